This is an optimization exercise on Yosys and OpenROAD, whose aim is small area, not a production implementation.
In this exercise RTL edits were held to simulation tests only and were not proved equivalent to the original.
Runs are listed by start time; runs that overlapped did not see each other's results, and the first one shown may already differ from the original design.
The series may have gaps, and a smaller design here may also do less where the tests do not look.
No activity file was given, so power comes from the tool's default toggle rates.

==> flow/design.v <==
module Debounce_Switch
    (input i_Clk,
    input i_Rst,
    input i_Switch,
    output o_Switch);
    parameter c_DEBOUNCE_LIMIT = 250000;         
    reg r_State;
    reg [17:0] r_Count;
    always @(posedge i_Clk) begin
        if (i_Rst)
            begin
               r_Count <= 0;
               r_State <= 1'b0;
            end
        else if ((i_Switch != r_State) && (r_Count < c_DEBOUNCE_LIMIT))
            r_Count <= r_Count + 1;         
        else if (r_Count == c_DEBOUNCE_LIMIT)
            begin
               r_Count <= 0;
               r_State <= i_Switch; 
            end
        else
            r_Count <= 0;
    end
    assign o_Switch = r_State;
endmodule
module Binary_To_7Segment(
    input i_Clk,
    input [3:0] i_Binary_Num,
    output      o_Segment_A,
    output      o_Segment_B,
    output      o_Segment_C,
    output      o_Segment_D,
    output      o_Segment_E,
    output      o_Segment_F,
    output      o_Segment_G);
reg [6:0] r_Hex_Encoding;
always @(posedge i_Clk)
    begin
       case (i_Binary_Num)
        4'b0000 : r_Hex_Encoding <= 7'h7E;
        4'b0001 : r_Hex_Encoding <= 7'h30;
        4'b0010 : r_Hex_Encoding <= 7'h6D;
        4'b0011 : r_Hex_Encoding <= 7'h79;
        4'b0100 : r_Hex_Encoding <= 7'h33;
        4'b0101 : r_Hex_Encoding <= 7'h5B;
        4'b0110 : r_Hex_Encoding <= 7'h5F;
        4'b0111 : r_Hex_Encoding <= 7'h70;
        4'b1000 : r_Hex_Encoding <= 7'h7F;
        4'b1001 : r_Hex_Encoding <= 7'h7B;
        4'b1010 : r_Hex_Encoding <= 7'h77;
        4'b1011 : r_Hex_Encoding <= 7'h1F;
        4'b1100 : r_Hex_Encoding <= 7'h4E;
        4'b1101 : r_Hex_Encoding <= 7'h3D;
        4'b1110 : r_Hex_Encoding <= 7'h4F;
        4'b1111 : r_Hex_Encoding <= 7'h47;
       endcase        
    end
assign o_Segment_A = r_Hex_Encoding[6];
assign o_Segment_B = r_Hex_Encoding[5];
assign o_Segment_C = r_Hex_Encoding[4];
assign o_Segment_D = r_Hex_Encoding[3];
assign o_Segment_E = r_Hex_Encoding[2];
assign o_Segment_F = r_Hex_Encoding[1];
assign o_Segment_G = r_Hex_Encoding[0];
endmodule
module uart_recv
#(
    parameter CLKS_PER_BIT = 217                
)
(
    input i_clk,						 
    input i_rst,						 
    input i_rx_serial,					 
    output o_rx_dv,						 
  output [7:0] o_rx_byte				 
);
  localparam STATE_IDLE = 0;			 
  localparam STATE_STARTBIT = 1;		 
  localparam STATE_DATABITS = 2;		 
  localparam STATE_STOPBIT = 3;			 
  localparam STATE_CLEANUP = 4;			 
  reg [2:0] r_state;
  reg r_rx_dv;							 
  reg [7:0] r_rx_byte;					 
  reg [10:0] r_counter;					 
  reg [2:0] r_bit_index;				 
  always @(posedge i_clk)
    begin
      if (i_rst) begin
        r_state <= STATE_IDLE;
        r_rx_dv <= 0;
      end
      else
      case (r_state)
        STATE_IDLE : begin
          r_rx_dv <= 0;
          if (i_rx_serial == 0) begin
            r_state <= STATE_STARTBIT;
            r_counter <= 0;
          end
        end
        STATE_STARTBIT : begin
          if (r_counter == CLKS_PER_BIT/2)
            begin
              r_counter <= 0;
              r_state <= STATE_DATABITS;
              r_bit_index <= 0;
            end
          else
            begin
                r_counter <= r_counter + 1;
            end
        end
        STATE_DATABITS : begin
          if (r_counter == CLKS_PER_BIT)
            begin
              r_counter <= 0;
              r_rx_byte[r_bit_index] <= i_rx_serial;		 
              if (r_bit_index == 7)
                begin
                  r_state <= STATE_STOPBIT;
                end
              else
                begin
                  r_bit_index <= r_bit_index + 1;
                end
            end
          else
            begin
              r_counter <= r_counter + 1;
            end
        end
        STATE_STOPBIT : begin
          if (r_counter == CLKS_PER_BIT)
            begin
              r_rx_dv <= 1;
              r_state <= STATE_CLEANUP;          
            end
          else
            r_counter <= r_counter + 1;
        end
        STATE_CLEANUP : begin
          r_rx_dv <= 0;
          r_state <= STATE_IDLE;
        end
        default : begin
          r_state <= STATE_IDLE;
        end
      endcase
    end
  assign o_rx_dv = r_rx_dv;
  assign o_rx_byte[7:0] = r_rx_byte[7:0];
endmodule
module uart_send
  #(
    parameter CLKS_PER_BIT = 217
  )
  (
    input i_clk,				 
    input i_rst,				 
    input [7:0] i_tx_byte,		 
    input i_tx_dv,				 
    output o_tx_active,			 
    output o_tx_serial,			 
    output o_tx_done  			 
  );
  reg [7:0] r_tx_byte;			 
  reg r_tx_active;				 
  reg r_tx_done;
  reg r_tx_serial;
  reg [2:0] r_bit_index;
  reg [7:0] r_counter;
  localparam STATE_IDLE = 0;
  localparam STATE_STARTBIT = 1;
  localparam STATE_DATABITS = 2;
  localparam STATE_STOPBIT = 3;
  localparam STATE_CLEANUP = 4;
  reg [2:0] state;
  always @(posedge i_clk)
  	begin
      if (i_rst)
        begin
          state <= STATE_IDLE;
          r_tx_done <= 0;
          r_tx_active <= 0;
          r_tx_serial <= 1;
        end
      else
      case (state)
        STATE_IDLE :
          begin
            r_tx_done <= 0;
            r_tx_active <= 0;
            r_tx_serial <= 1;
            if (i_tx_dv) 
              begin
                r_tx_byte[7:0] <= i_tx_byte[7:0];
                r_tx_active <= 1;
                r_counter <= 0;
                state <= STATE_STARTBIT;
              end
          end
        STATE_STARTBIT :
          begin
            r_tx_serial <= 0;
            if (r_counter == (CLKS_PER_BIT-1)) 
              begin
                r_bit_index <= 0;
                r_counter <= 0;
                state <= STATE_DATABITS;                
              end
            else
              begin
                r_counter <= r_counter + 1;
              end
          end
        STATE_DATABITS :
          begin
            r_tx_serial <= r_tx_byte[r_bit_index];
            if (r_counter == (CLKS_PER_BIT-1)) 
              begin
                r_counter <= 0;
                if (r_bit_index == 7)
                  begin
                    state <= STATE_STOPBIT;
                  end
                else
                  begin
                   	r_bit_index <= r_bit_index + 1;
                  end
              end
            else
              begin
                r_counter <= r_counter + 1;
              end
          end
        STATE_STOPBIT :
          begin
            r_tx_serial <= 1;
            if (r_counter == (CLKS_PER_BIT-1))
              begin
                r_tx_done <= 1;
                state <= STATE_CLEANUP;
              end
            else
              begin
                r_counter <= r_counter + 1;
              end
          end
        STATE_CLEANUP :
          begin
            r_tx_done <= 0;
            r_tx_active <= 0;
            state <= STATE_IDLE;
          end
        default :
          begin
            state <= STATE_IDLE;
          end
      endcase
    end  
  assign o_tx_active = r_tx_active;
  assign o_tx_done = r_tx_done;
  assign o_tx_serial = r_tx_serial;
endmodule
module VGASyncPulseGenerator
  #(
    parameter WIDTH = 800,   
    parameter HEIGHT = 525,
    parameter WIDTH_ACTIVE = 640,
    parameter HEIGHT_ACTIVE = 480
  )
  (
    input i_clk,
    input i_rst,
    output o_hsync,
    output o_vsync,
    output [10:0] o_x,
    output [10:0] o_y,
    output o_active
  );
  reg [10:0] r_counter_x;
  reg [10:0] r_counter_y;
  always @(posedge i_clk)
    begin
      if (i_rst)
        begin
          r_counter_x <= 0;
          r_counter_y <= 0;
        end
      else if (r_counter_x < (WIDTH-1))
        begin
          r_counter_x <= r_counter_x + 1;
        end
      else
        begin
          r_counter_x <= 0;
          if (r_counter_y < (HEIGHT-1))
            begin
              r_counter_y <= r_counter_y + 1;
            end
          else
            begin
              r_counter_y <= 0;
            end           
        end
    end
  assign o_hsync = (r_counter_x < WIDTH_ACTIVE);
  assign o_vsync = (r_counter_y < HEIGHT_ACTIVE);
  assign o_x = r_counter_x;
  assign o_y = r_counter_y;
  assign o_active = (r_counter_x < WIDTH_ACTIVE) && (r_counter_y < HEIGHT_ACTIVE);
endmodule
module VGASyncPorch
  #(
    parameter WIDTH = 800,   
    parameter HEIGHT = 525,
    parameter WIDTH_ACTIVE = 640,
    parameter HEIGHT_ACTIVE = 480,
    parameter FRONT_PORCH_X = 18,
    parameter BACK_PORCH_X = 50,
    parameter FRONT_PORCH_Y = 10,
    parameter BACK_PORCH_Y = 33
  )  
  (
    input [2:0] i_red,
    input [2:0] i_green,
    input [2:0] i_blue,
    input i_active,
    input i_hsync,
    input i_vsync,
    input [10:0] i_x,
    input [10:0] i_y,
    output [2:0] o_red,
    output [2:0] o_green,
    output [2:0] o_blue,
    output reg o_hsync,
    output reg o_vsync
  );
  always @*
    begin
 		  o_hsync = (i_x < (WIDTH_ACTIVE + FRONT_PORCH_X)) || (i_x >= (WIDTH - BACK_PORCH_X));
  		o_vsync = (i_y < (HEIGHT_ACTIVE + FRONT_PORCH_Y)) | (i_y >= (HEIGHT - BACK_PORCH_Y));
    end
  assign o_red[2:0] = i_active ? i_red[2:0] : 0;
  assign o_green[2:0] = i_active ? i_green[2:0] : 0;
  assign o_blue[2:0] = i_active ? i_blue[2:0] : 0;
endmodule
module Rectangle(
    input [10:0] i_left,
    input [10:0] i_top,
    input [10:0] i_right,
    input [10:0] i_bottom,
    input [10:0] i_test_x,
    input [10:0] i_test_y,
    output o_is_xy_inside
);
    reg r_is_xy_inside;
    always @*
    begin
        r_is_xy_inside = (i_test_x >= i_left) & (i_test_x < i_right) & (i_test_y >= i_top) & (i_test_y < i_bottom);
    end
    assign o_is_xy_inside = r_is_xy_inside;
endmodule
module Sprite
    #(
        parameter WIDTH = 3,
        parameter HEIGHT = 5,
        parameter PIXEL_SIZE = 8
    )
    (
        input [(WIDTH*HEIGHT)-1:0] i_data,
        input [10:0] i_pos_x,
        input [10:0] i_pos_y,
        input [10:0] i_test_x,
        input [10:0] i_test_y,
        output o_test_result
    );
    reg r_test_result;
    always @*
    begin
        if ((i_test_x < i_pos_x) || (i_test_x >= (i_pos_x + (WIDTH * PIXEL_SIZE)) || (i_test_y < i_pos_y) || (i_test_y >= (i_pos_y + (HEIGHT * PIXEL_SIZE)))))
        begin
            r_test_result = 0;
        end
        else
        begin
            r_test_result = i_data[((HEIGHT - 1 - ((i_test_y - i_pos_y) / PIXEL_SIZE)) * WIDTH) + (WIDTH - 1 - ((i_test_x - i_pos_x) / PIXEL_SIZE))];
        end
    end
    assign o_test_result = r_test_result;
endmodule
module ScoreSprite
    #(
        parameter WIDTH = 3,
        parameter HEIGHT = 5,
        parameter PIXEL_SIZE = 8
    )
    (
        input [3:0] i_score,
        input [10:0] i_pos_x,
        input [10:0] i_pos_y,
        input [10:0] i_test_x,
        input [10:0] i_test_y,
        output o_test_result
    );
    wire w_output_active_sprite;
    wire w_output_active_sprite_0;
    wire w_output_active_sprite_1;
    wire w_output_active_sprite_2;
    wire w_output_active_sprite_3;
    wire w_output_active_sprite_4;
    wire w_output_active_sprite_5;
    wire w_output_active_sprite_6;
    wire w_output_active_sprite_7;
    wire w_output_active_sprite_8;
    wire w_output_active_sprite_9;
    Sprite #(.WIDTH(WIDTH), .HEIGHT(HEIGHT), .PIXEL_SIZE(PIXEL_SIZE)) sprite_0(
        .i_data( { 3'b111, 3'b101, 3'b101, 3'b101, 3'b111 } ),
        .i_pos_x( i_pos_x ),
        .i_pos_y( i_pos_y ),
        .i_test_x( i_test_x ),
        .i_test_y( i_test_y ),
        .o_test_result( w_output_active_sprite_0 )
    );
    Sprite #(.WIDTH(WIDTH), .HEIGHT(HEIGHT), .PIXEL_SIZE(PIXEL_SIZE)) sprite_1(
        .i_data( { 3'b010, 3'b010, 3'b010, 3'b010, 3'b010 } ),
        .i_pos_x( i_pos_x ),
        .i_pos_y( i_pos_y ),
        .i_test_x( i_test_x ),
        .i_test_y( i_test_y ),
        .o_test_result( w_output_active_sprite_1 )
    );
    Sprite #(.WIDTH(WIDTH), .HEIGHT(HEIGHT), .PIXEL_SIZE(PIXEL_SIZE)) sprite_2(
        .i_data( { 3'b111, 3'b001, 3'b111, 3'b100, 3'b111 } ),
        .i_pos_x( i_pos_x ),
        .i_pos_y( i_pos_y ),
        .i_test_x( i_test_x ),
        .i_test_y( i_test_y ),
        .o_test_result( w_output_active_sprite_2 )
    );
    Sprite #(.WIDTH(WIDTH), .HEIGHT(HEIGHT), .PIXEL_SIZE(PIXEL_SIZE)) sprite_3(
        .i_data( { 3'b111, 3'b001, 3'b111, 3'b001, 3'b111 } ),
        .i_pos_x( i_pos_x ),
        .i_pos_y( i_pos_y ),
        .i_test_x( i_test_x ),
        .i_test_y( i_test_y ),
        .o_test_result( w_output_active_sprite_3 )
    );
    Sprite #(.WIDTH(WIDTH), .HEIGHT(HEIGHT), .PIXEL_SIZE(PIXEL_SIZE)) sprite_4(
        .i_data( { 3'b101, 3'b101, 3'b111, 3'b001, 3'b001 } ),
        .i_pos_x( i_pos_x ),
        .i_pos_y( i_pos_y ),
        .i_test_x( i_test_x ),
        .i_test_y( i_test_y ),
        .o_test_result( w_output_active_sprite_4 )
    );
    Sprite #(.WIDTH(WIDTH), .HEIGHT(HEIGHT), .PIXEL_SIZE(PIXEL_SIZE)) sprite_5(
        .i_data( { 3'b111, 3'b100, 3'b111, 3'b001, 3'b111 } ),
        .i_pos_x( i_pos_x ),
        .i_pos_y( i_pos_y ),
        .i_test_x( i_test_x ),
        .i_test_y( i_test_y ),
        .o_test_result( w_output_active_sprite_5 )
    );
    Sprite #(.WIDTH(WIDTH), .HEIGHT(HEIGHT), .PIXEL_SIZE(PIXEL_SIZE)) sprite_6(
        .i_data( { 3'b111, 3'b100, 3'b111, 3'b101, 3'b111 } ),
        .i_pos_x( i_pos_x ),
        .i_pos_y( i_pos_y ),
        .i_test_x( i_test_x ),
        .i_test_y( i_test_y ),
        .o_test_result( w_output_active_sprite_6 )
    );
    Sprite #(.WIDTH(WIDTH), .HEIGHT(HEIGHT), .PIXEL_SIZE(PIXEL_SIZE)) sprite_7(
        .i_data( { 3'b111, 3'b001, 3'b001, 3'b001, 3'b001 } ),
        .i_pos_x( i_pos_x ),
        .i_pos_y( i_pos_y ),
        .i_test_x( i_test_x ),
        .i_test_y( i_test_y ),
        .o_test_result( w_output_active_sprite_7 )
    );
    Sprite #(.WIDTH(WIDTH), .HEIGHT(HEIGHT), .PIXEL_SIZE(PIXEL_SIZE)) sprite_8(
        .i_data( { 3'b111, 3'b101, 3'b111, 3'b101, 3'b111 } ),
        .i_pos_x( i_pos_x ),
        .i_pos_y( i_pos_y ),
        .i_test_x( i_test_x ),
        .i_test_y( i_test_y ),
        .o_test_result( w_output_active_sprite_8 )
    );
    Sprite #(.WIDTH(WIDTH), .HEIGHT(HEIGHT), .PIXEL_SIZE(PIXEL_SIZE)) sprite_9(
        .i_data( { 3'b111, 3'b101, 3'b111, 3'b001, 3'b001 } ),
        .i_pos_x( i_pos_x ),
        .i_pos_y( i_pos_y ),
        .i_test_x( i_test_x ),
        .i_test_y( i_test_y ),
        .o_test_result( w_output_active_sprite_9 )
    );
    reg r_output_active;
    always @*
    begin
        case (i_score)
            0: r_output_active = w_output_active_sprite_0;
            1: r_output_active = w_output_active_sprite_1;
            2: r_output_active = w_output_active_sprite_2;
            3: r_output_active = w_output_active_sprite_3;
            4: r_output_active = w_output_active_sprite_4;
            5: r_output_active = w_output_active_sprite_5;
            6: r_output_active = w_output_active_sprite_6;
            7: r_output_active = w_output_active_sprite_7;
            8: r_output_active = w_output_active_sprite_8;
            9: r_output_active = w_output_active_sprite_9;
            default: r_output_active = 1'b0;
        endcase
    end
    assign o_test_result = r_output_active;
endmodule
module pong_top
#(
    parameter CLOCK_DIVIDER_BITS = 9,
    parameter DEBOUNCE_LIMIT = 250,
    parameter FLASH_COUNTER_BITS = 14
)
(
    input i_Clk,                 
    input i_Rst,                 
    input i_UART_RX,
    output o_UART_TX,
    input i_Switch_1,
    input i_Switch_2,
    input i_Switch_3,
    input i_Switch_4,
    output o_LED_1,
    output o_LED_2,
    output o_LED_3,
    output o_LED_4,
    output o_Segment1_A,
    output o_Segment1_B,
    output o_Segment1_C,
    output o_Segment1_D,
    output o_Segment1_E,
    output o_Segment1_F,
    output o_Segment1_G,
    output o_Segment2_A,
    output o_Segment2_B,
    output o_Segment2_C,
    output o_Segment2_D,
    output o_Segment2_E,
    output o_Segment2_F,
    output o_Segment2_G,
    output o_VGA_HSync,
    output o_VGA_VSync,
    output o_VGA_Red_0,
    output o_VGA_Red_1,
    output o_VGA_Red_2,
    output o_VGA_Grn_0,
    output o_VGA_Grn_1,
    output o_VGA_Grn_2,
    output o_VGA_Blu_0,
    output o_VGA_Blu_1,
    output o_VGA_Blu_2
);
    localparam PADDLE_WIDTH = 20;
    localparam PADDLE_HEIGHT = 100;
    localparam SCREEN_WIDTH_ACTIVE = 640;
    localparam SCREEN_HEIGHT_ACTIVE = 480;
    localparam BALL_WIDTH = 20;
    localparam BALL_HEIGHT = 20;
    localparam SCORE_WIN = 9;
    assign o_LED_1 = 1'b0;
    assign o_LED_2 = 1'b0;
    assign o_LED_3 = 1'b0;
    assign o_LED_4 = 1'b0;
    wire w_reset;
    reg r_game_active;
    reg r_game_over;
    reg r_game_over_flash;
    reg [FLASH_COUNTER_BITS-1:0] r_game_over_flash_counter;
    reg [10:0] r_paddle_y_1;
    reg [3:0] r_score_1;
    reg [10:0] r_paddle_y_2;
    reg [3:0] r_score_2;
    reg [10:0] r_ball_x;
    reg [10:0] r_ball_y;
    reg [10:0] r_ball_last_x;
    reg [10:0] r_ball_last_y;
    wire w_Switch_1;
    wire w_Switch_2;
    wire w_Switch_3;
    wire w_Switch_4;
    Debounce_Switch #(.c_DEBOUNCE_LIMIT(DEBOUNCE_LIMIT)) debounce_switch_1(
        .i_Clk(i_Clk),
        .i_Rst(i_Rst),
        .i_Switch(i_Switch_1),
        .o_Switch(w_Switch_1)
    );
    Debounce_Switch #(.c_DEBOUNCE_LIMIT(DEBOUNCE_LIMIT)) debounce_switch_2(
        .i_Clk(i_Clk),
        .i_Rst(i_Rst),
        .i_Switch(i_Switch_2),
        .o_Switch(w_Switch_2)
    );
    Debounce_Switch #(.c_DEBOUNCE_LIMIT(DEBOUNCE_LIMIT)) debounce_switch_3(
        .i_Clk(i_Clk),
        .i_Rst(i_Rst),
        .i_Switch(i_Switch_3),
        .o_Switch(w_Switch_3)
    );
    Debounce_Switch #(.c_DEBOUNCE_LIMIT(DEBOUNCE_LIMIT)) debounce_switch_4(
        .i_Clk(i_Clk),
        .i_Rst(i_Rst),
        .i_Switch(i_Switch_4),
        .o_Switch(w_Switch_4)
    );
    wire w_Segment1_A;
    wire w_Segment1_B;
    wire w_Segment1_C;
    wire w_Segment1_D;
    wire w_Segment1_E;
    wire w_Segment1_F;
    wire w_Segment1_G;
    Binary_To_7Segment score_7segment_1(
        .i_Clk(i_Clk),
        .i_Binary_Num(r_score_1),
        .o_Segment_A(w_Segment1_A),
        .o_Segment_B(w_Segment1_B),
        .o_Segment_C(w_Segment1_C),
        .o_Segment_D(w_Segment1_D),
        .o_Segment_E(w_Segment1_E),
        .o_Segment_F(w_Segment1_F),
        .o_Segment_G(w_Segment1_G)
    );
    wire w_game_over_flash;
    assign w_game_over_flash = r_game_over & r_game_over_flash;
    assign o_Segment1_A = ~w_Segment1_A | w_game_over_flash;
    assign o_Segment1_B = ~w_Segment1_B | w_game_over_flash;
    assign o_Segment1_C = ~w_Segment1_C | w_game_over_flash;
    assign o_Segment1_D = ~w_Segment1_D | w_game_over_flash;
    assign o_Segment1_E = ~w_Segment1_E | w_game_over_flash;
    assign o_Segment1_F = ~w_Segment1_F | w_game_over_flash;
    assign o_Segment1_G = ~w_Segment1_G | w_game_over_flash;
    wire w_Segment2_A;
    wire w_Segment2_B;
    wire w_Segment2_C;
    wire w_Segment2_D;
    wire w_Segment2_E;
    wire w_Segment2_F;
    wire w_Segment2_G;
    Binary_To_7Segment score_7segment_2(
        .i_Clk(i_Clk),
        .i_Binary_Num(r_score_2),
        .o_Segment_A(w_Segment2_A),
        .o_Segment_B(w_Segment2_B),
        .o_Segment_C(w_Segment2_C),
        .o_Segment_D(w_Segment2_D),
        .o_Segment_E(w_Segment2_E),
        .o_Segment_F(w_Segment2_F),
        .o_Segment_G(w_Segment2_G)
    );
    assign o_Segment2_A = ~w_Segment2_A | w_game_over_flash;
    assign o_Segment2_B = ~w_Segment2_B | w_game_over_flash;
    assign o_Segment2_C = ~w_Segment2_C | w_game_over_flash;
    assign o_Segment2_D = ~w_Segment2_D | w_game_over_flash;
    assign o_Segment2_E = ~w_Segment2_E | w_game_over_flash;
    assign o_Segment2_F = ~w_Segment2_F | w_game_over_flash;
    assign o_Segment2_G = ~w_Segment2_G | w_game_over_flash;
    wire w_RX_DV;
    wire [7:0] w_RX_Byte;
    wire w_TX_Active;
    wire w_TX_Serial;
    wire w_TX_Done;
    uart_recv uart_recv_inst(
        .i_clk(i_Clk),
        .i_rst(i_Rst),
        .i_rx_serial(i_UART_RX),
        .o_rx_dv(w_RX_DV),
        .o_rx_byte(w_RX_Byte)
    );
    uart_send uart_send_inst(
        .i_clk(i_Clk),
        .i_rst(i_Rst),
        .i_tx_dv(w_RX_DV),               
        .i_tx_byte(w_RX_Byte),           
        .o_tx_active(w_TX_Active),
        .o_tx_serial(w_TX_Serial),
        .o_tx_done(w_TX_Done)
    );
    assign o_UART_TX = w_TX_Active ? w_TX_Serial : 1'b1;
    assign w_reset = w_RX_DV;
    wire w_hsync;
    wire w_vsync;
    wire [10:0] w_x;
    wire [10:0] w_y;
    wire w_active;
    wire [2:0] w_red;
    wire [2:0] w_green;
    wire [2:0] w_blue;
    wire [2:0] w_output_red;
    wire [2:0] w_output_green;
    wire [2:0] w_output_blue;
    wire w_output_hsync;
    wire w_output_vsync;
    VGASyncPulseGenerator uut_syncpulse(
        .i_clk(i_Clk),
        .i_rst(i_Rst),
        .o_hsync(w_hsync),
        .o_vsync(w_vsync),
        .o_x(w_x),
        .o_y(w_y),
        .o_active(w_active)
    );
    VGASyncPorch uut_syncporch(
        .i_red(w_red),
        .i_green(w_green),
        .i_blue(w_blue),
        .i_active(w_active),
        .i_hsync(w_hsync),
        .i_vsync(w_vsync),
        .i_x(w_x),
        .i_y(w_y),
        .o_red(w_output_red),
        .o_green(w_output_green),
        .o_blue(w_output_blue),
        .o_hsync(w_output_hsync),
        .o_vsync(w_output_vsync)
    );
    assign o_VGA_HSync = w_output_hsync;
    assign o_VGA_VSync = w_output_vsync;
    assign o_VGA_Red_0 = w_output_red[0];
    assign o_VGA_Red_1 = w_output_red[1];
    assign o_VGA_Red_2 = w_output_red[2];
    assign o_VGA_Grn_0 = w_output_green[0];
    assign o_VGA_Grn_1 = w_output_green[1];
    assign o_VGA_Grn_2 = w_output_green[2];
    assign o_VGA_Blu_0 = w_output_blue[0];
    assign o_VGA_Blu_1 = w_output_blue[1];
    assign o_VGA_Blu_2 = w_output_blue[2];
    reg [CLOCK_DIVIDER_BITS-1:0] clock_divider;
    always @(posedge i_Clk)
    begin
        clock_divider <= clock_divider + 1;
        if (i_Rst)
        begin
            clock_divider <= 0;
            r_paddle_y_1 <= (SCREEN_HEIGHT_ACTIVE - PADDLE_HEIGHT) / 2;
            r_paddle_y_2 <= (SCREEN_HEIGHT_ACTIVE - PADDLE_HEIGHT) / 2;
            r_ball_x <= (SCREEN_WIDTH_ACTIVE - BALL_WIDTH) / 2;
            r_ball_y <= (SCREEN_HEIGHT_ACTIVE - BALL_HEIGHT) / 2;
            r_ball_last_x <= ((SCREEN_WIDTH_ACTIVE - BALL_WIDTH) / 2) - 1;
            r_ball_last_y <= ((SCREEN_HEIGHT_ACTIVE - BALL_HEIGHT) / 2) - 1;
            r_score_1 <= 0;
            r_score_2 <= 0;
            r_game_active <= 1;
            r_game_over <= 0;
            r_game_over_flash <= 0;
            r_game_over_flash_counter <= 0;
        end
        else if (w_reset) 
        begin
            r_paddle_y_1 <= (SCREEN_HEIGHT_ACTIVE - PADDLE_HEIGHT) / 2;
            r_paddle_y_2 <= (SCREEN_HEIGHT_ACTIVE - PADDLE_HEIGHT) / 2;
            r_ball_x <= (SCREEN_WIDTH_ACTIVE - BALL_WIDTH) / 2;
            r_ball_y <= (SCREEN_HEIGHT_ACTIVE - BALL_HEIGHT) / 2;
            r_score_1 <= 0;
            r_score_2 <= 0;
            r_game_active <= 1;
            r_game_over <= 0;
        end
        else if (r_game_over) begin
            r_game_over_flash_counter <= r_game_over_flash_counter + 1;
            if (&r_game_over_flash_counter == 1) 
            begin
                r_game_over_flash <= ~r_game_over_flash;
            end
        end
        else if ((r_score_1 == SCORE_WIN) || (r_score_2 == SCORE_WIN))
        begin
            r_game_active <= 0;
            r_game_over <= 1;
        end
        else
        begin
            if (&clock_divider == 1)
            begin
                r_ball_last_x <= r_ball_x;
                r_ball_last_y <= r_ball_y;
                if (r_ball_x > r_ball_last_x)
                begin
                    if (r_ball_x == SCREEN_WIDTH_ACTIVE)
                    begin
                        r_score_1 <= r_score_1 + 1;
                        r_ball_x <= SCREEN_WIDTH_ACTIVE / 2;
                        r_ball_y <= SCREEN_HEIGHT_ACTIVE / 2;
                    end
                    else if ((r_ball_x >= (SCREEN_WIDTH_ACTIVE - BALL_WIDTH)) && ((r_ball_y + BALL_HEIGHT) > r_paddle_y_2) && (((r_ball_y + BALL_HEIGHT) - r_paddle_y_2) < (PADDLE_HEIGHT + BALL_HEIGHT)))
                    begin
                        r_ball_x <= r_ball_x - 1;
                    end
                    else
                    begin
                        r_ball_x <= r_ball_x + 1;
                    end
                end
                else if (r_ball_x < r_ball_last_x)
                begin
                    if (r_ball_x == 0)
                    begin
                        r_score_2 <= r_score_2 + 1;
                        r_ball_x <= SCREEN_WIDTH_ACTIVE / 2;
                        r_ball_y <= SCREEN_HEIGHT_ACTIVE / 2;
                    end
                    else if ((r_ball_x <= BALL_WIDTH) && ((r_ball_y + BALL_HEIGHT) > r_paddle_y_1) && (((r_ball_y + BALL_HEIGHT) - r_paddle_y_1) < (PADDLE_HEIGHT + BALL_HEIGHT)))
                    begin
                        r_ball_x <= r_ball_x + 1;
                    end
                    else
                    begin
                        r_ball_x <= r_ball_x - 1;
                    end
                end
                if (r_ball_y > r_ball_last_y)
                begin
                    if (r_ball_y >= (SCREEN_HEIGHT_ACTIVE - BALL_HEIGHT))
                    begin
                        r_ball_y <= r_ball_y - 1;
                    end
                    else
                    begin
                        r_ball_y <= r_ball_y + 1;
                    end
                end
                else if (r_ball_y < r_ball_last_y)
                begin
                    if (r_ball_y == 0)
                    begin
                        r_ball_y <= r_ball_y + 1;
                    end
                    else
                    begin
                        r_ball_y <= r_ball_y - 1;
                    end
                end
                if (w_Switch_1)
                begin
                    if (r_paddle_y_1 > 0)
                        r_paddle_y_1 <= r_paddle_y_1 - 1;
                end
                else if (w_Switch_2)
                begin
                    if (r_paddle_y_1 < (SCREEN_HEIGHT_ACTIVE - PADDLE_HEIGHT))
                        r_paddle_y_1 <= r_paddle_y_1 + 1;
                end
                if (w_Switch_3)
                begin
                    if (r_paddle_y_2 > 0)
                        r_paddle_y_2 <= r_paddle_y_2 - 1;
                end
                else if (w_Switch_4)
                begin
                    if (r_paddle_y_2 < (SCREEN_HEIGHT_ACTIVE - PADDLE_HEIGHT))
                        r_paddle_y_2 <= r_paddle_y_2 + 1;
                end
            end
        end
    end
    wire output_active;
    wire output_active_paddle1;
    wire output_active_paddle2;
    wire output_active_ball;
    Rectangle rectangle_paddle1(
        .i_left(0),
        .i_right(PADDLE_WIDTH),
        .i_top(r_paddle_y_1),
        .i_bottom(r_paddle_y_1 + PADDLE_HEIGHT),
        .i_test_x(w_x),
        .i_test_y(w_y),
        .o_is_xy_inside(output_active_paddle1)
    );
    Rectangle rectangle_paddle2(
        .i_left(SCREEN_WIDTH_ACTIVE-PADDLE_WIDTH),
        .i_right(SCREEN_WIDTH_ACTIVE),
        .i_top(r_paddle_y_2),
        .i_bottom(r_paddle_y_2 + PADDLE_HEIGHT),
        .i_test_x(w_x),
        .i_test_y(w_y),
        .o_is_xy_inside(output_active_paddle2)
    );
    Rectangle rectangle_ball(
        .i_left(r_ball_x),
        .i_right(r_ball_x + BALL_WIDTH),
        .i_top(r_ball_y),
        .i_bottom(r_ball_y + BALL_HEIGHT),
        .i_test_x(w_x),
        .i_test_y(w_y),
        .o_is_xy_inside(output_active_ball)
    );
    wire w_output_active_sprite_1;
    wire w_output_active_sprite_2;
    ScoreSprite score_sprite_1(
        .i_score( r_score_1 ),
        .i_pos_x( (SCREEN_WIDTH_ACTIVE / 2) - (4*8) ),
        .i_pos_y( 20 ),
        .i_test_x( w_x ),
        .i_test_y( w_y ),
        .o_test_result( w_output_active_sprite_1 )
    );
    ScoreSprite score_sprite_2(
        .i_score( r_score_2 ),
        .i_pos_x( SCREEN_WIDTH_ACTIVE / 2 ),
        .i_pos_y( 20 ),
        .i_test_x( w_x ),
        .i_test_y( w_y ),
        .o_test_result( w_output_active_sprite_2 )
    );
    assign output_active = output_active_paddle1 | output_active_paddle2 | (r_game_active & output_active_ball) | w_output_active_sprite_1 | w_output_active_sprite_2;
    assign w_red = output_active ? 3'b111 : 3'b000;
    assign w_green = output_active ? 3'b111 : 3'b000;
    assign w_blue = output_active ? 3'b111 : 3'b000;
endmodule
==> flow/run.sh <==
#!/bin/bash
# synth_recipe.tcl (not shown) runs the flow's synth.tcl, then flattens the netlist and writes it again
# the make line also repeats each setting of config.mk as NAME=value (left out here)
make -C /OpenROAD-flow-scripts/flow DESIGN_CONFIG=/design/flow/config.mk WORK_HOME=/design/flow/orfs CLKGATE_MAP_FILE= SYNTH_SCRIPT=/design/flow/synth_recipe.tcl finish
==> flow/config.mk <==
export PLATFORM = sky130hd
export DESIGN_NAME = pong_top
export DESIGN_NICKNAME = pong_top
export VERILOG_FILES = /design/flow/design.v
export SDC_FILE = /design/flow/constraint.sdc
export NUM_CORES = 4
export LEC_CHECK = 0
export CAP_MARGIN = 20
export CORE_MARGIN = 2
export CORE_UTILIZATION = 40
export SLEW_MARGIN = 20
==> flow/constraint.sdc <==
create_clock -name core_clock -period 40.0 [get_ports {i_Clk}]
set_input_delay 8.0000 -clock core_clock [delete_from_list [all_inputs] [get_ports {i_Clk}]]
set_output_delay 8.0000 -clock core_clock [all_outputs]
set_load 0.01 [all_outputs]
==> run summary, run 1 <==
The buffers inserted during post-CTS setup optimization came out at 0. The mapped cell area came out at 18100 um^2. The leakage power of the design is between 8 and 9 nW. The data required time of the worst path is ~32 ns. The minimum clock period is approximately 15 ns. At the later pin of the worst-skew pair, clock insertion delay measures 0.58 ns.

The cell count of the worst reg-to-reg path is 19. The headroom to the max-slew limit is 0.294. The async set-or-reset flop fraction in the synthesized netlist is 0. The actual transition at the worst max-transition pin came out at approximately 1.1 ns. The number of antenna violations at the first check in global routing is 0. The number of different library cells used by synthesis comes to 85. The filler cell count is between 4000 and 5000. The count of antenna diodes in the layout came out at 0.

The area of the die is 47000 um^2. The starting density of the core came out at 0.402. Ranked by instance count, the synthesized netlist is headed by nor2_1, ha_1, dfxtp_1. Yosys printed 22 warnings. For this run, the leading register cell type out of synthesis is dfxtp_1.

The flow ran to the end and the layout has no timing, DRC or antenna violations. In this run the remaining antenna-violating nets after routing total 0. The number of global-route vias before repair came to between 10000 and 15000. The final instance area is roughly 20000 um^2.

The ratio of total power to cell area is between 30 and 40 nW/um^2. The count of pins on the block boundary is 37. The number of cells produced by synthesis is 2163. The area overhead of the layout relative to synthesis came out at 10.6%. At the end of the flow, the number of nets in the layout was around 2400. By area the synthesized netlist is led by dfxtp_1, ha_1, edfxtp_1. The number of failing setup endpoints in the final timing report is 0. The setup TNS is 0 ns. The maximum fanout along the worst path is 15. Of the available clock period, the critical path in the final layout requires 0.378. The share of post-route cells with drive strength above 1 is 0.0412. Setup repair after global routing left no endpoint under its margin. The die outline height is around 220 um. The minimum setup slack after placement came out at approximately 26 ns.

The worst hold path terminates at uart_send_inst.r_tx_byte[0]. The maximum resistive drop on vdd is 0.0340 mV. Of the synthesized area, sequential elements account for 0.312. The max-slew violation count came to 0. The placeable core area is 45100 um^2. The number of hold buffers added after CTS was 0.

The largest total area in the synthesized netlist belongs to dfxtp_1. The total iterations of the first detailed-routing run is 5. The wire length of the first global-routing pass came out at between 70000 and 80000 um. The worst clock skew came out at about 0.022 ns. The critical path in this run is classified as reg2out. The clock transition time at the flip-flop clock pins of the worst setup and hold paths came out at roughly 0.060 ns. On the worst path, the slowest cell contributes a delay of 0.85 ns. After detailed routing, the average wire length per cell comes to approximately 15 um. The achievable clock frequency is ~66 MHz. The worst register-to-register path ends at r_ball_x[4]. The number of buffers inserted during clock tree synthesis came out at 31. The final-report hold violation count is 0. The clock passes through at most 3 buffers. Max-cap violations in this run came to 0.

The number of cells upsized or downsized after cts came out at 0. The area share of the largest cell type after synthesis came out at 0.244. The maximum number of pins on one net before global-route repair came out at 45.

Dividing the detail-routed via count by the number of cells gives 5.38. The leftover overflow at the end of global routing came out at 0. The global placement routability congestion is ~0.84.

The reg2reg setup slack came out at 34.41 ns. Yosys instantiated no cell more often than nor2_1. The number of H-tree levels is 1. STA classifies the critical path endpoint as an output pin.

The worst setup path is launched from a flip-flop. The clock sink count came out at around 260. In the routed design, unresolved DRC markers number 0. The final route contains 15100 vias. For this block, the routed nets add up to roughly 43000 um of wire. The post-placement cell area came out at between 15000 and 20000 um^2. STA puts the critical path data arrival time at 7.12 ns. TritonCTS built the clock tree. The path class of the tightest hold or removal check is reg2reg. The cell sitting at the root of the clock tree is a clkbuf_16. The post-synthesis sequential element count is 262.

The worst hold path begins at uart_recv_inst.r_rx_byte[0]. Buffers placed on the I/O ports in this run total 32. In this run, the number of DRC markers left after iteration 0 of detailed routing was about 860. The cell with the biggest individual delay on the critical path is xnor2_1.

The signal on the critical path passes through inv_1 -> ha_1 -> xnor2_1 -> inv_1 -> ha_1 -> xnor2_1 -> fa_1 -> ha_1 -> xnor2_1 -> nor2b_1 -> nand2_1 -> nand3_1 -> nand3b_1 -> a31oi_1 -> a21oi_1 -> or4_1 -> a211oi_2 -> clkdlybuf4s50_1. The average footprint of a synthesized cell came out at about 8.4 um^2. The instance count along the most critical hold path came out at 0. The site row count is between 70 and 80. Counting flops with a built-in enable in the synthesized netlist gives about 40.

The die is between 200 and 250 um wide. The setup slack after layout came out at 24.88 ns. The startpoint identified for the worst register-to-register timing path is r_ball_y[2]. The overall routing resource usage is 0.181.

The HPWL reported at the end of detailed placement came out at 32000 um.
sequential cells by signal, indices dropped and copies added (netlist names), 14 cells and up:
| register | cells |
|---|---|
| debounce_switch_4.r_Count | 18 |
| debounce_switch_3.r_Count | 18 |
| debounce_switch_2.r_Count | 18 |
| debounce_switch_1.r_Count | 18 |
| r_game_over_flash_counter | 14 |
through the flow:
step	cells	utilization	hold WS (ns)	power [W]
after floorplan	2206	-	0.418	0.000326
after global placement	2753	0.422	0.428	0.000336
after detailed placement	2753	0.422	0.438	0.000337
after CTS	2809	0.445	0.453	0.000628
after global routing	2809	0.445	0.471	0.000645
final	2809	0.445	0.447	0.000620
layout by cell type (no fill, tap or decap), drive strengths merged, types with 12 or more instances in the layout:
| cell | Yosys | routed |
|---|---|---|
| clkbuf | 62 | 39 |
| nand2b | 24 | 24 |
| inv | 146 | 149 |
| a211oi | 12 | 12 |
| nor3 | 58 | 58 |
| o211ai | 25 | 25 |
| xnor2 | 117 | 117 |
| a21o | 29 | 29 |
| or3 | 17 | 17 |
| nand3 | 90 | 90 |
| nor4 | 31 | 31 |
| ha | 225 | 225 |
| mux2i | 32 | 32 |
| nor2 | 253 | 253 |
| dfxtp | 221 | 221 |
| xor2 | 60 | 60 |
| conb | 1 | 44 |
| o21ai | 102 | 102 |
| edfxtp | 41 | 41 |
| clkdlybuf4s50 | 0 | 31 |
| and3 | 22 | 22 |
| nor2b | 30 | 30 |
| a211o | 14 | 14 |
| o21a | 17 | 17 |
| a31oi | 17 | 17 |
| nand4 | 37 | 37 |
| a21oi | 111 | 111 |
| nand2 | 158 | 158 |
| and2 | 13 | 13 |
area by class of cell:
class                      instances  area (um^2)  area share
clock buffer                      39          826      0.0412
clock inverter                    17          206      0.0103
inverter                         147          552      0.0275
multi-input combinational       1704        11700       0.583
sequential                       262         5660       0.282
tap                              600          751      0.0374
timing repair buffer              40          375      0.0187
worst max-delay path, delay by kind of cell, from the launching register on:
family,cells,cell delay [ns]
flip-flops,1,0.64
adder cells (fa/ha/maj),4,1.42
AND/OR/NAND/NOR,5,1.24
buffers and inverters,3,0.95
XOR/XNOR,3,1.57
AO/OA/AOI/OAI,3,0.72
layer usage:
| layer | global-route usage | part of all wire | wire length, um | vias to the layer above |
|---|---|---|---|---|
| met5 | 0 | 0 | 0 | - |
| met4 | 0.0603 | 0.029 | 1250 | 0 |
| met3 | 0.0264 | 0.040 | 1720 | 78 |
| met2 | 0.314 | 0.47 | 20400 | 287 |
| met1 | 0.231 | 0.46 | 19800 | 7079 |
| li1 | - | - | - | 7661 |
worst max-delay path by stage:
| stage | from | slack, ns | endpoint |
|---|---|---|---|
| global placement | uut_syncpulse.r_counter_y[2] | 25.83 | o_VGA_Red_0 |
| finish | uut_syncpulse.r_counter_y[2] | 24.88 | o_VGA_Red_2 |
| CTS | uut_syncpulse.r_counter_y[2] | 24.93 | o_VGA_Red_2 |
| detailed placement | uut_syncpulse.r_counter_y[2] | 25.58 | o_VGA_Red_2 |
| global route | uut_syncpulse.r_counter_y[3] | 24.50 | o_VGA_Red_1 |
| floorplan | uut_syncpulse.r_counter_y[2] | 26.92 | o_VGA_Blu_1 |
power breakdown:
| group | leakage [nW] | switching (W) | internal [W] |
|---|---|---|---|
| registers | 2.18 | 0.0000104 | 0.000279 |
| clock network | 0.501 | 0.000116 | 0.000172 |
| logic | 5.38 | 0.0000257 | 0.0000164 |
| total | 8.06 | 0.000152 | 0.000467 |
logic make-up (layout without fill, tap and decap cells):
| logic type | Yosys count | count (layout) | synth area share |
|---|---|---|---|
| buffers and inverters | 240 | 243 | 0.0535 |
| AO/OA/AOI/OAI | 435 | 435 | 0.158 |
| AND/OR/NAND/NOR | 776 | 776 | 0.205 |
| XOR/XNOR | 177 | 177 | 0.0859 |
| other | 1 | 44 | 0.000207 |
| flip-flops | 262 | 262 | 0.312 |
| adder cells (fa/ha/maj) | 230 | 230 | 0.160 |
| multiplexers | 42 | 42 | 0.0251 |
==> inputs of run 2 (changes only) <==
==> flow/design.v (replaced) <==
module Debounce_Switch
    (input i_Clk,
    input i_Rst,
    input i_Switch,
    output o_Switch);
    reg r_State;
    reg [7:0] r_Count;
    wire [7:0] w_Next = {r_Count[6:0], ~(r_Count[7] ^ r_Count[5] ^ r_Count[4] ^ r_Count[3])};
    always @(posedge i_Clk) begin
        if (i_Rst) begin
            r_Count <= 0;
            r_State <= 1'b0;
        end else if (r_Count == 8'b11011000) begin
            r_Count <= 0;
            r_State <= i_Switch;
        end else if (i_Switch != r_State)
            r_Count <= w_Next;
        else
            r_Count <= 0;
    end
    assign o_Switch = r_State;
endmodule
module pong_top
(
    input i_Clk,                 
    input i_Rst,                 
    input i_UART_RX,
    output o_UART_TX,
    input i_Switch_1,
    input i_Switch_2,
    input i_Switch_3,
    input i_Switch_4,
    output o_LED_1,
    output o_LED_2,
    output o_LED_3,
    output o_LED_4,
    output o_Segment1_A,
    output o_Segment1_B,
    output o_Segment1_C,
    output o_Segment1_D,
    output o_Segment1_E,
    output o_Segment1_F,
    output o_Segment1_G,
    output o_Segment2_A,
    output o_Segment2_B,
    output o_Segment2_C,
    output o_Segment2_D,
    output o_Segment2_E,
    output o_Segment2_F,
    output o_Segment2_G,
    output o_VGA_HSync,
    output o_VGA_VSync,
    output o_VGA_Red_0,
    output o_VGA_Red_1,
    output o_VGA_Red_2,
    output o_VGA_Grn_0,
    output o_VGA_Grn_1,
    output o_VGA_Grn_2,
    output o_VGA_Blu_0,
    output o_VGA_Blu_1,
    output o_VGA_Blu_2
);
    assign o_LED_1 = 1'b0;
    assign o_LED_2 = 1'b0;
    assign o_LED_3 = 1'b0;
    assign o_LED_4 = 1'b0;
    function [9:0] inc10;
        input [9:0] a;
        integer i;
        reg c;
        begin
            c = 1'b1;
            for (i = 0; i < 10; i = i + 1) begin
                inc10[i] = a[i] ^ c;
                c = c & a[i];
            end
        end
    endfunction
    function [9:0] updn10;
        input [9:0] a;
        input dn;
        integer i;
        reg c;
        begin
            c = 1'b1;
            for (i = 0; i < 10; i = i + 1) begin
                updn10[i] = a[i] ^ c;
                c = c & (a[i] ^ dn);
            end
        end
    endfunction
    function [9:0] sub10;
        input [9:0] a;
        input [9:0] b;
        integer i;
        reg c;
        begin
            c = 1'b1;
            for (i = 0; i < 10; i = i + 1) begin
                sub10[i] = a[i] ^ ~b[i] ^ c;
                c = (a[i] & ~b[i]) | (c & (a[i] | ~b[i]));
            end
        end
    endfunction
    wire w_Switch_1, w_Switch_2, w_Switch_3, w_Switch_4;
    Debounce_Switch debounce_switch_1(.i_Clk(i_Clk), .i_Rst(i_Rst), .i_Switch(i_Switch_1), .o_Switch(w_Switch_1));
    Debounce_Switch debounce_switch_2(.i_Clk(i_Clk), .i_Rst(i_Rst), .i_Switch(i_Switch_2), .o_Switch(w_Switch_2));
    Debounce_Switch debounce_switch_3(.i_Clk(i_Clk), .i_Rst(i_Rst), .i_Switch(i_Switch_3), .o_Switch(w_Switch_3));
    Debounce_Switch debounce_switch_4(.i_Clk(i_Clk), .i_Rst(i_Rst), .i_Switch(i_Switch_4), .o_Switch(w_Switch_4));
    reg [3:0] r_rx_phase;
    reg [7:0] r_rx_count;
    reg [7:0] r_rx_byte;
    wire w_rx_end = (r_rx_count == 8'b01110011);
    wire [7:0] w_rx_next = {r_rx_count[6:0], ~(r_rx_count[7] ^ r_rx_count[5] ^ r_rx_count[4] ^ r_rx_count[3])};
    wire w_rx_dv = (r_rx_phase == 4'd11);
    always @(posedge i_Clk) begin
        if (i_Rst)
            r_rx_phase <= 4'd0;
        else if (r_rx_phase == 4'd0) begin
            if (!i_UART_RX) begin
                r_rx_phase <= 4'd1;
                r_rx_count <= 8'b10010000;
            end
        end else if (r_rx_phase == 4'd11)
            r_rx_phase <= 4'd0;
        else if (w_rx_end) begin
            r_rx_count <= 8'd0;
            r_rx_phase <= r_rx_phase + 1'b1;
            if (r_rx_phase != 4'd10)
                r_rx_byte <= {i_UART_RX, r_rx_byte[7:1]};
        end else
            r_rx_count <= w_rx_next;
    end
    reg [3:0] r_tx_phase;
    reg [7:0] r_tx_count;
    reg [7:0] r_tx_byte;
    reg r_tx_serial;
    wire w_tx_end = (r_tx_count == 8'b10111001);
    wire [7:0] w_tx_next = {r_tx_count[6:0], ~(r_tx_count[7] ^ r_tx_count[5] ^ r_tx_count[4] ^ r_tx_count[3])};
    always @(posedge i_Clk) begin
        if (i_Rst) begin
            r_tx_phase <= 4'd0;
            r_tx_serial <= 1'b1;
        end else if (r_tx_phase == 4'd0) begin
            r_tx_serial <= 1'b1;
            if (w_rx_dv) begin
                r_tx_byte <= r_rx_byte;
                r_tx_count <= 8'd0;
                r_tx_phase <= 4'd1;
            end
        end else if (r_tx_phase == 4'd11)
            r_tx_phase <= 4'd0;
        else begin
            if (r_tx_phase == 4'd1)
                r_tx_serial <= 1'b0;
            else if (r_tx_phase == 4'd10)
                r_tx_serial <= 1'b1;
            else
                r_tx_serial <= r_tx_byte[r_tx_phase[2:0] - 3'd2];
            if (w_tx_end) begin
                r_tx_count <= 8'd0;
                r_tx_phase <= r_tx_phase + 1'b1;
            end else
                r_tx_count <= w_tx_next;
        end
    end
    assign o_UART_TX = r_tx_serial;
    reg [9:0] r_x;
    reg [9:0] r_y;
    wire w_x_last = r_x[9] & r_x[8] & (&r_x[4:0]);       
    wire w_y_last = r_y[9] & r_y[3] & r_y[2];             
    always @(posedge i_Clk) begin
        if (i_Rst) begin
            r_x <= 0;
            r_y <= 0;
        end else if (w_x_last) begin
            r_x <= 0;
            if (w_y_last)
                r_y <= 0;
            else
                r_y <= inc10(r_y);
        end else
            r_x <= inc10(r_x);
    end
    wire w_x_active = ~(r_x[9] & (r_x[8] | r_x[7]));                   
    wire w_y_active = ~(r_y[9] | (r_y[8] & r_y[7] & r_y[6] & r_y[5]));   
    assign o_VGA_HSync = (r_x < 658) | (r_x >= 750);
    assign o_VGA_VSync = ~(r_y[9:1] == 9'd245);                        
    reg [3:0] r_div;
    reg [8:0] r_paddle_1;
    reg [8:0] r_paddle_2;
    reg [9:0] r_ball_x;
    reg [8:0] r_ball_y;
    reg r_dx_p, r_dx_n, r_dy_p, r_dy_n;
    reg r_rx_p, r_rx_n, r_ry_p, r_ry_n;
    reg [3:0] r_sd1;
    reg [3:0] r_sd2;
    reg r_zero;
    reg r_inc1, r_inc2;
    reg r_game_over;
    reg r_flash_state;
    reg [13:0] r_flash;
    wire [13:0] w_flash_next = {r_flash[12:0], ~(r_flash[13] ^ r_flash[12] ^ r_flash[11] ^ r_flash[1]) ^ (&r_flash[12:0])};
    wire [3:0] w_score_1 = r_zero ? 4'd0 : (r_inc1 ? inc10({6'd0, r_sd1}) : r_sd1);
    wire [3:0] w_score_2 = r_zero ? 4'd0 : (r_inc2 ? inc10({6'd0, r_sd2}) : r_sd2);
    wire w_tick = (&r_div) & (&r_x[4:0]);
    wire w_win = (w_score_1[3] & w_score_1[0]) | (w_score_2[3] & w_score_2[0]);
    wire w_bx_right_edge = r_ball_x[9] & r_ball_x[7];         
    wire w_bx_left_edge = (r_ball_x == 0);
    wire [8:0] w_hit_pad = r_dx_p ? r_paddle_2 : r_paddle_1;
    wire [9:0] w_hit_d = sub10({1'b0, r_ball_y}, {1'b0, w_hit_pad});
    wire w_hit_y = (w_hit_d < 100) | (w_hit_d >= 1005);
    wire w_hit = w_hit_y & (r_dx_p ? (r_ball_x >= 620) : (r_ball_x <= 20));
    wire w_by_bottom = r_ball_y[8] & r_ball_y[7] & r_ball_y[6] & r_ball_y[3] & r_ball_y[2];   
    wire w_by_top = (r_ball_y == 0);
    wire w_goal_1 = r_dx_p & w_bx_right_edge;
    wire w_goal_2 = r_dx_n & w_bx_left_edge;
    wire w_tick_play = ~i_Rst & ~w_rx_dv & ~r_game_over & ~w_win & w_tick;
    wire [9:0] w_bx_step = updn10(r_ball_x, r_dx_n ^ w_hit);
    wire [9:0] w_by_step = updn10({1'b0, r_ball_y}, r_dy_p ? w_by_bottom : ~w_by_top);
    wire [9:0] w_p1_step = updn10({1'b0, r_paddle_1}, w_Switch_1);
    wire [9:0] w_p2_step = updn10({1'b0, r_paddle_2}, w_Switch_3);
    wire w_p1_limit_lo = (r_paddle_1 == 0);
    wire w_p1_limit_hi = r_paddle_1[8] & r_paddle_1[6] & r_paddle_1[5] & r_paddle_1[4] & r_paddle_1[3] & r_paddle_1[2];   
    wire w_p2_limit_lo = (r_paddle_2 == 0);
    wire w_p2_limit_hi = r_paddle_2[8] & r_paddle_2[6] & r_paddle_2[5] & r_paddle_2[4] & r_paddle_2[3] & r_paddle_2[2];
    always @(posedge i_Clk) begin
        if (&r_x[4:0]) r_div <= r_div + 1'b1;
        r_sd1 <= w_score_1;
        r_sd2 <= w_score_2;
        r_inc1 <= w_tick_play & w_goal_1;
        r_inc2 <= w_tick_play & w_goal_2;
        r_zero <= i_Rst | w_rx_dv;
        if (i_Rst) begin
            r_div <= 0;
            r_paddle_1 <= 190;
            r_paddle_2 <= 190;
            r_ball_x <= 310;
            r_ball_y <= 230;
            r_dx_p <= 1'b1; r_dx_n <= 1'b0;
            r_dy_p <= 1'b1; r_dy_n <= 1'b0;
            r_rx_p <= 1'b1; r_rx_n <= 1'b0;
            r_ry_p <= 1'b1; r_ry_n <= 1'b0;
            r_game_over <= 1'b0;
            r_flash <= 0;
            r_flash_state <= 1'b0;
        end else if (w_rx_dv) begin
            r_paddle_1 <= 190;
            r_paddle_2 <= 190;
            r_ball_x <= 310;
            r_ball_y <= 230;
            r_dx_p <= r_rx_p; r_dx_n <= r_rx_n;
            r_dy_p <= r_ry_p; r_dy_n <= r_ry_n;
            r_game_over <= 1'b0;
        end else if (r_game_over) begin
            r_flash <= w_flash_next;
            if (r_flash == 14'b10000000000000)
                r_flash_state <= ~r_flash_state;
        end else if (w_win)
            r_game_over <= 1'b1;
        else if (w_tick) begin
            r_rx_p <= (r_ball_x < 310);
            r_rx_n <= (r_ball_x > 310);
            r_ry_p <= (r_ball_y < 230);
            r_ry_n <= (r_ball_y > 230);
            if (r_dx_p | r_dx_n) begin
                if (w_goal_1 | w_goal_2) begin
                    r_ball_x <= 320;
                    r_dx_p <= w_goal_2; r_dx_n <= w_goal_1;
                end else begin
                    r_ball_x <= w_bx_step;
                    r_dx_p <= r_dx_p ^ w_hit; r_dx_n <= r_dx_n ^ w_hit;
                end
            end
            if (r_dy_p | r_dy_n) begin
                r_ball_y <= w_by_step[8:0];
                if (r_dy_p ? w_by_bottom : w_by_top) begin
                    r_dy_p <= r_dy_n; r_dy_n <= r_dy_p;
                end
            end else if (w_goal_1 | w_goal_2) begin
                r_ball_y <= 240;
                r_dy_p <= (r_ball_y < 240);
                r_dy_n <= (r_ball_y > 240);
            end
            if (w_Switch_1 ? ~w_p1_limit_lo : (w_Switch_2 & ~w_p1_limit_hi))
                r_paddle_1 <= w_p1_step[8:0];
            if (w_Switch_3 ? ~w_p2_limit_lo : (w_Switch_4 & ~w_p2_limit_hi))
                r_paddle_2 <= w_p2_step[8:0];
        end
    end
    wire w_r_sd1_A = (r_sd1[1]) | (r_sd1[3]) | (r_sd1[0] & r_sd1[2]) | (~r_sd1[0] & ~r_sd1[2]);
    wire w_r_sd1_B = (~r_sd1[2]) | (~r_sd1[0] & ~r_sd1[1]) | (r_sd1[0] & r_sd1[1]);
    wire w_r_sd1_C = (~r_sd1[1]) | (r_sd1[2]) | (r_sd1[0]);
    wire w_r_sd1_D = (~r_sd1[0] & ~r_sd1[2]) | (r_sd1[3]) | (r_sd1[1] & ~r_sd1[2]) | (~r_sd1[0] & r_sd1[1]) | (r_sd1[0] & ~r_sd1[1] & r_sd1[2]);
    wire w_r_sd1_E = (~r_sd1[0] & ~r_sd1[2]) | (~r_sd1[0] & r_sd1[1]);
    wire w_r_sd1_F = (~r_sd1[0] & ~r_sd1[1]) | (r_sd1[3]) | (~r_sd1[1] & r_sd1[2]) | (~r_sd1[0] & r_sd1[2]);
    wire w_r_sd1_G = (r_sd1[3]) | (~r_sd1[0] & r_sd1[2]) | (r_sd1[1] & ~r_sd1[2]) | (~r_sd1[1] & r_sd1[2]);
    wire w_r_sd2_A = (r_sd2[1]) | (r_sd2[3]) | (r_sd2[0] & r_sd2[2]) | (~r_sd2[0] & ~r_sd2[2]);
    wire w_r_sd2_B = (~r_sd2[2]) | (~r_sd2[0] & ~r_sd2[1]) | (r_sd2[0] & r_sd2[1]);
    wire w_r_sd2_C = (~r_sd2[1]) | (r_sd2[2]) | (r_sd2[0]);
    wire w_r_sd2_D = (~r_sd2[0] & ~r_sd2[2]) | (r_sd2[3]) | (r_sd2[1] & ~r_sd2[2]) | (~r_sd2[0] & r_sd2[1]) | (r_sd2[0] & ~r_sd2[1] & r_sd2[2]);
    wire w_r_sd2_E = (~r_sd2[0] & ~r_sd2[2]) | (~r_sd2[0] & r_sd2[1]);
    wire w_r_sd2_F = (~r_sd2[0] & ~r_sd2[1]) | (r_sd2[3]) | (~r_sd2[1] & r_sd2[2]) | (~r_sd2[0] & r_sd2[2]);
    wire w_r_sd2_G = (r_sd2[3]) | (~r_sd2[0] & r_sd2[2]) | (r_sd2[1] & ~r_sd2[2]) | (~r_sd2[1] & r_sd2[2]);
    wire w_flash_on = r_game_over & r_flash_state;
    assign o_Segment1_A = ~w_r_sd1_A | w_flash_on;
    assign o_Segment1_B = ~w_r_sd1_B | w_flash_on;
    assign o_Segment1_C = ~w_r_sd1_C | w_flash_on;
    assign o_Segment1_D = ~w_r_sd1_D | w_flash_on;
    assign o_Segment1_E = ~w_r_sd1_E | w_flash_on;
    assign o_Segment1_F = ~w_r_sd1_F | w_flash_on;
    assign o_Segment1_G = ~w_r_sd1_G | w_flash_on;
    assign o_Segment2_A = ~w_r_sd2_A | w_flash_on;
    assign o_Segment2_B = ~w_r_sd2_B | w_flash_on;
    assign o_Segment2_C = ~w_r_sd2_C | w_flash_on;
    assign o_Segment2_D = ~w_r_sd2_D | w_flash_on;
    assign o_Segment2_E = ~w_r_sd2_E | w_flash_on;
    assign o_Segment2_F = ~w_r_sd2_F | w_flash_on;
    assign o_Segment2_G = ~w_r_sd2_G | w_flash_on;
    wire w_pad_col_1 = (r_x < 20);
    wire w_pad_col_2 = (r_x >= 620);
    wire [8:0] w_pad = w_pad_col_1 ? r_paddle_1 : r_paddle_2;
    wire [9:0] w_pad_dy = sub10(r_y, {1'b0, w_pad});
    wire [9:0] w_ball_dx = sub10(r_x, r_ball_x);
    wire [9:0] w_ball_dy = sub10(r_y, {1'b0, r_ball_y});
    wire w_paddle_on = (w_pad_col_1 | w_pad_col_2) && (w_pad_dy < 100);
    wire w_ball_on = ~r_game_over && (w_ball_dx < 20) && (w_ball_dy < 20);
    wire w_digit_x = ((r_x[9:5] == 5'd9) | (r_x[9:5] == 5'd10)) & ~(r_x[4] & r_x[3]);
    wire w_digit_y = (r_y >= 20) & (r_y < 60);
    wire [3:0] w_digit = r_x[6] ? w_score_2 : w_score_1;
    wire w_row_0 = (~r_y[4]) | (r_y[2] & r_y[3]) | (~r_y[2] & ~r_y[3]);
    wire w_row_1 = (r_y[2] & r_y[3]) | (~r_y[2] & ~r_y[3]);
    wire w_row_2 = (r_y[4] & r_y[5]) | (r_y[2] & r_y[3] & r_y[5]);
    wire w_digit_pix = (~w_row_1 & w_digit[1] & ~w_digit[2]) | (~r_x[3] & ~w_digit[0] & ~w_digit[1] & ~w_digit[2]) | (~w_row_1 & w_digit[0] & ~w_digit[1] & w_digit[2]) | (~w_row_1 & ~w_row_2 & w_digit[3]) | (r_x[4] & w_digit[0] & w_digit[1]) | (~w_row_1 & ~w_digit[0] & w_digit[1]) | (r_x[3] & w_digit[0] & ~w_digit[1] & ~w_digit[2] & ~w_digit[3]) | (r_x[4] & w_row_2 & w_digit[2]) | (r_x[4] & w_digit[3]) | (~w_row_0 & ~w_digit[0] & ~w_digit[2]) | (~w_row_0 & ~w_row_2 & w_digit[1]) | (~r_x[3] & ~w_row_2 & ~w_digit[0] & ~w_digit[1]) | (~r_x[3] & ~r_x[4] & ~w_digit[0] & w_digit[1] & w_digit[2]) | (~r_x[3] & ~w_row_2 & w_digit[3]) | (r_x[4] & ~w_row_2 & w_digit[1] & ~w_digit[2]) | (w_row_0 & ~w_row_1 & ~w_digit[1] & w_digit[2]) | (~r_x[3] & ~r_x[4] & ~w_row_2 & ~w_digit[1] & w_digit[2]) | (~r_x[3] & ~r_x[4] & w_row_2 & ~w_digit[0] & w_digit[1]);
    wire w_digit_on = w_digit_x & w_digit_y & w_digit_pix;
    wire w_pixel = w_x_active & w_y_active & (w_paddle_on | w_ball_on | w_digit_on);
    assign {o_VGA_Red_0, o_VGA_Red_1, o_VGA_Red_2} = {3{w_pixel}};
    assign {o_VGA_Grn_0, o_VGA_Grn_1, o_VGA_Grn_2} = {3{w_pixel}};
    assign {o_VGA_Blu_0, o_VGA_Blu_1, o_VGA_Blu_2} = {3{w_pixel}};
endmodule
--- a/flow/config.mk
+++ b/flow/config.mk
@@ -9,3 +9,5 @@
 export CORE_MARGIN = 2
-export CORE_UTILIZATION = 40
+export CORE_UTILIZATION = 60
+export CTS_BUF_LIST = sky130_fd_sc_hd__clkbuf_8
+export CTS_CLUSTER_SIZE = 20
 export SLEW_MARGIN = 20
==> run summary, run 2 <==
The register with the most flip-flops in the final layout is r_flash. The relative contribution of the clock network to total power came out at 0.359 (-0.106). The worst endpoint data arrival time came out at 6.97 ns (-0.15 ns). The number of DRC markers in iteration 0 was 466 (-46%). The fraction of power consumed by combinational cells came out at 0.067 (about the same). The clock tree root driver cell is clkbuf_8. The buffers inserted during post-CTS setup optimization is 0 (unchanged). The number of buffers added on ports came out at 32 (unchanged). The filler cell count is 1423 (-68%).

The global placement routability congestion is 0.918 (+9.8%). The clock transition time at the flip-flop clock pins of the worst setup and hold paths is 0.10 ns (+0.04 ns). The number of design rule violations left after detail routing came out at 0 (unchanged). The maximum number of pins on one net before global-route repair is 41 (-8.9%). Setup repair after global routing left no endpoint under its margin. The starting density of the core is 0.612 (+0.209). The headroom to the max-slew limit came out at 0.246 (-0.0483). Ranked by total cell area, the synthesized netlist is headed by dfxtp_1, edfxtp_1, fa_1. The async set-or-reset flop fraction in the synthesized netlist came out at 0 (unchanged). The data required time of the worst path came to 32.00 ns (about the same). The cell count of the worst reg-to-reg path was 18 (-1). The number of global-route vias before repair came to 7149 (-51%). The mapped cell area was 10100 um^2 (-44%). The post-synthesis sequential element count was 173 (-34%). The number of enable-type register cells in the synthesized netlist is 32 (-22%).

The area overhead of the layout relative to synthesis is 6.35%. The maximum fanout along the worst path came out at 10 (-5). The clock sink count came out at 173 (-34%).

The number of maximum-capacitance violations is 0 (unchanged). The area of the die is 17800 um^2 (-62%). The sequential element share of the synthesized area is 0.376 (+0.0638). The maximum resistive drop on vdd is 0.0323 mV (-4.9%).

The number of antenna violations at the first check in global routing came out at 0 (unchanged). The flip-flop count of the largest register, all copies and words added came out at 14. The power share of the sequential group is 0.574 (+0.107). The synthesis warning total came to 2 (-91%).

TritonCTS built the clock tree. The switching power of the nets came out at 0.0000870 W (-43%). The detailed-route vias per instance came out at 5.74 (+6.8%). The minimum clock period came out at 14.97 ns (-0.148 ns). The area share of the largest cell type after synthesis is 0.280 (+0.0363). The switching power as a share of total power is 0.267 (+0.0210). The leftover overflow at the end of global routing came out at 0 (unchanged). dfxtp_1 takes more of the synthesized area than any other cell. The HPWL reported at the end of detailed placement came to 15300 um (-52%). The number of failing setup endpoints in the final timing report came out at 0 (unchanged).

The wire length of the first global-routing pass is 35000 um (-51%). The footprint of the flip-flops and latches is 3780 um^2 (-33%). The actual transition at the worst max-transition pin came to 1.13 ns (+0.0764 ns). In this run the worst hold path is classified as reg2reg.

The flow ran to the end and the layout has no timing, DRC or antenna violations. The library cell used most frequently in the layout, excluding fill and tap cells, is dfxtp_1. The count of antenna-violating nets left after detailed routing came out at 0 (unchanged). The die outline height is 134 um (-38%). The count of antenna diodes in the layout came out at 0 (unchanged). The internal portion of total power came out at 0.000239 W (-49%).

The final-report hold violation count is 0 (unchanged). In the layout the commonest cells are dfxtp_1, nand2_1, nor2_1. The number of buffers inserted during clock tree synthesis is 17 (-45%). The worst setup path is captured at an output pin.

STA classifies the critical path startpoint as a flip-flop. The sum of routed wire length over all layers is 20800 um (-52%). The wire length per cell is 15.7 um (+2.3%). The source-to-sink clock delay at the later pin of the worst-skew pair came out at 0.46 ns (-0.12 ns). The instance count along the most critical hold path came out at 0 (unchanged). The post-route core utilization came to 0.650 (+0.206).

The worst clock skew was 0.0174 ns (-0.00489 ns). The net total in the final layout came out at 1173 (-52%). The ratio of total power to cell area came out at 30.4 nW/um^2 (-1.5%). The number of distinct library cells after synthesis was 79 (-7.1%).

The share of post-route cells with drive strength above 1 came out at 0.0659 (+0.0247). The overall routing resource usage is 0.243 (+0.0616). The number of cells upsized or downsized after cts came to 0 (unchanged). The achievable clock frequency was 66.8 MHz (+0.99%). The number of H-tree levels came out at 4 (+3). The count of pins on the block boundary is 37 (unchanged).

The leakage power of the design is 4.09 nW (-49%). By count the netlist is led by dfxtp_1, nand2_1, nor2_1. The total iterations of the first detailed-routing run is 5 (unchanged). The number of hold buffers added after cts is 0 (unchanged). The average footprint of a synthesized cell is 9.09 um^2 (+8.4%). The worst setup path is of the reg2out kind. The site row count is 47 (-40%). The max-slew violation count came out at 0 (unchanged). The via count of the routed design is 7626 (-50%).

The placeable core area was 16500 um^2 (-63%). The area occupied by multi-input gates is 5730 um^2 (-51%). The setup TNS is 0 ns (unchanged). The part of the cycle the worst path needs came out at 0.374 (-0.00370). The maximum buffer depth of the clock tree was 2 (-1).

The number of cells produced by synthesis is 1108 (-49%). In the synthesized netlist the dominant register cell turns out to be dfxtp_1. In the post-synthesis netlist, the cell with the most instances is dfxtp_1.

The horizontal extent of the die came out at 134 um (-38%).
[run 2: cells by family (layout without fill, tap and decap cells)]
logic type	count (synthesis)	after routing	synth area share
XOR/XNOR	69	69	0.0619
AND/OR/NAND/NOR	429	429	0.223
AO/OA/AOI/OAI	197	197	0.125
other	1	4	0.000372
multiplexers	42	42	0.0468
buffers and inverters	125	122	0.0565
flip-flops	173	173	0.376
adder cells (fa/ha/maj)	72	72	0.111
[run 2: power groups by stage]
| stage | sequential [W] | combinational (W) | clock (W) |
|---|---|---|---|
| after floorplan | 0.000190 | 0.0000181 | 0 |
| after global placement | 0.000191 | 0.0000218 | 0 |
| after detailed placement | 0.000191 | 0.0000219 | 0 |
| after CTS | 0.000187 | 0.0000222 | 0.000120 |
| after global routing | 0.000188 | 0.0000252 | 0.000127 |
| final | 0.000187 | 0.0000220 | 0.000117 |
[run 2: metal layers]
layer | GRT usage | vias to the layer above | part of all wire
li1 | - | 3828 | -
met4 | 0.0668 | 0 | 0.016
met3 | 0.0514 | 29 | 0.039
met5 | 0 | - | 0
met1 | 0.339 | 3611 | 0.49
met2 | 0.385 | 158 | 0.45
[run 2: per-stage QoR]
| stage | std cells | setup slack, ns | total power [W] | hold slack, ns | cell area, um^2 |
|---|---|---|---|---|---|
| after floorplan | 1111 | 26.37 | 0.000208 | 0.400 | 10100 |
| after global placement | 1296 | 25.74 | 0.000213 | 0.402 | 10300 |
| after detailed placement | 1296 | 25.59 | 0.000213 | 0.415 | 10300 |
| after CTS | 1328 | 25.03 | 0.000329 | 0.440 | 10700 |
| after global routing | 1328 | 24.57 | 0.000340 | 0.455 | 10700 |
| final | 1328 | 25.03 | 0.000326 | 0.436 | 10700 |
[run 2: final timing paths]
kind / from / endpoint / slack, ns
hold reg to reg: r_rx_byte[0] / r_tx_byte[0] / 0.44
hold / removal: r_rx_byte[0] / r_tx_byte[0] / 0.44
setup reg to reg: r_dx_p / r_ball_x[5] / 34.12
setup / recovery: r_x[3] / o_VGA_Red_0 / 25.03
[run 2: layout make-up]
cell class | instances | area share
Inverter | 54 | 0.0189
Clock buffer | 18 | 0.0231
Sequential cell | 173 | 0.353
Multi-Input combinational cell | 813 | 0.535
Timing Repair Buffer | 36 | 0.0322
Tap cell | 220 | 0.0257
Clock inverter | 14 | 0.0113
[run 2: critical path, cell delays in order, from the launching register on]
cell and delay (ns):
dfxtp_1 0.42, o21ai_0 0.20, nand2_1 0.10, or4_1 0.67, mux2i_1 0.28, o22ai_1 0.11, nand2_1 0.09, fa_1 0.16
inv_1 0.05, fa_1 0.39, fa_1 0.40, fa_1 0.40, fa_1 0.41, fa_1 0.37, inv_1 0.07, fa_1 0.40
nand4b_1 0.19, a21oi_1 0.13, a21oi_1 0.05, o32ai_1 0.91, clkdlybuf4s50_1 0.71
==> inputs of run 3 (changes only) <==
--- a/flow/design.v
+++ b/flow/design.v
@@ -114,13 +114,14 @@
     wire [7:0] w_rx_next = {r_rx_count[6:0], ~(r_rx_count[7] ^ r_rx_count[5] ^ r_rx_count[4] ^ r_rx_count[3])};
-    wire w_rx_dv = (r_rx_phase == 4'd11);
+    wire w_rx_idle = (r_rx_phase == 4'd2);
+    wire w_rx_dv = (r_rx_phase == 4'd1);
     always @(posedge i_Clk) begin
         if (i_Rst)
-            r_rx_phase <= 4'd0;
-        else if (r_rx_phase == 4'd0) begin
+            r_rx_phase <= 4'd2;
+        else if (w_rx_idle) begin
             if (!i_UART_RX) begin
-                r_rx_phase <= 4'd1;
+                r_rx_phase <= 4'd7;
                 r_rx_count <= 8'b10010000;
             end
-        end else if (r_rx_phase == 4'd11)
-            r_rx_phase <= 4'd0;
+        end else if (w_rx_dv)
+            r_rx_phase <= 4'd2;
         else if (w_rx_end) begin
@@ -128,3 +129,3 @@
             r_rx_phase <= r_rx_phase + 1'b1;
-            if (r_rx_phase != 4'd10)
+            if (r_rx_phase != 4'd0)
                 r_rx_byte <= {i_UART_RX, r_rx_byte[7:1]};
@@ -139,22 +140,19 @@
     wire [7:0] w_tx_next = {r_tx_count[6:0], ~(r_tx_count[7] ^ r_tx_count[5] ^ r_tx_count[4] ^ r_tx_count[3])};
+    wire w_tx_idle = (r_tx_phase == 4'd2);
     always @(posedge i_Clk) begin
+        if (w_tx_idle)
+            r_tx_byte <= r_rx_byte;
         if (i_Rst) begin
-            r_tx_phase <= 4'd0;
+            r_tx_phase <= 4'd2;
             r_tx_serial <= 1'b1;
-        end else if (r_tx_phase == 4'd0) begin
+        end else if (w_tx_idle) begin
             r_tx_serial <= 1'b1;
             if (w_rx_dv) begin
-                r_tx_byte <= r_rx_byte;
                 r_tx_count <= 8'd0;
-                r_tx_phase <= 4'd1;
+                r_tx_phase <= 4'd7;
             end
-        end else if (r_tx_phase == 4'd11)
-            r_tx_phase <= 4'd0;
+        end else if (r_tx_phase == 4'd1)
+            r_tx_phase <= 4'd2;
         else begin
-            if (r_tx_phase == 4'd1)
-                r_tx_serial <= 1'b0;
-            else if (r_tx_phase == 4'd10)
-                r_tx_serial <= 1'b1;
-            else
-                r_tx_serial <= r_tx_byte[r_tx_phase[2:0] - 3'd2];
+            r_tx_serial <= r_tx_phase[3] ? r_tx_byte[r_tx_phase[2:0]] : (r_tx_phase != 4'd7);
             if (w_tx_end) begin
@@ -209,6 +207,4 @@
     wire w_bx_left_edge = (r_ball_x == 0);
-    wire [8:0] w_hit_pad = r_dx_p ? r_paddle_2 : r_paddle_1;
-    wire [9:0] w_hit_d = sub10({1'b0, r_ball_y}, {1'b0, w_hit_pad});
-    wire w_hit_y = (w_hit_d < 100) | (w_hit_d >= 1005);
-    wire w_hit = w_hit_y & (r_dx_p ? (r_ball_x >= 620) : (r_ball_x <= 20));
+    reg r_hit_y;
+    wire w_hit = r_hit_y & (r_dx_p ? (r_ball_x >= 620) : (r_ball_x <= 20));
     wire w_by_bottom = r_ball_y[8] & r_ball_y[7] & r_ball_y[6] & r_ball_y[3] & r_ball_y[2];   
@@ -320,5 +316,9 @@
     wire w_pad_col_1 = (r_x < 20);
-    wire w_pad_col_2 = (r_x >= 620);
-    wire [8:0] w_pad = w_pad_col_1 ? r_paddle_1 : r_paddle_2;
-    wire [9:0] w_pad_dy = sub10(r_y, {1'b0, w_pad});
+    wire w_pad_col_2 = (r_x >= 620) & w_x_active;
+    wire w_pad_free = ~(w_pad_col_1 | w_pad_col_2);
+    wire [8:0] w_pad = (w_pad_free ? r_dx_p : ~w_pad_col_1) ? r_paddle_2 : r_paddle_1;
+    wire [9:0] w_pad_dy = sub10(w_pad_free ? {1'b0, r_ball_y} : r_y, {1'b0, w_pad});
+    always @(posedge i_Clk)
+        if (w_pad_free)
+            r_hit_y <= (w_pad_dy < 100) | (w_pad_dy >= 1005);
     wire [9:0] w_ball_dx = sub10(r_x, r_ball_x);
--- a/flow/config.mk
+++ b/flow/config.mk
@@ -10,4 +10,5 @@
 export CORE_UTILIZATION = 60
-export CTS_BUF_LIST = sky130_fd_sc_hd__clkbuf_8
-export CTS_CLUSTER_SIZE = 20
+export CTS_BUF_LIST = sky130_fd_sc_hd__clkbuf_16
+export CTS_CLUSTER_DIAMETER = 150
+export CTS_CLUSTER_SIZE = 50
 export SLEW_MARGIN = 20
==> run summary, run 3 <==
In this run the worst hold path is classified as reg2reg. The detailed-route vias per instance is 5.82 (+1.3%). The count of pins on the block boundary came out at 37 (unchanged). The slowest stage of the critical path belongs to the cell a21oi_1. The total iterations of the first detailed-routing run is 5 (unchanged). The achievable clock frequency came out at 65.9 MHz (-1.4%). The global placement routability congestion is 0.916 (-0.27%). The number of global-route vias before repair came out at 7076 (-1.0%). The number of enable-type register cells in the synthesized netlist is 33 (+3.1%). The cell count along the critical path is 24 (+20%). Summed over all instances, the cell type with the most area after synthesis is dfxtp_1.

The register with the most flip-flops in the final layout is r_flash. The number of failing setup endpoints in the final timing report came out at 0 (unchanged). The async set-or-reset flop fraction in the synthesized netlist came out at 0 (unchanged). The HPWL reported at the end of detailed placement is 15000 um (-2.0%). The reg2reg setup slack is 34.43 ns (+0.31 ns). The share of synthesized area spent on multiplexers is 0.0383 (-0.00858). The share of the synthesized area in compound gates (AO/OA/AOI/OAI) came to 0.133 (+0.00744). The post-route core utilization came to 0.673 (+0.0228).

The flow ran to the end and the layout has no timing, DRC or antenna violations. The overall routing resource usage is 0.249 (+0.00557). The wire length per cell is 16.0 um (+1.6%). The library cell used most frequently in the layout, excluding fill and tap cells, is dfxtp_1. The share of post-route cells with drive strength above 1 came out at 0.0577 (-0.00819). The site row count came out at 46 (-2.1%). The library cell appearing most often on the critical path is fa_1. The footprint of the flip-flops and latches is 3810 um^2 (+0.79%).

The number of buffers added on ports is 32 (unchanged). The headroom to the max-slew limit was 0.312 (+0.0667). The setup TNS was 0 ns (unchanged). The via count of the routed design came out at 7612 (-0.18%). The reg-to-reg startpoint is r_x[4]. The most common cell in the synthesized netlist is dfxtp_1. The source-to-sink clock delay at the later pin of the worst-skew pair came to 0.44 ns (-0.02 ns).

The worst endpoint data arrival time came out at 7.17 ns (+0.20 ns). The actual transition at the worst max-transition pin came out at 1.02 ns (-0.104 ns). The number of design rule violations left after detail routing came out at 0 (unchanged). The filler cell count came out at 1355 (-4.8%). The maximum fanout along the worst path was 12 (+2). The signal on the critical path passes through a21oi_1 -> nor3_1 -> nand2_1 -> nand2_1 -> a21oi_1 -> mux2_2 -> ha_1 -> inv_1 -> fa_1 -> fa_1 -> fa_1 -> inv_1 -> fa_1 -> fa_1 -> fa_1 -> fa_1 -> inv_1 -> fa_1 -> inv_1 -> o311ai_0 -> nor3_1 -> a21oi_1 -> o22ai_1 -> clkdlybuf4s50_1.

The delay contributed by the slowest stage of the critical path came to 0.78 ns (-0.13 ns). The wire length of the first global-routing pass is 35100 um (+0.41%). The number of hold buffers added after cts was 0 (unchanged). Ranked by instance count, the synthesized netlist is headed by dfxtp_1, nand2_1, nor2_1. The net total in the final layout came to 1149 (-2.0%). The number of DRC markers in iteration 0 was 601 (+29%).

The launching instance or port of the critical path is r_x[4]. The leftover overflow at the end of global routing was 0 (unchanged). The starting density of the core is 0.616 (+0.00400). TritonCTS built the clock tree. The minimum clock period came out at 15.18 ns (+0.206 ns). The clock sink count came out at 174 (+0.58%).

The worst clock skew came to 0.00949 ns (-0.00786 ns). The number of buffers inserted during clock tree synthesis came out at 17 (unchanged). The power consumption came out at 0.000432 W (+33%). The worst setup path category is reg2out.

The dominant delay contributor by cell family on the critical path is adder cells. The horizontal extent of the die came out at 132 um (-1.4%). The number of maximum-capacitance violations is 0 (unchanged). The flip-flop count of the largest register, all copies and words added came to 14 (unchanged). The number of antenna violations at the first check in global routing came out at 0 (unchanged). The max-slew violation count came to 0 (unchanged). The tree is rooted in a clkbuf_16.

The number of H-tree levels came out at 4 (unchanged). The die outline height came to 132 um (-1.4%). In this run the critical register-to-register path is captured at r_hit_y. Ranked by total cell area, the synthesized netlist is headed by dfxtp_1, edfxtp_1, ha_1. The post-route worst hold slack was 0.440 ns (+0.00381 ns).

The post-synthesis sequential element count is 174 (+0.58%). The sum of routed wire length over all layers is 20900 um (+0.11%). Setup repair after global routing left no endpoint under its margin. The count of antenna-violating nets left after detailed routing is 0 (unchanged). The placeable core area came out at 15900 um^2 (-3.5%). The part of the cycle the worst path needs came out at 0.379 (+0.00515). The cell count of the worst reg-to-reg path was 21 (+3). The maximum resistive drop on vdd is 0.0283 mV (-12%). The critical path capture point type is an output pin. The fraction of the mapped netlist area in simple logic gates is 0.224 (+0.00178). The sort of element at the start of the critical path is a flip-flop. In the layout the commonest cells are dfxtp_1, nand2_1, nor2_1. The maximum buffer depth of the clock tree is 2 (unchanged). The ratio of total power to cell area is 40.4 nW/um^2 (+33%).

The data required time of the worst path came out at 32.00 ns (about the same). The final-report hold violation count is 0 (unchanged). The average footprint of a synthesized cell came to 9.01 um^2 (-0.84%). The sequential element share of the synthesized area came out at 0.390 (+0.0143). The buffers plus inverters on the worst setup path is 5 (+2).

The clock transition time at the flip-flop clock pins of the worst setup and hold paths is 0.07 ns (-0.03 ns). The buffers inserted during post-CTS setup optimization was 0 (unchanged). The number of cells produced by synthesis came to 1085 (-2.1%). The number of cells upsized or downsized after cts is 0 (unchanged).

The maximum number of pins on one net before global-route repair is 38 (-7.3%). The synthesized-area fraction occupied by xor and xnor cells came out at 0.0618 (-0.0000747). The count of antenna diodes in the layout came out at 0 (unchanged).

The mapped cell area is 9780 um^2 (-2.9%). The number of distinct library cells after synthesis is 81 (+2.5%). The largest family of logic cells by synthesized area is simple AND/OR/NAND/NOR gates. The area of the die is 17300 um^2 (-2.8%).

The area share of the largest cell type after synthesis is 0.289 (+0.00836). The leakage power of the design came to 4.15 nW (+1.5%). The critical path capture point is o_VGA_Grn_2. The area occupied by multi-input gates is 5470 um^2 (-4.6%). From synthesis to final layout, the design area changed by 9.37%. The most used flip-flop cell after synthesis is dfxtp_1. The synthesis warning total is 2 (unchanged).

The share of synthesized cell area in full adder, half adder and majority cells is 0.0995 (-0.0113).
==> run 3: changes by cell type in the layout (fill, tap and decap cells not counted), sizes merged, moves of 5 or more <==
cell | before | now
nor4b | 0 | 5
fa | 29 | 22
o211ai | 4 | 10
nand3b | 5 | 0
or3 | 7 | 14
nand2 | 111 | 104
nor3 | 37 | 28
==> run 3: cells by family (layout without fill, tap and decap cells) <==
logic type | Yosys count | in the layout
compound gates | 203 | 203
xor+xnor | 69 | 69
fa+ha+maj | 65 | 65
buf+inv | 120 | 124
flops | 174 | 174
mux | 34 | 34
other cells | 1 | 4
simple gates | 419 | 419
==> run 3: routing by layer <==
metal | GRT usage | routed length, um
met5 | 0 | 0
met4 | 0.0743 | 389
met3 | 0.0467 | 784
met2 | 0.410 | 9970
met1 | 0.333 | 9730
==> run 3: report_power, final <==
part	switching (W)	internal, W	leakage, nW	total (W)
Clock	0.0000752	0.0000877	0.285	0.000163
Combinational	0.0000341	0.0000237	2.41	0.0000578
Sequential	0.0000122	0.000199	1.46	0.000212
==> run 3: worst reg2reg max path: stages, from the launching register on <==
cell	delay, ns
dfxtp_1	0.45
a21oi_1	0.20
nor3_1	0.10
nand2_1	0.07
nand2_1	0.05
a21oi_1	0.78
mux2_2	0.43
ha_1	0.18
inv_1	0.07
fa_1	0.19
fa_1	0.20
fa_1	0.16
inv_1	0.05
fa_1	0.39
fa_1	0.40
fa_1	0.40
fa_1	0.38
inv_1	0.08
fa_1	0.40
inv_1	0.08
o311ai_0	0.16
mux2i_1	0.19
==> run 3: area by class of cell <==
cell class                 count  area share
multi-input combinational    794       0.512
sequential                   174       0.357
clock buffer                  17      0.0398
timing repair buffer          38      0.0337
tap                          216      0.0253
inverter                      54      0.0190
clock inverter                15      0.0140
==> run 3: how the worst min path moves through the flow <==
| stage | from | to | cells past startpoint |
|---|---|---|---|
| CTS | r_rx_byte[0] | r_tx_byte[0] | 0 |
| floorplan | r_rx_byte[0] | r_tx_byte[0] | 0 |
| finish | r_rx_byte[0] | r_tx_byte[0] | 0 |
| detailed placement | r_rx_byte[0] | r_tx_byte[0] | 0 |
| global placement | r_rx_byte[0] | r_tx_byte[0] | 0 |
| global route | r_rx_byte[0] | r_tx_byte[0] | 0 |
==> run 3: stage by stage <==
step	cell area, um^2	worst slack [ns]	cells
floorplan	9790	26.33	1088
global placement	10100	25.51	1276
detailed placement	10100	25.34	1276
CTS	10700	24.85	1308
global route	10700	24.25	1308
finish	10700	24.83	1308
==> inputs of run 4 (changes only) <==
--- a/flow/config.mk
+++ b/flow/config.mk
@@ -10,5 +10,5 @@
 export CORE_UTILIZATION = 60
-export CTS_BUF_LIST = sky130_fd_sc_hd__clkbuf_16
-export CTS_CLUSTER_DIAMETER = 150
-export CTS_CLUSTER_SIZE = 50
+export CTS_BUF_LIST = sky130_fd_sc_hd__clkbuf_8
+export CTS_CLUSTER_DIAMETER = 80
+export CTS_CLUSTER_SIZE = 30
 export SLEW_MARGIN = 20
==> run summary, run 4 <==
The run finished with no timing, DRC or antenna violations. The number of enable-type register cells in the synthesized netlist was 33 (unchanged). The sort of element at the start of the critical path is a flip-flop. The count of antenna diodes in the layout is 0 (unchanged).

The wire length per cell is 15.7 um (-1.5%). The clock sink count is 174 (unchanged). The leftover overflow at the end of global routing came out at 0 (unchanged). The number of distinct library cells after synthesis was 81 (unchanged). The HPWL reported at the end of detailed placement is 15000 um (unchanged).

The maximum buffer depth of the clock tree came out at 2 (unchanged). Leaving out fill and tap cells, the most frequent cell in the layout is dfxtp_1. The clock transition time at the flip-flop clock pins of the worst setup and hold paths came out at 0.10 ns (+0.03 ns). The critical path capture point type is an output pin. The synthesis warning total is 2 (unchanged).

The power share of the sequential group came to 0.543 (+0.053). The number of buffers inserted during clock tree synthesis came out at 17 (unchanged). The post-route core utilization came out at 0.661 (-0.0121). The min-delay analysis places its worst path in the category reg2reg. The number of DRC markers in iteration 0 came out at 562 (-6.5%). The max-slew violation count is 0 (unchanged). The share of post-route cells with drive strength above 1 came out at 0.0577 (unchanged). The setup slack after layout came to 24.78 ns (-0.0488 ns).

The placeable core area came out at 15900 um^2 (unchanged). Among the stages of the critical path, the cell type that occurs most often is fa_1. The number of H-tree levels came out at 4 (unchanged).

The net total in the final layout came out at 1149 (unchanged). The sequential element share of the synthesized area came out at 0.390 (unchanged). In this run the top signal layer used is met4. The number of design rule violations left after detail routing came out at 0 (unchanged).

The maximum fanout along the worst path was 12 (unchanged). The number of maximum-capacitance violations came out at 0 (unchanged). The minimum setup slack after placement was 25.34 ns (unchanged). The instance count after placement with tap cells included came out at 1276 (unchanged). The area overhead of the layout relative to synthesis came out at 7.41%. On the critical path, the stage with the largest delay is an instance of a21oi_1. The part of the cycle the worst path needs came out at 0.381 (+0.00122). The CTS tree is done.

The count of pins on the block boundary is 37 (unchanged). The switching power as a share of total power came out at 0.296 (+0.0147). The number of global-route vias before repair came to 7036 (-0.57%).

The delay contributed by the slowest stage of the critical path is 0.78 ns (about the same). The die outline height is 132 um (unchanged). The filler cell count is 1370 (+1.1%). The relative contribution of the clock network to total power is 0.309 (-0.068). The number of antenna violations at the first check in global routing came out at 0 (unchanged). The switching power of the nets came out at 0.000115 W (-5.2%).

The data required time of the worst path came to 32.00 ns (about the same). The number of cells upsized or downsized after cts is 0 (unchanged). The ratio of total power to cell area came out at 37.1 nW/um^2 (-8.3%).

In the post-synthesis netlist, the cell with the most instances is dfxtp_1. The detailed-route wire length on metal 1 came out at 9710 um (-0.11%). The area share of the largest cell type after synthesis is 0.289 (unchanged). The headroom to the max-slew limit was 0.307 (-0.00551). The starting density of the core is 0.616 (unchanged). The buffers plus inverters on the worst setup path is 5 (unchanged). The total iterations of the first detailed-routing run was 5 (unchanged).

The source-to-sink clock delay at the later pin of the worst-skew pair came out at 0.47 ns (+0.03 ns). The mapped cell area is 9780 um^2 (unchanged). The maximum resistive drop on vdd is 0.0230 mV (-19%). The horizontal extent of the die came out at 132 um (unchanged). The register with the most flip-flops in the final layout is r_flash.

The signal on the critical path passes through a21oi_1 -> nor3_1 -> nand2_1 -> nand2_1 -> a21oi_1 -> mux2_2 -> ha_1 -> inv_1 -> fa_1 -> fa_1 -> fa_1 -> inv_1 -> fa_1 -> fa_1 -> fa_1 -> fa_1 -> inv_1 -> fa_1 -> inv_1 -> o311ai_0 -> nor3_1 -> a21oi_1 -> o22ai_1 -> clkdlybuf4s50_1. The met3 layer wire length in the routed design came out at 749 um (-4.5%). The count of antenna-violating nets left after detailed routing came out at 0 (unchanged). Grouping stages by cell kind, the critical path spends the most delay in adder cells. The achievable clock frequency came out at 65.7 MHz (-0.32%). The maximum number of pins on one net before global-route repair came out at 38 (unchanged). The number of hold buffers added after cts is 0 (unchanged). After synthesis, the cell types taking the most area are dfxtp_1, edfxtp_1, ha_1. The buffers inserted during post-CTS setup optimization is 0 (unchanged). The minimum clock period is 15.22 ns (+0.0488 ns).

The site row count came to 46 (unchanged). The actual transition at the worst max-transition pin is 1.03 ns (+0.00820 ns). The dominant synthesized flop cell is dfxtp_1. The met2 layer wire length in the routed design came to 9660 um (-3.1%). The internal portion of total power came out at 0.000274 W (-12%).

Setup repair after global routing left no endpoint under its margin. The fraction of power consumed by combinational cells is 0.148 (+0.014). The async set-or-reset flop fraction in the synthesized netlist is 0 (unchanged).

Summed over all instances, the cell type with the most area after synthesis is dfxtp_1. The global placement routability congestion came out at 0.916 (unchanged). The number of failing setup endpoints in the final timing report came out at 0 (unchanged). The number of buffers added on ports came to 32 (unchanged). The wire length of the first global-routing pass came out at 34600 um (-1.7%).

The flip-flop count of the largest register, all copies and words added is 14 (unchanged). The library cells used most frequently in the layout, excluding fill and tap cells, are dfxtp_1, nand2_1, nor2_1. The worst clock skew came out at 0.0173 ns (+0.00781 ns). The critical path is of the reg2out type. The setup TNS came to 0 ns (unchanged). The leakage power of the design came out at 4.06 nW (-2.1%). The area of the die came out at 17300 um^2 (unchanged).

Ranked by instance count, the synthesized netlist is headed by dfxtp_1, nand2_1, nor2_1. The worst endpoint data arrival time came out at 7.22 ns (+0.05 ns). The via count of the routed design is 7604 (-0.11%).

The average footprint of a synthesized cell came out at 9.01 um^2 (unchanged). The sum of routed wire length over all layers is 20600 um (-1.5%). The detailed-route vias per instance came to 5.81 (-0.11%).

The final-report hold violation count came to 0 (unchanged). The overall routing resource usage came to 0.244 (-0.00474). The final cell count without fillers came out at 1308 (unchanged). The clock tree root driver cell is clkbuf_8. The post-synthesis sequential element count came out at 174 (unchanged). The number of cells produced by synthesis was 1085 (unchanged).
-- run 4: cell types whose count changed in the layout (fill, tap and decap cells not counted) --
cell	previous run	this run
clkbuf_16	17	0
clkbuf_8	0	17
-- run 4: cell families (layout without fill, tap and decap cells) --
family                     after synthesis  after routing  share of synthesized area
and+or+nand+nor                        419            419                      0.224
AOI/OAI and AO/OA                      203            203                      0.133
DFF                                    174            174                      0.390
other                                    1              4                   0.000383
muxes                                   34             34                     0.0383
xor gates and xnor gates                69             69                     0.0618
adders and majority gates               65             65                     0.0995
buffers and inverters                  120            124                     0.0530
-- run 4: metrics by stage --
stage / power [W] / cell area, um^2 / hold slack (ns)
2_1_floorplan: 0.000258 / 9790 / 0.400
3_3_place_gp: 0.000272 / 10100 / 0.411
6_report: 0.000389 / 10500 / 0.448
5_1_grt: 0.000410 / 10500 / 0.467
4_1_cts: 0.000393 / 10500 / 0.457
3_5_place_dp: 0.000273 / 10100 / 0.435
-- run 4: area by class of cell --
cell class | instances | area [um^2] | share of cell area
timing repair buffer | 38 | 360 | 0.0343
inverter | 54 | 203 | 0.0193
clock inverter | 15 | 150 | 0.0143
multi-input combinational | 794 | 5470 | 0.521
clock buffer | 17 | 234 | 0.0223
tap | 216 | 270 | 0.0257
sequential | 174 | 3810 | 0.363
-- run 4: worst reg2reg max path, stage by stage, from the launching register on --
cell      delay, ns
dfxtp_1        0.45
a21oi_1        0.21
nor3_1         0.10
nand2_1        0.07
nand2_1        0.05
a21oi_1        0.78
mux2_2         0.43
ha_1           0.18
inv_1          0.07
fa_1           0.19
fa_1           0.19
fa_1           0.16
inv_1          0.05
fa_1           0.39
fa_1           0.40
fa_1           0.40
fa_1           0.38
inv_1          0.08
fa_1           0.40
inv_1          0.07
o311ai_0       0.17
mux2i_1        0.19
-- run 4: path summary, 6_finish.rpt --
check	start	endpoint	slack [ns]	cells past startpoint
hold / removal	r_rx_byte[0]	r_tx_byte[0]	0.45	0
setup / recovery	r_x[3]	o_VGA_Grn_2	24.78	24
setup reg to reg	r_x[3]	r_hit_y	34.42	21
hold reg to reg	r_rx_byte[0]	r_tx_byte[0]	0.45	0
-- run 4: per-layer routing --
metal / up-vias / GRT usage
met5: - / 0
met3: 42 / 0.0405
met2: 168 / 0.398
met4: 0 / 0.0882
li1: 3785 / -
met1: 3609 / 0.327
-- run 4: power by group through the flow --
| stage | logic, W | clock network [W] | registers, W |
|---|---|---|---|
| final | 0.0000576 | 0.000120 | 0.000212 |
| after global routing | 0.0000659 | 0.000130 | 0.000214 |
| after CTS | 0.0000580 | 0.000124 | 0.000212 |
| after detailed placement | 0.0000577 | 0 | 0.000216 |
| after global placement | 0.0000568 | 0 | 0.000215 |
| after floorplan | 0.0000473 | 0 | 0.000210 |
==> inputs of run 5 (changes only) <==
==> flow/flow/run.sh (new file) <==
#!/bin/bash
# Standard layout, with the port buffers made from the smallest buffer cell.
set -euo pipefail
export BUFFER_PORTS_ARGS="-buffer_cell sky130_fd_sc_hd__buf_1"
bash standard.sh > standard.log 2>&1
==> flow/standard.sh (new file) <==
#!/bin/bash
# synth_recipe.tcl (not shown) runs the flow's synth.tcl, then flattens the netlist and writes it again
# the make line also repeats each setting of config.mk as NAME=value (left out here)
make -C /OpenROAD-flow-scripts/flow DESIGN_CONFIG=/design/flow/config.mk WORK_HOME=/design/flow/orfs CLKGATE_MAP_FILE= SYNTH_SCRIPT=/design/flow/synth_recipe.tcl "${@:-finish}"
--- a/flow/config.mk
+++ b/flow/config.mk
@@ -11,4 +11,3 @@
 export CTS_BUF_LIST = sky130_fd_sc_hd__clkbuf_8
-export CTS_CLUSTER_DIAMETER = 80
-export CTS_CLUSTER_SIZE = 30
+export CTS_CLUSTER_SIZE = 20
 export SLEW_MARGIN = 20
removed: flow/run.sh
==> run summary, run 5 <==
The sequential element share of the synthesized area came out at 0.390 (unchanged). Leaving out fill and tap cells, the most frequent cells in the layout are dfxtp_1, nand2_1, nor2_1. The relative contribution of the clock network to total power came out at 0.313 (+0.004).

The starting density of the core was 0.616 (unchanged). The global placement routability congestion is 0.883 (-3.5%). The number of H-tree levels is 4 (unchanged). The number of cells produced by synthesis came to 1085 (unchanged). The clock sink count came to 174 (unchanged). The mapped cell area is 9780 um^2 (unchanged).

The placeable core area is 15900 um^2 (unchanged). The worst clock skew is 0.0113 ns (-0.00600 ns). The final-report hold violation count is 0 (unchanged). The biggest area contributor in the post-synthesis netlist is dfxtp_1.

The achievable clock frequency was 67.9 MHz (+3.4%). The wire length of the first global-routing pass came out at 34100 um (-1.2%). The max-slew violation count came to 0 (unchanged). The number of failing setup endpoints in the final timing report was 0 (unchanged). The number of design rule violations left after detail routing is 0 (unchanged).

The final instance area is 10300 um^2 (-1.9%). Counting flops per register, the top entry is r_flash. Walking the worst path, the cells encountered are a21oi_1 -> nor3_1 -> nand2_1 -> nand2_1 -> a21oi_1 -> mux2_2 -> ha_1 -> inv_1 -> fa_1 -> fa_1 -> fa_1 -> inv_1 -> fa_1 -> fa_1 -> fa_1 -> fa_1 -> inv_1 -> fa_1 -> inv_1 -> o311ai_0 -> nor3_1 -> a21oi_1 -> o22ai_1 -> buf_1. The number of enable-type register cells in the synthesized netlist came out at 33 (unchanged). The largest individual stage delay along the critical path comes from the cell a21oi_1. The total iterations of the first detailed-routing run came out at 5 (unchanged). The internal portion of total power came out at 0.000276 W (+0.65%).

The count of antenna-violating nets left after detailed routing is 0 (unchanged). The headroom to the max-slew limit came out at 0.308 (+0.000703). The die outline height was 132 um (unchanged).

The maximum resistive drop on vdd came out at 0.0277 mV (+20%). The instance count along the most critical hold path came out at 0 (unchanged). The worst register-to-register path ends at r_hit_y.

The worst register-to-register path begins at r_x[3]. TritonCTS built the clock tree. The switching power of the nets is 0.000114 W (-0.61%). The fraction of power consumed by combinational cells came out at 0.146 (-0.002).

The part of the cycle the worst path needs came to 0.368 (-0.0125). By instance count, the leading cell after synthesis is dfxtp_1. The cell count along the critical path came out at 24 (unchanged).

The net total in the final layout was 1146 (-0.26%). The setup TNS came to 0 ns (unchanged). The instance count after placement with tap cells included came to 1273 (-0.24%). The number of buffers inserted during clock tree synthesis is 17 (unchanged). On the critical path the largest part of the delay comes from adder cells.

The area overhead of the layout relative to synthesis came out at 5.39%. The power share of the sequential group came out at 0.541 (-0.002). The critical hold path startpoint is r_rx_byte[0]. The number of cells upsized or downsized after cts was 0 (unchanged).

The synthesis warning total was 2 (unchanged). Setup repair after global routing left no endpoint under its margin. The number of hold buffers added after cts was 0 (unchanged). The switching power as a share of total power is 0.293 (-0.00260).

The minimum clock period came to 14.72 ns (-0.502 ns). The count of pins on the block boundary was 37 (unchanged). The maximum number of pins on one net before global-route repair came out at 39 (+2.6%). The via count of the routed design came to 7564 (-0.53%). The average footprint of a synthesized cell is 9.01 um^2 (unchanged).

Leaving out fill and tap cells, the most frequent cell in the layout is dfxtp_1. The number of DRC markers in iteration 0 was 506 (-10%). The critical path capture point type is an output pin.

The site row count is 46 (unchanged). The ratio of total power to cell area came out at 37.9 nW/um^2 (+2.2%). The path class of the tightest hold or removal check is reg2reg. The data required time of the worst path came out at 32.00 ns (about the same). The buffers inserted during post-CTS setup optimization came to 0 (unchanged).

The sum of routed wire length over all layers was 20500 um (-0.39%). The overall routing resource usage is 0.241 (-0.00241). The flow ran to the end and the layout has no timing, DRC or antenna violations. The worst setup path is launched from a flip-flop. The number of buffers added on ports came out at 32 (unchanged).

The count of antenna diodes in the layout came out at 0 (unchanged). The async set-or-reset flop fraction in the synthesized netlist came to 0 (unchanged). The HPWL reported at the end of detailed placement came out at 15000 um (-0.31%).

The source-to-sink clock delay at the later pin of the worst-skew pair is 0.47 ns (about the same). The wire length per cell is 15.7 um (-0.17%). The post-synthesis sequential element count came to 174 (unchanged). The detailed-route vias per instance is 5.80 (-0.30%). Ranked by total cell area, the synthesized netlist is headed by dfxtp_1, edfxtp_1, ha_1.

By count the netlist is led by dfxtp_1, nand2_1, nor2_1. The delay contributed by the slowest stage of the critical path came to 0.79 ns (about the same). The most numerous cell type found on the critical path is fa_1.

The flip-flop count of the largest register, all copies and words added is 14 (unchanged). The buffers plus inverters on the worst setup path is 5 (unchanged). The number of global-route vias before repair is 6996 (-0.57%).

The maximum buffer depth of the clock tree came to 2 (unchanged). The leakage power of the design is 3.98 nW (-1.9%). The worst hold path terminates at r_tx_byte[0]. The clock transition time at the flip-flop clock pins of the worst setup and hold paths is 0.10 ns (about the same). The post-placement cell area is 9890 um^2 (-2.1%). The area share of the largest cell type after synthesis came to 0.289 (unchanged).

The cell count of the worst reg-to-reg path came to 21 (unchanged). The maximum fanout along the worst path came out at 12 (unchanged). The cell sitting at the root of the clock tree is a clkbuf_8. The horizontal extent of the die came out at 132 um (unchanged).

The number of maximum-capacitance violations came out at 0 (unchanged). The final cell count without fillers came out at 1305 (-0.23%). The reg2reg setup slack was 34.44 ns (+0.02 ns). The leftover overflow at the end of global routing is 0 (unchanged). The share of post-route cells with drive strength above 1 is 0.0569 (-0.000759). The worst endpoint data arrival time is 6.72 ns (-0.50 ns). The number of distinct library cells after synthesis is 81 (unchanged). The most used flip-flop cell after synthesis is dfxtp_1. The area of the die came out at 17300 um^2 (unchanged).

The actual transition at the worst max-transition pin came out at 1.03 ns (-0.00105 ns). The worst setup path is of the reg2out kind. The number of antenna violations at the first check in global routing came to 0 (unchanged).
## run 5: cell counts after synthesis
No cell type changed its count.
## run 5: layout make-up
| class | instances | area, um^2 |
|---|---|---|
| well taps | 216 | 270 |
| multi-input cells | 794 | 5480 |
| repair buffers | 35 | 144 |
| clock buffers | 18 | 248 |
| flip-flops and latches | 174 | 3810 |
| inverters | 54 | 203 |
| clock inverters | 14 | 148 |
| fillers | 1444 | 5580 |
## run 5: metal layers
layer,vias to the layer above,share of wire,track usage
met1,3601,0.48,0.326
met4,0,0.016,0.0779
met5,-,0,0
met3,25,0.029,0.0390
met2,152,0.47,0.398
li1,3786,-,-
## run 5: worst max-delay path by stage
stage	startpoint	endpoint	slack (ns)
finish	r_x[3]	o_VGA_Grn_2	25.28
global route	r_x[3]	o_VGA_Blu_1	24.77
CTS	r_x[3]	o_VGA_Grn_2	25.30
detailed placement	r_x[3]	o_VGA_Grn_2	25.83
global placement	r_x[4]	o_VGA_Blu_0	25.97
floorplan	r_x[3]	o_VGA_Blu_1	26.33
## run 5: cell families after synthesis
group	after synthesis	share of synthesized area
simple gates	419	0.224
compound gates	203	0.133
flops	174	0.390
buf+inv	120	0.0530
xor+xnor	69	0.0618
fa+ha+maj	65	0.0995
mux	34	0.0383
other cells	1	0.000383
## run 5: worst reg2reg max path: stages, from the launching register on
cell	delay, ns
dfxtp_1	0.45
a21oi_1	0.20
nor3_1	0.09
nand2_1	0.07
nand2_1	0.05
a21oi_1	0.79
mux2_2	0.42
ha_1	0.17
inv_1	0.06
fa_1	0.22
fa_1	0.21
fa_1	0.18
inv_1	0.05
fa_1	0.39
fa_1	0.40
fa_1	0.40
fa_1	0.37
inv_1	0.08
fa_1	0.40
inv_1	0.07
o311ai_0	0.15
mux2i_1	0.19
## run 5: per-stage QoR
step / setup WS [ns] / hold slack, ns / util / power [W]
2_1_floorplan: 26.33 / 0.400 / - / 0.000258
3_3_place_gp: 25.97 / 0.417 / 0.623 / 0.000271
3_5_place_dp: 25.83 / 0.423 / 0.623 / 0.000272
4_1_cts: 25.30 / 0.448 / 0.648 / 0.000395
5_1_grt: 24.77 / 0.464 / 0.649 / 0.000412
6_report: 25.28 / 0.448 / 0.649 / 0.000390
## run 5: power by group through the flow
| stage | Combinational, W | Sequential, W | Clock [W] |
|---|---|---|---|
| 2_1_floorplan | 0.0000473 | 0.000210 | 0 |
| 3_3_place_gp | 0.0000561 | 0.000215 | 0 |
| 3_5_place_dp | 0.0000566 | 0.000215 | 0 |
| 4_1_cts | 0.0000570 | 0.000211 | 0.000126 |
| 5_1_grt | 0.0000653 | 0.000214 | 0.000132 |
| 6_report | 0.0000570 | 0.000211 | 0.000122 |
==> inputs of run 6 (changes only) <==
==> flow/flow/run.sh (replaced) <==
#!/bin/bash
# Standard layout, with the port buffers made from the smallest buffer cell
# and larger clock-tree sink clusters.
set -euo pipefail
export BUFFER_PORTS_ARGS="-buffer_cell sky130_fd_sc_hd__buf_1"
export CTS_ARGS="-sink_clustering_enable -repair_clock_nets -sink_clustering_size 40 -sink_clustering_max_diameter 200 -buf_list sky130_fd_sc_hd__clkbuf_8 -sink_buffer_max_cap_derate 1.0"
bash standard.sh > standard.log 2>&1
==> run summary, run 6 <==
The area overhead of the layout relative to synthesis is 5.39% (unchanged). The synthesized-area fraction occupied by xor and xnor cells came to 0.0618 (unchanged). The worst clock skew is 0.0113 ns (unchanged). The net total in the final layout is 1146 (unchanged). The total iterations of the first detailed-routing run is 5 (unchanged).

TritonCTS built the clock tree. The area of the die is 17300 um^2 (unchanged). The largest family of logic cells by synthesized area is simple AND/OR/NAND/NOR gates. The library cells used most frequently in the layout, excluding fill and tap cells, are dfxtp_1, nand2_1, nor2_1.

The share of synthesized area spent on multiplexers is 0.0383 (unchanged). The mapped cell area is 9780 um^2 (unchanged). The placeable core area came out at 15900 um^2 (unchanged). The count of antenna-violating nets left after detailed routing is 0 (unchanged). The horizontal extent of the die is 132 um (unchanged). The headroom to the max-slew limit came out at 0.308 (unchanged). The clock sink count is 174 (unchanged). The leftover overflow at the end of global routing is 0 (unchanged). The number of buffers inserted during clock tree synthesis is 17 (unchanged). The count of pins on the block boundary came out at 37 (unchanged). The sequential element share of the synthesized area is 0.390 (unchanged). The maximum buffer depth of the clock tree came out at 2 (unchanged). The average footprint of a synthesized cell is 9.01 um^2 (unchanged). The maximum number of pins on one net before global-route repair came out at 39 (unchanged). Yosys attributes the largest share of cell area to dfxtp_1, edfxtp_1, ha_1. The run finished with no timing, DRC or antenna violations. The launching instance or port of the critical path is r_x[3].

The maximum resistive drop on vdd is 0.0277 mV (unchanged). The share of synthesized cell area in full adder, half adder and majority cells came out at 0.0995 (unchanged). The detailed-route vias per instance came out at 5.80 (unchanged). The async set-or-reset flop fraction in the synthesized netlist came out at 0 (unchanged). The final cell count without fillers is 1305 (unchanged).

The die outline height is 132 um (unchanged). The wire length per cell is 15.7 um (unchanged). The HPWL reported at the end of detailed placement is 15000 um (unchanged). The number of distinct library cells after synthesis came out at 81 (unchanged). The actual transition at the worst max-transition pin is 1.03 ns (unchanged). The ratio of total power to cell area is 37.9 nW/um^2 (unchanged). The synthesis warning total is 2 (unchanged). In the synthesized netlist the dominant register cell turns out to be dfxtp_1.

The reg-to-reg startpoint is r_x[3]. CTS placed an instance of clkbuf_8 at the clock tree root. The maximum fanout along the worst path came out at 12 (unchanged). Summed over all instances, the cell type with the most area after synthesis is dfxtp_1. The post-synthesis sequential element count came out at 174 (unchanged). The leakage power of the design came out at 3.98 nW (unchanged). The clock transition time at the flip-flop clock pins of the worst setup and hold paths is 0.10 ns (about the same).

The wire length of the first global-routing pass is 34100 um (unchanged). The part of the cycle the worst path needs is 0.368 (unchanged). The worst min-delay path category is reg2reg. The sum of routed wire length over all layers came out at 20500 um (unchanged). The worst hold path begins at r_rx_byte[0]. Leaving out fill and tap cells, the most frequent cell in the layout is dfxtp_1. The buffers inserted during post-CTS setup optimization is 0 (unchanged). The worst setup path is launched from a flip-flop. The number of failing setup endpoints in the final timing report is 0 (unchanged).

The number of maximum-capacitance violations is 0 (unchanged). The source-to-sink clock delay at the later pin of the worst-skew pair came out at 0.47 ns (about the same). The number of cells produced by synthesis came to 1085 (unchanged).

The site row count came out at 46 (unchanged). The starting density of the core is 0.616 (unchanged). The number of design rule violations left after detail routing came out at 0 (unchanged).

The share of post-route cells with drive strength above 1 came out at 0.0569 (unchanged). The final-report hold violation count came out at 0 (unchanged). The achievable clock frequency came out at 67.9 MHz (unchanged). The number of buffers added on ports came to 32 (unchanged).

STA classifies the critical path endpoint as an output pin. The setup TNS is 0 ns (unchanged). By instance count, the leading cell after synthesis is dfxtp_1.

The global placement routability congestion is 0.883 (unchanged). The minimum clock period came to 14.72 ns (unchanged). Setup repair after global routing left no endpoint under its margin. The worst endpoint data arrival time is 6.72 ns (about the same). The area share of the largest cell type after synthesis is 0.289 (unchanged). The fraction of the mapped netlist area in simple logic gates is 0.224 (unchanged). The number of hold buffers added after cts was 0 (unchanged).

The max-slew violation count is 0 (unchanged). In the synthesized netlist, the cells that appear most often are dfxtp_1, nand2_1, nor2_1. The data required time of the worst path is 32.00 ns (about the same). The number of DRC markers in iteration 0 is 506 (unchanged). The number of H-tree levels came out at 4 (unchanged). The flip-flop count of the largest register, all copies and words added came out at 14 (unchanged). The overall routing resource usage is 0.241 (unchanged). The number of antenna violations at the first check in global routing is 0 (unchanged). The number of enable-type register cells in the synthesized netlist came out at 33 (unchanged). The instance count after placement with tap cells included was 1273 (unchanged). The share of the synthesized area in compound gates (AO/OA/AOI/OAI) came to 0.133 (unchanged).

The number of global-route vias before repair is 6996 (unchanged). The via count of the routed design was 7564 (unchanged). r_flash holds more flip-flops than any other register. The number of cells upsized or downsized after cts came to 0 (unchanged). The worst setup path category is reg2out. The count of antenna diodes in the layout is 0 (unchanged).
-- run 6: metal layers --
layer | up-vias | global-route usage | part of all wire
li1 | 3786 | - | -
met4 | 0 | 0.0779 | 0.016
met5 | - | 0 | 0
met1 | 3601 | 0.326 | 0.48
met2 | 152 | 0.398 | 0.47
met3 | 25 | 0.0390 | 0.029
-- run 6: report_power, final --
part | internal, W | total [W] | switching, W
sequential | 0.000199 | 0.000211 | 0.0000119
combinational | 0.0000233 | 0.0000570 | 0.0000338
clock | 0.0000534 | 0.000122 | 0.0000688
-- run 6: final cells by class --
cell class,count,area (um^2)
Sequential cell,174,3810
Multi-Input combinational cell,794,5480
Clock buffer,18,248
Fill cell,1444,5580
Tap cell,216,270
Clock inverter,14,148
Timing Repair Buffer,35,144
Inverter,54,203
-- run 6: worst max-delay path: stages, from the launching register on --
cell	delay, ns
dfxtp_1	0.45
a21oi_1	0.20
nor3_1	0.09
nand2_1	0.07
nand2_1	0.05
a21oi_1	0.79
mux2_2	0.42
ha_1	0.17
inv_1	0.06
fa_1	0.22
fa_1	0.21
fa_1	0.18
inv_1	0.05
fa_1	0.39
fa_1	0.40
fa_1	0.40
fa_1	0.37
inv_1	0.08
fa_1	0.40
inv_1	0.07
o311ai_0	0.15
nor3_1	0.21
a21oi_1	0.06
o22ai_1	0.55
buf_1	0.22
-- run 6: final timing paths --
| check | to | slack, ns | depth (start not counted) |
|---|---|---|---|
| max reg2reg | r_hit_y | 34.44 | 21 |
| min reg2reg | r_tx_byte[0] | 0.45 | 0 |
| max | o_VGA_Grn_2 | 25.28 | 24 |
| min | r_tx_byte[0] | 0.45 | 0 |
-- run 6: through the flow --
stage	hold WS, ns	util	setup slack, ns	total power [W]	area (um^2)
floorplan	0.400	-	26.33	0.000258	9790
detailed placement	0.423	0.623	25.83	0.000272	9890
finish	0.448	0.649	25.28	0.000390	10300
CTS	0.448	0.648	25.30	0.000395	10300
global route	0.464	0.649	24.77	0.000412	10300
global placement	0.417	0.623	25.97	0.000271	9890
-- run 6: cell families after synthesis --
group | after synthesis
and+or+nand+nor | 419
AOI/OAI and AO/OA | 203
adders and majority gates | 65
muxes | 34
other | 1
buffers and inverters | 120
DFF | 174
xor gates and xnor gates | 69
==> inputs of run 7 (changes only) <==
==> flow/flow/run.sh (replaced) <==
#!/bin/bash
# Standard layout, with the port buffers made from the smallest buffer cell
# and larger clock-tree sink clusters.
set -euo pipefail
export BUFFER_PORTS_ARGS="-buffer_cell sky130_fd_sc_hd__buf_1"
export CTS_ARGS="-sink_clustering_enable -repair_clock_nets -sink_clustering_size 40 -sink_clustering_max_diameter 200 -buf_list sky130_fd_sc_hd__clkbuf_8 -sink_buffer_max_cap_derate 1.0 -root_buf sky130_fd_sc_hd__clkbuf_8 -sink_clustering_levels 1"
bash standard.sh > standard.log 2>&1
==> run summary, run 7 <==
The overall routing resource usage came to 0.241 (unchanged). The number of global-route vias before repair is 6996 (unchanged). The number of buffers inserted during clock tree synthesis came out at 17 (unchanged).

The average footprint of a synthesized cell was 9.01 um^2 (unchanged). The mapped cell area came out at 9780 um^2 (unchanged). The clock sink count is 174 (unchanged). The cell sitting at the root of the clock tree is a clkbuf_8. The final cell count without fillers came out at 1305 (unchanged). The synthesis warning total was 2 (unchanged). The largest individual stage delay along the critical path comes from the cell a21oi_1.

The via count of the routed design is 7564 (unchanged). The final-report hold violation count is 0 (unchanged). The wire length of the first global-routing pass is 34100 um (unchanged). In the synthesized netlist, the cells that appear most often are dfxtp_1, nand2_1, nor2_1. The post-synthesis sequential element count came to 174 (unchanged).

The number of H-tree levels came to 4 (unchanged). The number of design rule violations left after detail routing is 0 (unchanged). Setup repair after global routing left no endpoint under its margin. The final instance area was 10300 um^2 (unchanged). The critical path capture point type is an output pin. The net total in the final layout came to 1146 (unchanged). The total iterations of the first detailed-routing run is 5 (unchanged). The data required time of the worst path is 32.00 ns (about the same). The library cell used most frequently in the layout, excluding fill and tap cells, is dfxtp_1. The worst endpoint data arrival time came out at 6.72 ns (about the same). The count of antenna diodes in the layout came out at 0 (unchanged). The buffers inserted during post-CTS setup optimization came out at 0 (unchanged). The share of post-route cells with drive strength above 1 is 0.0569 (unchanged). The maximum fanout along the worst path came to 12 (unchanged). The flip-flop count of the largest register, all copies and words added was 14 (unchanged).

The area overhead of the layout relative to synthesis is 5.39% (unchanged). The number of cells produced by synthesis is 1085 (unchanged). The number of buffers added on ports was 32 (unchanged).

The area share of the largest cell type after synthesis was 0.289 (unchanged). In this run the critical register-to-register path is captured at r_hit_y. The async set-or-reset flop fraction in the synthesized netlist is 0 (unchanged). The critical path capture point is o_VGA_Grn_2. Yosys attributes the largest share of cell area to dfxtp_1, edfxtp_1, ha_1. TritonCTS built the clock tree.

dfxtp_1 takes more of the synthesized area than any other cell. The number of distinct library cells after synthesis came to 81 (unchanged). The actual transition at the worst max-transition pin is 1.03 ns (unchanged). The register containing the most flip-flops in the final layout is r_flash. The wire length per cell is 15.7 um (unchanged). The power consumption is 0.000390 W (unchanged). The die outline height is 132 um (unchanged). The area of the die is 17300 um^2 (unchanged). The number of DRC markers in iteration 0 is 506 (unchanged). The horizontal extent of the die is 132 um (unchanged). The instance count after placement with tap cells included is 1273 (unchanged). The post-placement cell area is 9890 um^2 (unchanged). The leftover overflow at the end of global routing is 0 (unchanged). In this run the critical register-to-register path is launched from r_x[3].

The most used standard cell by instance count after synthesis is dfxtp_1. The setup TNS came to 0 ns (unchanged). STA classifies the critical path startpoint as a flip-flop. The achievable clock frequency is 67.9 MHz (unchanged). The global placement routability congestion came out at 0.883 (unchanged). The starting density of the core was 0.616 (unchanged). The worst setup path is of the reg2out kind.

The sequential element share of the synthesized area came out at 0.390 (unchanged). The placeable core area came out at 15900 um^2 (unchanged). The clock transition time at the flip-flop clock pins of the worst setup and hold paths came out at 0.10 ns (about the same). The cell that appears most often on the critical path is fa_1. The maximum number of pins on one net before global-route repair is 39 (unchanged). The leakage power of the design came out at 3.98 nW (unchanged). The number of hold buffers added after cts is 0 (unchanged). The count of pins on the block boundary is 37 (unchanged).

The run finished with no timing, DRC or antenna violations. The worst clock skew is 0.0113 ns (unchanged). The number of antenna violations at the first check in global routing came to 0 (unchanged). The source-to-sink clock delay at the later pin of the worst-skew pair is 0.47 ns (about the same).

The max-slew violation count came to 0 (unchanged). The filler cell count came out at 1444 (unchanged). The site row count is 46 (unchanged). The HPWL reported at the end of detailed placement was 15000 um (unchanged). The maximum buffer depth of the clock tree is 2 (unchanged).

In the layout the commonest cells are dfxtp_1, nand2_1, nor2_1. The number of cells upsized or downsized after cts was 0 (unchanged). The worst min-delay path category is reg2reg.

The reg2reg setup slack is 34.44 ns (about the same). The count of antenna-violating nets left after detailed routing is 0 (unchanged). The detailed-route vias per instance is 5.80 (unchanged). The maximum resistive drop on vdd is 0.0277 mV (unchanged). The launching instance or port of the critical path is r_x[3].

The delay contributed by the slowest stage of the critical path is 0.79 ns (about the same). The minimum clock period came out at 14.72 ns (unchanged). Walking the worst path, the cells encountered are a21oi_1 -> nor3_1 -> nand2_1 -> nand2_1 -> a21oi_1 -> mux2_2 -> ha_1 -> inv_1 -> fa_1 -> fa_1 -> fa_1 -> inv_1 -> fa_1 -> fa_1 -> fa_1 -> fa_1 -> inv_1 -> fa_1 -> inv_1 -> o311ai_0 -> nor3_1 -> a21oi_1 -> o22ai_1 -> buf_1. The sum of routed wire length over all layers is 20500 um (unchanged).

The number of failing setup endpoints in the final timing report came to 0 (unchanged). The number of maximum-capacitance violations came out at 0 (unchanged). The part of the cycle the worst path needs came out at 0.368 (unchanged).

The ratio of total power to cell area came out at 37.9 nW/um^2 (unchanged). The number of enable-type register cells in the synthesized netlist is 33 (unchanged). The dominant synthesized flop cell is dfxtp_1. The headroom to the max-slew limit is 0.308 (unchanged). The cell count of the worst reg-to-reg path is 21 (unchanged).
==> run 7: cell counts in the layout (fill, tap and decap cells not counted) <==
Identical to the previous run, type by type.
==> run 7: cells by family after synthesis <==
family,count (synthesis),synth area share
muxes,34,0.0383
DFF,174,0.390
and+or+nand+nor,419,0.224
adders and majority gates,65,0.0995
other,1,0.000383
AOI/OAI and AO/OA,203,0.133
xor gates and xnor gates,69,0.0618
buffers and inverters,120,0.0530
==> run 7: worst max-delay path, delay by kind of cell (launching register included) <==
| family | cells | cell delay (ns) |
|---|---|---|
| compound gates | 5 | 1.75 |
| mux | 1 | 0.42 |
| flops | 1 | 0.45 |
| fa+ha+maj | 9 | 2.74 |
| buf+inv | 5 | 0.48 |
| simple gates | 4 | 0.42 |
==> run 7: report_power, final <==
part | leakage [nW] | switching, W | internal (W)
sequential | 1.46 | 0.0000119 | 0.000199
clock | 0.208 | 0.0000688 | 0.0000534
combinational | 2.32 | 0.0000338 | 0.0000233
total | 3.98 | 0.000114 | 0.000276
==> run 7: routing by layer <==
layer	GRT usage	routed length (um)	vias up
li1	-	-	3786
met1	0.326	9890	3601
met2	0.398	9660	152
met3	0.0390	594	25
met4	0.0779	323	0
met5	0	0	-
==> run 7: worst min-delay path by stage <==
stage,cells after the start,slack (ns),to,startpoint
2_1_floorplan,0,0.40,r_tx_byte[0],r_rx_byte[0]
3_3_place_gp,0,0.42,r_tx_byte[0],r_rx_byte[0]
3_5_place_dp,0,0.42,r_tx_byte[0],r_rx_byte[0]
4_1_cts,0,0.45,r_tx_byte[0],r_rx_byte[0]
5_1_grt,0,0.46,r_tx_byte[0],r_rx_byte[0]
6_report,0,0.45,r_tx_byte[0],r_rx_byte[0]
==> run 7: per-stage QoR <==
step	setup WS (ns)	utilization	hold WS, ns
after floorplan	26.33	-	0.400
after global placement	25.97	0.623	0.417
after detailed placement	25.83	0.623	0.423
after CTS	25.30	0.648	0.448
after global routing	24.77	0.649	0.464
final	25.28	0.649	0.448
==> run 7: final cells by class <==
cell class              count  area [um^2]  share of cell area
multi-input cells         794         5480               0.532
flip-flops and latches    174         3810               0.370
well taps                 216          270              0.0262
clock buffers              18          248              0.0240
inverters                  54          203              0.0197
clock inverters            14          148              0.0143
repair buffers             35          144              0.0140

==> afterwards: timing with drivers on the ports <==
The flow's constraints put no driver on any port. The routed layouts listed below were extracted and timed again, unchanged, in two steps.
Step 1, drivers: a clkbuf_16 drives i_Clk and a buf_2 each remaining input, both assumed.
Step 2 times the ports against the registers' clock, not the clock port: input delays grow and output delays shrink by t, the midpoint of the rising clock arrivals with the driver on.
a / b / c = ideal / step 1 / step 2; a / b = the first two.
| run | shift t [ns] | setup WS [ns] | hold slack, ns |
|---|---|---|---|
| run 1 | 0.625 | 24.883 / 24.828 / 25.453 | 0.447 / 0.447 / 0.447 |
| run 2 | 0.492 | 25.031 / 24.992 / 25.484 | 0.436 / 0.436 / 0.436 |
| run 3 | 0.482 | 24.825 / 24.782 / 25.264 | 0.440 / 0.440 / 0.440 |
| run 4 | 0.501 | 24.776 / 24.737 / 25.238 | 0.448 / 0.448 / 0.448 |
| run 5 | 0.502 | 25.278 / 25.237 / 25.740 | 0.448 / 0.448 / 0.448 |
| run 6 | 0.502 | 25.278 / 25.237 / 25.740 | 0.448 / 0.448 / 0.448 |
| run 7 | 0.502 | 25.278 / 25.237 / 25.740 | 0.448 / 0.448 / 0.448 |
After both steps every run listed still meets setup and hold.
